Context: an optimization exercise on an open-source flow, tuned for small area. The choices shown serve that exercise and are no tape-out recipe. Where RTL was checked, it was by simulation tests only, not by an equivalence proof against the original. Runs are listed by start time; runs that overlapped did not see each other's results, and the first one shown may already differ from the original design. Some runs may be left out. An edit can pass the tests and still lose a function that they never use. No functional check of the RTL was part of run 4. The clock input has no modelled driver; a real chip could not lean on it and would need a root buffer or a full tree. No activity file was given, so power comes from the tool's default toggle rates.

<file path="run.sh">
#!/bin/bash
# synth_recipe.tcl (not shown) runs the flow's synth.tcl, then flattens the netlist and writes it again
# the make line also repeats each setting of config.mk as NAME=value (left out here)
make -C /OpenROAD-flow-scripts/flow DESIGN_CONFIG=/design/flow/config.mk WORK_HOME=/design/flow/orfs CLKGATE_MAP_FILE= SYNTH_SCRIPT=/design/flow/synth_recipe.tcl finish
</file>
<file path="config.mk">
export PLATFORM = sky130hd
export DESIGN_NAME = uart
export DESIGN_NICKNAME = uart
export VERILOG_FILES = /design/flow/design.v
export SDC_FILE = /design/flow/constraint.sdc
export NUM_CORES = 4
export LEC_CHECK = 0
export CAP_MARGIN = 20
export CORE_MARGIN = 2
export CORE_UTILIZATION = 40
export SLEW_MARGIN = 20
</file>
<file path="constraint.sdc">
create_clock -name core_clock -period 10.0 [get_ports {clock}]
set_input_delay 2.0000 -clock core_clock [delete_from_list [all_inputs] [get_ports {clock}]]
set_output_delay 2.0000 -clock core_clock [all_outputs]
set_load 0.01 [all_outputs]
</file>
<file path="design.v">
module uart(clock,reset,tx);
input clock,reset;
output tx;
reg [31:0] delay;
reg active;
always @ (negedge reset, posedge clock) begin
	if (!reset) begin
		delay <= 0;
		active <= 0;
	end else begin
		if (delay == 24000000) begin
			delay <= 0;
			active <= !active;
		end else begin
			delay <= delay + 1;
		end
	end
end
reg [6:0] index;
reg [1:0] status;
reg [31:0] baudrate;
reg [31:0] cursor;
reg out;
wire [7:0] message [0:12];
assign message[0] = 104;
assign message[1] = 101;
assign message[2] = 108;
assign message[3] = 108;
assign message[4] = 111;
assign message[5] = 32;
assign message[6] = 119;
assign message[7] = 111;
assign message[8] = 114;
assign message[9] = 108;
assign message[10] = 100;
assign message[11] = 33;
assign message[12] = 10;
always @ (negedge reset, posedge clock) begin
	if (!reset) begin
		baudrate <= 0;
		index <= 0;
		cursor <= 0;
		status <= 2'b01;
		out <= 1;
	end else if (active) begin
		baudrate <= 0;
		index <= 0;
		cursor <= 0;
		status <= 2'b01;
	end else begin
		if (baudrate == 5000) begin
			baudrate <= 0;
			case (status)
				2'b01: begin out <= 0; status <= 2'b11; end
				2'b10: begin
					out <= 1;
					if (cursor == 0) begin
						status <= 2'b00;
					end else begin
						status <= 2'b01;
					end
				end
				2'b11: begin
					out <= message[cursor[3:0]][index[2:0]];
					if (index == 7) begin
						index <= 0;
						status <= 2'b10;
						if (cursor == 12) begin
							cursor <= 0;
						end else begin
							cursor <= cursor + 1;
						end
					end else begin
						status <= 2'b11;
						index <= index + 1;
					end
				end
				default: begin out <= 1; status <= 2'b00; end
			endcase
		end else begin
			baudrate <= baudrate + 1;
		end
	end
end
assign tx = out;
endmodule
</file>
==> results of run 1 <==
==> per-layer routing <==
metal / vias to the layer above / global-route usage
li1: 2399 / -
met1: 2430 / 0.237
met2: 88 / 0.281
met3: 16 / 0.0373
met4: 0 / 0.0562
met5: - / 0
==> flip-flops by register name (all words and copies together) (netlist names) <==
name,cells
active,1
delay,32
cursor,32
status,2
baudrate,32
out,1
index,7
==> how the worst max path moves through the flow <==
stage / start / end / slack, ns / cells past startpoint
floorplan: out / tx / 7.47 / 0
global placement: reset / delay[29] / 6.66 / 2
detailed placement: reset / delay[29] / 6.61 / 2
CTS: out / tx / 6.56 / 1
global route: out / tx / 6.54 / 1
finish: out / tx / 6.58 / 1
==> cell usage after synthesis (2+ instances only) <==
master	number
a2111oi_0	2
and3_1	17
nand4_1	30
ha_1	9
o21ai_0	23
nand2b_1	3
mux2i_1	7
nor4b_1	5
nor2_1	72
nand3_1	39
or4_1	8
a22oi_1	2
inv_1	31
nand2_1	41
a41oi_1	4
a21o_1	2
o31ai_1	2
and2_1	9
nor4bb_1	2
o31a_1	2
xor2_1	23
dfrtp_1	105
a221o_1	3
xnor2_1	36
or2_2	2
mux2_2	3
dfstp_2	2
or3_1	5
a31oi_1	8
o41ai_1	2
a22o_1	11
nor3_1	25
o21ai_1	6
buf_2	11
nor2b_1	3
and4_1	11
a21oi_1	20
nor4_1	31
a31o_2	2
clkbuf_1	20
nor4_2	3
==> cell usage in the layout, fill, tap and decap left out, types with 8 or more instances in the layout <==
cell / instances
a22o_1: 11
nor2_1: 72
and3_1: 17
or4_1: 8
xor2_1: 23
nor3_1: 25
nand2_1: 41
a21oi_1: 20
nor4_1: 31
inv_1: 31
xnor2_1: 36
clkbuf_16: 9
o21ai_0: 23
and4_1: 11
nand3_1: 39
nand4_1: 30
ha_1: 9
dfrtp_1: 105
and2_1: 9
==> area by class of cell <==
class	count	area (um2)	share of cell area
multi-input combinational	492	3140	0.480
sequential	107	2680	0.409
tap	184	230	0.0352
clock buffer	9	225	0.0344
inverter	31	116	0.0178
clock inverter	7	87.6	0.0134
timing repair buffer	8	66.3	0.0101
==> kinds of logic (layout without fill, tap and decap cells) <==
| family | count (synthesis) | after routing | share of synthesized area |
|---|---|---|---|
| xor gates and xnor gates | 59 | 59 | 0.0853 |
| buffers and inverters | 63 | 55 | 0.0415 |
| muxes | 10 | 10 | 0.0172 |
| AOI/OAI and AO/OA | 100 | 100 | 0.112 |
| DFF | 107 | 107 | 0.443 |
| and+or+nand+nor | 314 | 314 | 0.283 |
| adders and majority gates | 9 | 9 | 0.0186 |
==> stage by stage <==
step / utilization / hold slack [ns]
global route: 0.447 / 0.510
global placement: 0.425 / 0.456
detailed placement: 0.425 / 0.460
CTS: 0.446 / 0.472
floorplan: - / 0.443
finish: 0.447 / 0.470
==> flow_metrics.env, run 1 <==
export IMPL_drc=0
export IMPL_syn_avg_cell_area_um2=9.15
export IMPL_met2_length_um=6310
export IMPL_place_congestion=0.786
export IMPL_fin_ws_ns=6.58
export IMPL_drv_cap=0
export IMPL_root_buffer="clkbuf_16"
export IMPL_slowest_delay_ns=0.53
export IMPL_worstRegToRegCells=6
export IMPL_cts_setup_buffers=0
export IMPL_dr_max_layer_used="met4"
export IMPL_synth_seq_cells=107
export IMPL_place_inst=822
export IMPL_slowest_stage="dfstp_2"
export IMPL_num_rows=44
export IMPL_first_pass_iters=5
export IMPL_min_path_cells=1
export IMPL_crit_buf_inv=1
export IMPL_min_delay_start="delay[31]"
export IMPL_ys_seq_area_frac=0.443
export IMPL_finalSetupTns_ns=0
export IMPL_cts_max_level=3
export IMPL_dp_worst_setup_slack_ns=6.61
export IMPL_m1WireLength_um=6370
export IMPL_slew_violations=0
export IMPL_clkLatencyLatePin_ns=0.37
export IMPL_syn_area_um2=6050
export IMPL_diodes=0
export IMPL_grt_pass1_vias=4748
export IMPL_max_freq_ghz=0.292
export IMPL_crit_chain="clkdlybuf4s50_1"
export IMPL_hold_viol=0
export IMPL_maxSlewHeadroom=0.504
export IMPL_grt_max_degree=83
export IMPL_arrival_ns=1.42
export IMPL_synth_top_area_frac=0.434
export IMPL_worstMarginPinSlew_ns=0.744
export IMPL_post_route_cells_drive_above_1_share=0.0673
export IMPL_area_growth_pct=8.14
export IMPL_ys_warnings_count=1
export IMPL_core_area_um2=14600
export IMPL_syn_nets=673
export IMPL_clock_path_buffers=2
export IMPL_grt_ovfl_total=0
export IMPL_worstPathRequired_ns=8.00
export IMPL_cts_sinks=107
export IMPL_synth_largest_area_cell="dfrtp_1"
export IMPL_yosys_top_cells_area="dfrtp_1 (43%), xnor2_1 (5.2%), nor2_1 (4.5%)"
export IMPL_min_to="delay[31]"
export IMPL_end_kind="output port"
export IMPL_wl_met3_um=446
export IMPL_numCtsBuffers=9
export IMPL_die_h_um=127
export IMPL_placed_area_um2=6220
export IMPL_antenna_left=0
export IMPL_die_area_um2=16100
export IMPL_routed_wl_um=13300
export IMPL_cts_repair_resized=0
export IMPL_synth_ff_type="dfrtp_1"
export IMPL_synth_edf_count=0
export IMPL_async_flop_share=1.00
export IMPL_io_pins=3
export IMPL_io_buffers=2
export IMPL_final_cells=838
export IMPL_period_needed_ns=3.42
export IMPL_min_path_type="reg -> reg"
export IMPL_wl_per_cell_um=15.9
export IMPL_cp_start_kind="flip-flop"
export IMPL_grt_pass1_wl_um=23300
export IMPL_via_count=4933
export IMPL_antenna_found_initial=0
export IMPL_crit_type="reg -> out"
export IMPL_r2r_setup_slack_ns=7.10
export IMPL_reg2reg_to="cursor[28]"
export IMPL_grt_setup_unrepaired="no"
export IMPL_clkTransAtPathRegs_ns=0.08
export IMPL_n_fill_cell=1421
export IMPL_postLayoutCellArea_um2=6550
export IMPL_gr_usage_all_layers=0.175
export IMPL_cp_max_fo=2
export IMPL_ctsHoldBuffers=0
export IMPL_dr_first_iter_drc_count=379
export IMPL_cts_tree="yes"
export IMPL_status="complete, no violations"
export IMPL_skew_ns=0.0132
export IMPL_setup_viol=0
export IMPL_post_route_period_util=0.342
export IMPL_vias_per_cell=5.89
export IMPL_die_w_um=127
export IMPL_crit_family="flip-flops"
export IMPL_synth_distinct_cells=61
export IMPL_synthCells=662
export IMPL_initial_core_util=0.413
export IMPL_layout_nets=660
export IMPL_r2r_start="baudrate[17]"
export IMPL_dp_final_hpwl_um=8680
Power of run 1 is not shown: the default activity estimate is doubtful for this run.
==> run 2, diff against run 1 <==
==> design.v (replaced) <==
module uart(clock, reset, tx);
input clock, reset;
output tx;
localparam [15:0] TAPS = 16'b1000100000000101;
localparam [15:0] Z    = 16'b1100111111100001;
localparam [15:0] X1   = 16'b0110011111110000;
localparam [15:0] X3   = 16'b1111000011000001;
localparam [15:0] PB   = 16'b1010101010101010;
localparam [3:0] PR = 4'b0101;
localparam [5:0] PJ = 6'b010101;
localparam [255:0] ROM = 256'b1111111111111111111111111111111111111110000101001111111001000010111111101100100011111110110110001111111011100100111111101101111011111110111011101111111001000000111111101101111011111110110110001111111011011000111111101100101011111110110100001111111111111111;
reg [15:0] bq;
reg [3:0] rq;
reg [5:0] jq;
wire [15:0] b = bq ^ PB;    
wire [3:0] r = rq ^ PR;        
wire [5:0] j = jq ^ PJ;   
wire tick = (b == X1);
wire jhi  = (|j[5:4]) | (j[3] & j[2] & j[1]);           
wire msg  = !jhi && (j[3:0] != 4'd0);                    
wire rw   = msg ? (r == 4'd9) : (r == 4'd15);
wire pend = (j[0] & j[1] & j[3] & j[4] & j[5]) & (r[0] & r[1]) & (b == X3);
wire fb   = (^(b & TAPS)) ^ (tick & !jhi);
always @(posedge clock) begin
  if (!reset || pend) bq <= Z ^ PB;
  else bq <= {b[14:0], fb} ^ PB;
  if (!reset || pend) begin
    rq <= 4'd15 ^ PR;
    jq <= PJ;
  end else if (tick) begin
    rq <= (rw ? 4'd0 : r + 4'd1) ^ PR;
    if (rw) jq <= (j + 6'd1) ^ PJ;
  end
end
assign tx = !reset | jhi | ROM[{j[3:0], r}];
endmodule
==> flow/run.sh (new file) <==
#!/bin/bash
# Own flow: the standard layout (standard.sh) with three changes:
# - synthesis maps for area: flow/my_synth.tcl wraps synth_recipe.tcl and swaps ABC's script
#   for flow/area.abc; ADDER_MAP_FILE is empty so adders go through ABC, not ha/fa cells;
# - CTS inserts no dummy loads, and flow/post_cts.tcl collapses the small tree to one buffer;
# - port buffers are buf_1.
# make's full output is in flow_make.log, each ORFS step's log under orfs/logs/.
set -euo pipefail
W=$(pwd)
export FLOW_SYNTH_TCL="$W/synth_recipe.tcl"
export MY_ABC_SCRIPT="$W/flow/area.abc"
export CTS_ARGS="-sink_clustering_enable -repair_clock_nets -dont_use_dummy_load -buf_list sky130_fd_sc_hd__clkbuf_8"
#export POST_CTS_TCL="$W/flow/post_cts.tcl"
export ROOT_CLKBUF=sky130_fd_sc_hd__clkbuf_16
export BUFFER_PORTS_ARGS="-buffer_cell sky130_fd_sc_hd__buf_1"
sed -e "s#SYNTH_SCRIPT=[^ ]*#SYNTH_SCRIPT=$W/flow/my_synth.tcl ADDER_MAP_FILE= #" standard.sh > my_standard.sh
bash my_standard.sh > "$W/flow_make.log" 2>&1
==> flow/area.abc (new file) <==
strash
&get -n
&deepsyn -T 30
&put
dch
map -a
topo
==> flow/my_synth.tcl (new file) <==
# The standard flow's synthesis script (synth_recipe.tcl), with ABC's technology mapping run from an
# area-oriented script (flow/area.abc) instead of ORFS's speed script. Everything else,
# including flip-flop mapping, flattening and renaming, is synth_recipe.tcl unchanged.
proc abc {args} {
  set i [lsearch -exact $args -script]
  if {$i >= 0} { lset args [expr {$i + 1}] $::env(MY_ABC_SCRIPT) }
  set j [lsearch -exact $args -D]
  if {$j >= 0} { set args [lreplace $args $j [expr {$j + 1}]] }
  yosys abc {*}$args
}
source $::env(FLOW_SYNTH_TCL)
==> flow/post_cts.tcl (new file) <==
# Hook run by ORFS's cts.tcl after clock tree synthesis (POST_CTS_TCL).
# For this small design CTS builds a root buffer feeding two leaf buffers. Collapse that into
# one buffer: the clock port drives only the root buffer, every clock sink moves onto the root
# buffer's output, the leaf buffers are deleted, and the root is sized to ROOT_CLKBUF.
set block [ord::get_db_block]
set clknet [[$block findBTerm clock] getNet]
set roots {}
foreach it [$clknet getITerms] { lappend roots [$it getInst] }
if {[llength $roots] == 1} {
  set root [lindex $roots 0]
  set rootnet [[$root findITerm X] getNet]
  foreach it [$rootnet getITerms] {
    set inst [$it getInst]
    if {$inst == $root} continue
    if {![string match sky130_fd_sc_hd__clkbuf_* [[$inst getMaster] getName]]} continue
    set onet [[$inst findITerm X] getNet]
    if {$onet != "NULL"} {
      foreach sink [$onet getITerms] {
        if {[$sink getInst] != $inst} { $sink disconnect; $sink connect $rootnet }
      }
    }
    $it disconnect
    odb::dbInst_destroy $inst
    if {$onet != "NULL"} { odb::dbNet_destroy $onet }
  }
  if {[info exists ::env(ROOT_CLKBUF)]} { replace_cell [$root getName] $::env(ROOT_CLKBUF) }
  detailed_placement
  estimate_parasitics -placement
  report_clock_skew
}
==> standard.sh (new file) <==
#!/bin/bash
# synth_recipe.tcl (not shown) runs the flow's synth.tcl, then flattens the netlist and writes it again
# the make line also repeats each setting of config.mk as NAME=value (left out here)
make -C /OpenROAD-flow-scripts/flow DESIGN_CONFIG=/design/flow/config.mk WORK_HOME=/design/flow/orfs CLKGATE_MAP_FILE= SYNTH_SCRIPT=/design/flow/synth_recipe.tcl "${@:-finish}"
--- a/config.mk
+++ b/config.mk
@@ -6,6 +6,6 @@
 export NUM_CORES = 4
 export LEC_CHECK = 0
 export CAP_MARGIN = 20
-export CORE_MARGIN = 2
-export CORE_UTILIZATION = 40
+export CORE_AREA = 3 3 61 61
+export DIE_AREA = 0 0 64 64
 export SLEW_MARGIN = 20
removed: run.sh
==> flow_metrics.env, run 2 <==
export IMPL_first_pass_iters=4
export IMPL_ys_seq_area_frac=0.504
export IMPL_wl_met3_um=86
export IMPL_top_regs="bq (16), jq (6), rq (4)"
export IMPL_clkTransAtPathRegs_ns=0.08
export IMPL_min_path_type="reg -> reg"
export IMPL_vias_per_cell=4.84
export IMPL_maxSlewHeadroom=0.719
export IMPL_min_delay_start="bq[13]"
export IMPL_diodes=0
export IMPL_cts_sinks=26
export IMPL_postLayoutCellArea_um2=1140
export IMPL_drv_cap=0
export IMPL_cp_startpoint="reset"
export IMPL_gr_usage_all_layers=0.107
export IMPL_seqPwrFrac=0.638
export IMPL_largest_register_ffs=16
export IMPL_die_area_um2=4100
export IMPL_dr_max_layer_used="met4"
export IMPL_slew_violations=0
export IMPL_skew_ns=0.00945
export IMPL_layout_nets=142
export IMPL_synth_most_common_cell="dfxtp_1"
export IMPL_die_h_um=64
export IMPL_clkLatencyLatePin_ns=0.27
export IMPL_synth_ff_type="dfxtp_1"
export IMPL_layout_commonest_cell="dfxtp_1"
export IMPL_clockPowerShare=0.321
export IMPL_crit_type="in -> out"
export IMPL_yosys_top_cells_area="dfxtp_1 (50%), nand2_1 (9.1%), nor2_1 (9.1%)"
export IMPL_setup_viol=0
export IMPL_dr_first_iter_drc_count=85
export IMPL_period_needed_ns=4.62
export IMPL_synth_seq_cells=26
export IMPL_placed_area_um2=1090
export IMPL_antenna_left=0
export IMPL_syn_avg_cell_area_um2=7.76
export IMPL_async_flop_share=0
export IMPL_dp_final_hpwl_um=1530
export IMPL_hold_viol=0
export IMPL_switching_share=0.207
export IMPL_final_cell_mix="dfxtp_1 (26), nor2_1 (25), nand2_1 (25)"
export IMPL_antenna_found_initial=0
export IMPL_synth_top_area_frac=0.504
export IMPL_num_rows=20
export IMPL_worstMarginPinSlew_ns=0.419
export IMPL_cellPowerDensity_nw_per_um2=153
export IMPL_cp_max_fo=2
export IMPL_wl_per_cell_um=10.9
export IMPL_post_route_cells_drive_above_1_share=0.0362
export IMPL_arrival_ns=2.62
export IMPL_grt_pass1_vias=823
export IMPL_synth_edf_count=0
export IMPL_end_kind="output port"
export IMPL_grt_max_degree=16
export IMPL_core_area_um2=3130
export IMPL_pwr_share_comb=0.042
export IMPL_grt_ovfl_total=0
export IMPL_drc=0
export IMPL_synthCells=133
export IMPL_io_buffers=2
export IMPL_post_route_period_util=0.462
export IMPL_irDropWorstVdd_uv=93.2
export IMPL_syn_area_um2=1030
export IMPL_status="complete, no violations"
export IMPL_area_growth_pct=10.1
export IMPL_grt_setup_unrepaired="no"
export IMPL_internal_power_uw=138
export IMPL_initial_core_util=0.330
export IMPL_cp_start_kind="input pin"
export IMPL_cts_tree="yes"
export IMPL_p_leak_uw=0.000402
export IMPL_m1WireLength_um=972
export IMPL_via_count=880
export IMPL_synth_distinct_cells=24
export IMPL_met2_length_um=897
export IMPL_synth_largest_area_cell="dfxtp_1"
export IMPL_top_register="bq"
export IMPL_place_congestion=0.867
export IMPL_worstPathRequired_ns=8.00
export IMPL_die_w_um=64
export IMPL_max_freq_ghz=0.216
export IMPL_p_switching_uw=35.9
export IMPL_r2r_start="bq[11]"
export IMPL_syn_nets=135
export IMPL_io_pins=3
export IMPL_ys_warnings_count=1
export IMPL_grt_pass1_wl_um=3540
export IMPL_synth_common_cells="dfxtp_1 (26), nand2_1 (25), nor2_1 (25)"
export IMPL_n_fill_cell=320
export IMPL_fin_util=0.363
export IMPL_routed_wl_um=1980
export IMPL_finalSetupTns_ns=0
[run 2: changes by cell type after synthesis, sizes merged, moves of 31 or more]
| cell | before | now |
|---|---|---|
| dfrtp | 105 | 0 |
| nor2 | 73 | 25 |
| nand3 | 39 | 2 |
| nor4 | 35 | 2 |
| xnor2 | 36 | 3 |
| inv | 31 | 0 |
[run 2: final timing paths]
check,end,depth (start not counted),slack [ns]
worst max-delay path,tx,5,5.38
worst min-delay path,bq[14],1,0.41
worst max register to register,jq[5],14,7.26
worst min register to register,bq[14],1,0.41
[run 2: cells by family after synthesis]
group	Yosys count	share of synthesized area
xor gates and xnor gates	4	0.0339
DFF	26	0.504
buffers and inverters	18	0.0654
and+or+nand+nor	63	0.259
AOI/OAI and AO/OA	22	0.137
[run 2: final cells by class]
type,instances,area (um2),area share
Sequential cell,26,520,0.458
Multi-Input combinational cell,89,444,0.391
Inverter,18,67.6,0.0595
Tap cell,44,55.1,0.0485
Clock buffer,3,41.3,0.0363
Timing Repair Buffer,2,7.51,0.00661
[run 2: worst max-delay path, stage by stage]
cell       delay (ns)
buf_1            0.11
clkinv_1         0.12
a21oi_1          0.13
o2111ai_1        0.11
buf_1            0.15
[run 2: through the flow]
stage,hold WS (ns),power (uW),worst slack (ns),instances
after floorplan,0.366,118,5.67,133
after global placement,0.376,120,5.39,179
after detailed placement,0.390,120,5.38,179
after global routing,0.420,181,5.26,182
final,0.405,173,5.38,182
[run 2: metal layers]
metal / up-vias / GRT usage
li1: 460 / -
met1: 397 / 0.135
met2: 21 / 0.172
met3: 2 / 0.0316
met4: 0 / 0.0377
met5: - / 0
[run 2: power by group through the flow]
stage / logic [uW] / registers, uW / clock network (uW)
after global routing: 8.18 / 111 / 61.9
after global placement: 7.11 / 113 / 0
after detailed placement: 7.32 / 113 / 0
after floorplan: 5.88 / 112 / 0
final: 7.22 / 111 / 55.6
==> run 3, diff against run 2 <==
--- a/flow/run.sh
+++ b/flow/run.sh
@@ -10,7 +10,7 @@
 export FLOW_SYNTH_TCL="$W/synth_recipe.tcl"
 export MY_ABC_SCRIPT="$W/flow/area.abc"
 export CTS_ARGS="-sink_clustering_enable -repair_clock_nets -dont_use_dummy_load -buf_list sky130_fd_sc_hd__clkbuf_8"
-#export POST_CTS_TCL="$W/flow/post_cts.tcl"
+export POST_CTS_TCL="$W/flow/post_cts.tcl"
 export ROOT_CLKBUF=sky130_fd_sc_hd__clkbuf_16
 export BUFFER_PORTS_ARGS="-buffer_cell sky130_fd_sc_hd__buf_1"
 sed -e "s#SYNTH_SCRIPT=[^ ]*#SYNTH_SCRIPT=$W/flow/my_synth.tcl ADDER_MAP_FILE= #" standard.sh > my_standard.sh
==> flow_metrics.env, run 3 <==
export IMPL_gr_usage_all_layers=0.131
export IMPL_postLayoutCellArea_um2=1120
export IMPL_final_cell_mix="dfxtp_1 (26), nor2_1 (24), nand2_1 (23)"
export IMPL_min_path_type="reg -> reg"
export IMPL_syn_nets=136
export IMPL_wl_per_cell_um=11.7
export IMPL_io_buffers=2
export IMPL_cts_sinks=26
export IMPL_via_count=878
export IMPL_io_pins=3
export IMPL_diodes=0
export IMPL_worstPathRequired_ns=8.00
export IMPL_p_leak_uw=0.000379
export IMPL_first_pass_iters=8
export IMPL_ys_warnings_count=1
export IMPL_crit_chain="buf_1 > clkinv_1 > a21oi_1 > o2111a_1 > o21ai_0 > buf_1"
export IMPL_seqCellArea_um2=520
export IMPL_num_rows=20
export IMPL_reg2reg_to="jq[5]"
export IMPL_cpMostUsedCell="buf_1"
export IMPL_die_h_um=64
export IMPL_clkLatencyLatePin_ns=0.16
export IMPL_syn_area_um2=1030
export IMPL_layout_nets=141
export IMPL_slowest_delay_ns=0.20
export IMPL_arrival_ns=2.79
export IMPL_area_growth_pct=8.48
export IMPL_cp_max_fo=2
export IMPL_grt_pass1_wl_um=3710
export IMPL_die_area_um2=4100
export IMPL_top_register="bq"
export IMPL_crit_type="in -> out"
export IMPL_top_regs="bq (16), jq (6), rq (4)"
export IMPL_min_to="bq[14]"
export IMPL_r2r_setup_slack_ns=7.05
export IMPL_synthAdderAreaFrac=0
export IMPL_crit_buf_inv=3
export IMPL_placed_area_um2=1090
export IMPL_antenna_found_initial=0
export IMPL_synth_top_family_by_area="simple AND/OR/NAND/NOR gates"
export IMPL_post_route_period_util=0.479
export IMPL_slowest_stage="o2111a_1"
export IMPL_worstRegToRegCells=16
export IMPL_worst_hold_slack_ns=0.412
export IMPL_synth_compound_area_share=0.136
export IMPL_largest_register_ffs=16
export IMPL_cp_start_kind="input pin"
export IMPL_n_fill_cell=343
export IMPL_status="complete, no violations"
export IMPL_cellPowerDensity_nw_per_um2=143
export IMPL_vias_per_cell=4.85
export IMPL_die_w_um=64
export IMPL_initial_core_util=0.330
export IMPL_place_congestion=0.899
export IMPL_r2r_start="bq[11]"
export IMPL_antenna_left=0
export IMPL_synth_xor_area_frac=0.0339
export IMPL_yosys_top_cells_area="dfxtp_1 (50%), nor2_1 (8.7%), nand2_1 (8.4%)"
export IMPL_grt_max_degree=27
export IMPL_synth_most_common_cell="dfxtp_1"
export IMPL_min_path_cells=1
export IMPL_min_delay_start="bq[13]"
export IMPL_synthMuxAreaShare=0
export IMPL_async_flop_share=0
export IMPL_max_freq_ghz=0.209
export IMPL_end_kind="output port"
export IMPL_irDropWorstVdd_uv=68.3
export IMPL_synth_common_cells="dfxtp_1 (26), nor2_1 (24), nand2_1 (23)"
export IMPL_drv_cap=0
export IMPL_worstMarginPinSlew_ns=0.516
export IMPL_yosys_area_share_simple=0.261
export IMPL_place_inst=180
export IMPL_synth_top_area_frac=0.504
export IMPL_hold_viol=0
export IMPL_synthCells=134
export IMPL_grt_setup_unrepaired="no"
export IMPL_grt_pass1_vias=804
export IMPL_multi_input_area_um2=444
export IMPL_syn_avg_cell_area_um2=7.70
export IMPL_dr_first_iter_drc_count=126
export IMPL_grt_ovfl_total=0
export IMPL_dp_final_hpwl_um=1630
export IMPL_clkTransAtPathRegs_ns=0.09
export IMPL_synth_distinct_cells=21
export IMPL_crit_family="compound AO/OA/AOI/OAI gates"
export IMPL_core_area_um2=3130
export IMPL_finalSetupTns_ns=0
export IMPL_synth_largest_area_cell="dfxtp_1"
export IMPL_final_cells=181
export IMPL_post_route_cells_drive_above_1_share=0.00730
export IMPL_drc=0
export IMPL_synth_seq_cells=26
export IMPL_routed_wl_um=2120
export IMPL_maxSlewHeadroom=0.655
export IMPL_fin_util=0.358
export IMPL_ys_seq_area_frac=0.504
export IMPL_skew_ns=0.00491
export IMPL_synth_edf_count=0
export IMPL_synth_ff_type="dfxtp_1"
export IMPL_setup_viol=0
export IMPL_slew_violations=0
export IMPL_period_needed_ns=4.79
export IMPL_layout_commonest_cell="dfxtp_1"
## run 3: cell types whose count changed after synthesis, sizes merged, moves of 2 or more
cell / previous run / this run
nand2: 25 / 23
a21oi: 5 / 8
nand4: 5 / 3
nand3: 2 / 6
## run 3: metal layers
| layer | global-route usage | wire [um] |
|---|---|---|
| met1 | 0.193 | 989 |
| met5 | 0 | 0 |
| met4 | 0.0162 | 12 |
| met2 | 0.206 | 1010 |
| met3 | 0.0211 | 111 |
## run 3: metrics by stage
stage | setup WS, ns | total power (uW)
floorplan | 5.54 | 118
global placement | 5.28 | 120
detailed placement | 5.25 | 120
global route | 5.15 | 169
finish | 5.21 | 160
## run 3: worst max path at each step
stage	startpoint	end	slack, ns	cells past startpoint
2_1_floorplan	reset	tx	5.54	4
3_3_place_gp	reset	tx	5.28	6
3_5_place_dp	reset	tx	5.25	6
5_1_grt	reset	tx	5.15	6
6_report	reset	tx	5.21	6
## run 3: area by class of cell
type | instances | share of cell area
well taps | 44 | 0.0492
repair buffers | 2 | 0.00670
multi-input cells | 90 | 0.397
clock buffers | 1 | 0.0223
flip-flops and latches | 26 | 0.465
inverters | 18 | 0.0603
## run 3: report_power, final
part           internal, uW  total [uW]  switching [uW]
clock                  18.4        42.9            24.5
combinational          3.28        7.11            3.83
sequential              107         110            3.14
## run 3: worst reg2reg max path: cells and delay by family, from the launching register on
kind	cells	cell delay [ns]
AND/OR/NAND/NOR	10	1.79
AO/OA/AOI/OAI	3	0.38
flip-flops	1	0.38
buffers and inverters	3	0.36
## run 3: cell families (layout without fill, tap and decap cells)
group / count (synthesis) / after routing
xor gates and xnor gates: 4 / 4
DFF: 26 / 26
buffers and inverters: 18 / 21
AOI/OAI and AO/OA: 23 / 23
and+or+nand+nor: 63 / 63
==> run 4, diff against run 3 <==
==> design.v (replaced) <==
module uart(clock, reset, tx);
input clock, reset;
output tx;
localparam [15:0] TAPS = 16'b1000100000000101;
localparam [15:0] Z    = 16'b1100111111100001;
localparam [15:0] X1   = 16'b0110011111110000;
localparam [15:0] X3   = 16'b1111000011000001;
localparam [15:0] PB   = 16'b1010101010101010;
localparam [3:0] PR = 4'b0000;
localparam [5:0] PJ = 6'b000000;
localparam [255:0] ROM = 256'b1111111111111111111111111111111110000101001111111001000010111111101100100011111110110110001111111011100100111111101101111011111110111011101111111001000000111111101101111011111110110110001111111011011000111111101100101011111110110100001111111111111111111111;
reg [15:0] bq;
reg [3:0] rq;
reg [5:0] jq;
wire [15:0] b = bq ^ PB;    
wire [3:0] r = rq ^ PR;        
wire [5:0] j = jq ^ PJ;   
wire tick = (b == X1);
wire jhi  = (|j[5:4]) | (j[3] & j[2] & j[1]);           
wire pend = (j[0] & j[1] & j[3] & j[4] & j[5]) & (r[0] & r[3]) & (b == X3);
wire fb   = (^(b & TAPS)) ^ (tick & !jhi);
wire [4:0] r1 = {1'b0, r} + 5'd1;
always @(posedge clock) begin
  if (!reset || pend) bq <= Z ^ PB;
  else bq <= {b[14:0], fb} ^ PB;
  if (!reset || pend) begin
    rq <= 4'd15 ^ PR;
    jq <= PJ;
  end else if (tick) begin
    rq <= (r1[4] ? {1'b0, !jhi, !jhi, 1'b0} : r1[3:0]) ^ PR;
    if (r1[4]) jq <= (j + 6'd1) ^ PJ;
  end
end
assign tx = !reset | jhi | ROM[{j[3:0], r}];
endmodule
==> flow_metrics.env, run 4 <==
export IMPL_status="complete, no violations"
export IMPL_switching_share=0.205
export IMPL_synth_common_cells="nor2_1 (28), dfxtp_1 (26), clkinv_1 (20)"
export IMPL_maxSlewHeadroom=0.689
export IMPL_layout_nets=142
export IMPL_via_count=948
export IMPL_top_regs="bq (16), jq (6), rq (4)"
export IMPL_synth_largest_area_cell="dfxtp_1"
export IMPL_dr_first_iter_drc_count=117
export IMPL_power_uw=162
export IMPL_synth_distinct_cells=18
export IMPL_grt_pass1_wl_um=3870
export IMPL_p_switching_uw=33.2
export IMPL_min_delay_start="bq[13]"
export IMPL_routed_wl_um=2260
export IMPL_syn_area_um2=1040
export IMPL_internal_power_uw=129
export IMPL_synth_seq_cells=26
export IMPL_area_growth_pct=8.41
export IMPL_first_pass_iters=5
export IMPL_seqPwrFrac=0.683
export IMPL_clkLatencyLatePin_ns=0.16
export IMPL_cp_max_fo=3
export IMPL_post_route_cells_drive_above_1_share=0.00725
export IMPL_ys_warnings_count=1
export IMPL_yosys_top_cells_area="dfxtp_1 (50%), nor2_1 (10%), clkinv_1 (7.2%)"
export IMPL_die_area_um2=4100
export IMPL_io_pins=3
export IMPL_end_kind="output port"
export IMPL_syn_nets=137
export IMPL_worstPathRequired_ns=8.00
export IMPL_slowest_delay_ns=0.29
export IMPL_place_congestion=0.816
export IMPL_vias_per_cell=5.21
export IMPL_crit_type="in -> out"
export IMPL_cellPowerDensity_nw_per_um2=144
export IMPL_irDropWorstVdd_uv=77.8
export IMPL_num_rows=20
export IMPL_drv_cap=0
export IMPL_cpMostUsedCell="buf_1"
export IMPL_min_path_cells=1
export IMPL_layout_commonest_cell="nor2_1"
export IMPL_grt_ovfl_total=0
export IMPL_grt_pass1_vias=905
export IMPL_slowest_stage="nor3_1"
export IMPL_setup_viol=0
export IMPL_dp_final_hpwl_um=1690
export IMPL_slew_violations=0
export IMPL_crit_chain="buf_1 > clkinv_1 > nor3_1 > nand4_1 > buf_1"
export IMPL_synth_most_common_cell="nor2_1"
export IMPL_synth_ff_type="dfxtp_1"
export IMPL_synth_top_area_frac=0.500
export IMPL_synth_edf_count=0
export IMPL_hold_viol=0
export IMPL_die_w_um=64
export IMPL_initial_core_util=0.333
export IMPL_cp_start_kind="input pin"
export IMPL_antenna_left=0
export IMPL_skew_ns=0.00763
export IMPL_worstMarginPinSlew_ns=0.466
export IMPL_diodes=0
export IMPL_r2r_setup_slack_ns=7.15
export IMPL_die_h_um=64
export IMPL_core_area_um2=3130
export IMPL_grt_max_degree=27
export IMPL_arrival_ns=2.80
export IMPL_wl_per_cell_um=12.4
export IMPL_largest_register_ffs=16
export IMPL_antenna_found_initial=0
export IMPL_gr_usage_all_layers=0.135
export IMPL_min_to="bq[14]"
export IMPL_p_leak_uw=0.000382
export IMPL_drc=0
export IMPL_worstRegToRegCells=16
export IMPL_ys_seq_area_frac=0.500
export IMPL_synthCells=135
export IMPL_postLayoutCellArea_um2=1130
export IMPL_grt_setup_unrepaired="no"
export IMPL_fin_util=0.361
export IMPL_syn_avg_cell_area_um2=7.71
export IMPL_pwr_share_comb=0.044
export IMPL_cts_sinks=26
export IMPL_reg2reg_to="jq[5]"
export IMPL_post_route_period_util=0.480
export IMPL_final_cell_mix="nor2_1 (28), dfxtp_1 (26), clkinv_1 (20)"
export IMPL_min_path_type="reg -> reg"
export IMPL_top_register="bq"
export IMPL_placed_area_um2=1100
export IMPL_clockPowerShare=0.273
export IMPL_max_freq_ghz=0.208
export IMPL_clkTransAtPathRegs_ns=0.10
export IMPL_io_buffers=2
export IMPL_r2r_start="bq[11]"
export IMPL_period_needed_ns=4.80
export IMPL_async_flop_share=0
export IMPL_finalSetupTns_ns=0
[run 4: logic make-up after synthesis]
group | count (synthesis) | share of synthesized area
and+or+nand+nor | 69 | 0.294
AOI/OAI and AO/OA | 17 | 0.108
xor gates and xnor gates | 3 | 0.0252
DFF | 26 | 0.500
buffers and inverters | 20 | 0.0721
[run 4: power groups by stage]
stage               Clock (uW)  Sequential (uW)  Combinational, uW
floorplan                    0              112               5.77
global placement             0              113               6.97
detailed placement           0              113               7.18
global route              48.1              112               8.01
finish                    44.3              111               7.06
[run 4: final cells by class]
cell class / count / area (um2)
clock buffer: 1 / 25.0
tap: 44 / 55.1
sequential: 26 / 520
inverter: 20 / 75.1
fill: 334 / 2000
timing repair buffer: 2 / 7.51
multi-input combinational: 89 / 445
[run 4: through the flow]
| stage | setup slack (ns) | hold slack [ns] | instances |
|---|---|---|---|
| after detailed placement | 5.27 | 0.389 | 181 |
| final | 5.20 | 0.411 | 182 |
| after global routing | 5.17 | 0.427 | 182 |
| after global placement | 5.29 | 0.373 | 181 |
| after floorplan | 5.60 | 0.366 | 135 |
[run 4: worst max-delay path by stage]
stage / start / cells past startpoint / end
floorplan: reset / 3 / tx
global placement: reset / 5 / tx
detailed placement: reset / 5 / tx
global route: reset / 5 / tx
finish: reset / 5 / tx
[run 4: routing by layer]
layer	track usage	vias up	wire (um)
li1	-	470	-
met3	0.0176	4	130
met2	0.239	40	1160
met1	0.169	434	942
met5	0	-	0
met4	0.0377	0	32
[run 4: worst max-delay path: cells and delay by family]
family                 cells  cell delay [ns]
buffers and inverters      3             0.36
and+or+nand+nor            2             0.43
==> run 5, diff against run 4 <==
==> design.v (replaced) <==
module uart(clock, reset, tx);
input clock, reset;
output tx;
localparam [15:0] TAPS = 16'b1000000101010000;
localparam [15:0] Z    = 16'b0100111011001101;
localparam [15:0] X1   = 16'b0010011101100110;
localparam [15:0] X3   = 16'b0110001101101110;
localparam [15:0] SAME = 16'b1011101111110111;    
localparam [15:0] PB   = 16'b1010101010101010;
localparam [3:0] PR = 4'b0000;
localparam [5:0] PJ = 6'b000000;
localparam [5:0] JR = 6'd0;
localparam [255:0] ROM = 256'b1111111111111111111111111111111110000101000001011001000010010000101100100011001010110110001101101011100100111001101101111011011110111011101110111001000000010000101101111011011110110110001101101011011000110110101100101011001010110100001101001111111111111111;
reg [15:0] bq;
reg [3:0] rq;
reg [5:0] jq;
wire [15:0] b = bq ^ PB;    
wire [3:0] r = rq ^ PR;        
wire [5:0] j = jq ^ PJ;   
wire near = ((b & SAME) == (X1 & SAME));
wire tick = near && ((b & ~SAME) == (X1 & ~SAME));      
wire done = ((|j[5:4]) | (j[3:0] >= 4'd14));    
wire pend = (j[0] & j[1] & j[3] & j[4] & j[5]) & (r[0] & r[3]) & near && ((b & ~SAME) == (X3 & ~SAME));    
wire fb   = (^(b & TAPS)) ^ (tick & !done);
wire [4:0] r1 = {1'b0, r} + 5'd1;
always @(posedge clock) begin
  if (!reset || pend) bq <= Z ^ PB;
  else bq <= {b[14:0], fb} ^ PB;
  if (!reset || pend) begin
    rq <= 4'd15 ^ PR;
    jq <= JR ^ PJ;
  end else if (tick) begin
    rq <= (r1[4] ? {1'b0, !done, !done, 1'b0} : r1[3:0]) ^ PR;
    if (r1[4]) jq <= (j + 6'd1) ^ PJ;
  end
end
assign tx = !reset | done | ROM[{j[3:0], r}];
endmodule
==> flow/run.sh (replaced) <==
#!/bin/bash
# Own flow: the standard layout (standard.sh) with three changes:
# - synthesis maps for area: flow/my_synth.tcl wraps synth_recipe.tcl, runs ABC with each
#   flow/area*.abc script and keeps the smallest netlist; ADDER_MAP_FILE is empty so adders
#   go through ABC, not ha/fa cells;
# - CTS inserts no dummy loads, and flow/post_cts.tcl collapses the small tree to one buffer;
# - port buffers are buf_1.
# make's full output is in flow_make.log, each ORFS step's log under orfs/logs/.
set -euo pipefail
W=$(pwd)
export FLOW_SYNTH_TCL="$W/synth_recipe.tcl"
export MY_ABC_DIR="$W/flow"
export CTS_ARGS="-sink_clustering_enable -repair_clock_nets -dont_use_dummy_load -buf_list sky130_fd_sc_hd__clkbuf_8"
export POST_CTS_TCL="$W/flow/post_cts.tcl"
export ROOT_CLKBUF=sky130_fd_sc_hd__clkbuf_16
export BUFFER_PORTS_ARGS="-buffer_cell sky130_fd_sc_hd__buf_1"
sed -e "s#SYNTH_SCRIPT=[^ ]*#SYNTH_SCRIPT=$W/flow/my_synth.tcl ADDER_MAP_FILE= #" standard.sh > my_standard.sh
bash my_standard.sh > "$W/flow_make.log" 2>&1
==> flow/area0.abc (new file) <==
strash
&get -n
&deepsyn -J 1000 -T 300 -S 0
&put
dch
amap
==> flow/area1.abc (new file) <==
strash
&get -n
&deepsyn -J 1000 -T 300 -S 1
&put
dch
amap
==> flow/area2.abc (new file) <==
strash
&get -n
&deepsyn -J 1000 -T 300 -S 2
&put
dch
amap
==> flow/area3.abc (new file) <==
strash
&get -n
&deepsyn -J 1000 -T 300 -S 3
&put
dch
amap
==> flow/area4.abc (new file) <==
strash
&get -n
&deepsyn -J 1000 -T 300 -S 4
&put
dch
amap
==> flow/area5.abc (new file) <==
strash
&get -n
&deepsyn -J 1000 -T 300 -S 5
&put
dch
amap
==> flow/area6.abc (new file) <==
strash
&get -n
&deepsyn -J 1000 -T 300
&put
dch -f
amap
==> flow/my_synth.tcl (replaced) <==
# The standard flow's synthesis script (synth_recipe.tcl), with ABC's technology mapping done for area:
# ABC runs once for each flow/area*.abc script (area-oriented scripts that differ in the
# random seed of &deepsyn and in dch's options) and the smallest mapped netlist is kept.
# Everything else, including flip-flop mapping, flattening and renaming, is synth_recipe.tcl.
proc abc {args} {
  set j [lsearch -exact $args -D]
  if {$j >= 0} { set args [lreplace $args $j [expr {$j + 1}]] }
  set i [lsearch -exact $args -script]
  set best ""
  yosys design -save my_pre_abc
  foreach s [lsort [glob $::env(MY_ABC_DIR)/area*.abc]] {
    yosys design -load my_pre_abc
    lset args [expr {$i + 1}] $s
    yosys abc {*}$args
    set out [tee -q -s result.string stat {*}$::lib_args]
    regexp {Chip area for module[^:]*:\s*([0-9.]+)} $out -> area
    puts "area-oriented ABC script [file tail $s]: cell area $area"
    if {$best eq "" || $area < $best} {
      set best $area
      set kept $s
      yosys design -save my_best_abc
    }
  }
  yosys design -load my_best_abc
  puts "kept the netlist of [file tail $kept]: cell area $best"
}
source $::env(FLOW_SYNTH_TCL)
removed: flow/area.abc
==> flow_metrics.env, run 5 <==
export IMPL_slew_violations=0
export IMPL_synthCells=121
export IMPL_drv_cap=0
export IMPL_first_pass_iters=6
export IMPL_cellPowerDensity_nw_per_um2=149
export IMPL_largest_register_ffs=16
export IMPL_async_flop_share=0
export IMPL_setup_viol=0
export IMPL_cp_max_fo=2
export IMPL_wl_per_cell_um=10.8
export IMPL_synth_edf_count=0
export IMPL_clkTransAtPathRegs_ns=0.09
export IMPL_top_register="bq"
export IMPL_antenna_left=0
export IMPL_fin_ws_ns=5.45
export IMPL_power_uw=160
export IMPL_ys_seq_area_frac=0.531
export IMPL_grt_setup_unrepaired="no"
export IMPL_internal_power_uw=129
export IMPL_die_h_um=64
export IMPL_synth_ff_type="dfxtp_1"
export IMPL_skew_ns=0.00571
export IMPL_arrival_ns=2.55
export IMPL_grt_max_degree=27
export IMPL_syn_avg_cell_area_um2=8.11
export IMPL_io_buffers=2
export IMPL_area_growth_pct=9.69
export IMPL_p_leak_uw=0.000387
export IMPL_post_route_cells_drive_above_1_share=0.0160
export IMPL_r2r_setup_slack_ns=7.53
export IMPL_yosys_top_cells_area="dfxtp_1 (53%), nand2_1 (9.2%), nor2_1 (8.8%)"
export IMPL_gr_usage_all_layers=0.115
export IMPL_grt_ovfl_total=0
export IMPL_routed_wl_um=1820
export IMPL_via_count=844
export IMPL_dr_first_iter_drc_count=127
export IMPL_clkLatencyLatePin_ns=0.16
export IMPL_drc=0
export IMPL_worst_hold_slack_ns=0.391
export IMPL_synth_distinct_cells=24
export IMPL_finalSetupTns_ns=0
export IMPL_synth_seq_cells=26
export IMPL_antenna_found_initial=0
export IMPL_die_area_um2=4100
export IMPL_end_kind="output port"
export IMPL_grt_pass1_wl_um=3260
export IMPL_top_regs="bq (16), jq (6), rq (4)"
export IMPL_postLayoutCellArea_um2=1080
export IMPL_pwr_share_comb=0.042
export IMPL_syn_nets=123
export IMPL_irDropWorstVdd_uv=70.2
export IMPL_period_needed_ns=4.55
export IMPL_cp_start_kind="input pin"
export IMPL_synth_common_cells="dfxtp_1 (26), nand2_1 (24), nor2_1 (23)"
export IMPL_p_switching_uw=31.1
export IMPL_layout_nets=129
export IMPL_switching_share=0.194
export IMPL_placed_area_um2=1050
export IMPL_initial_core_util=0.314
export IMPL_post_route_period_util=0.455
export IMPL_n_fill_cell=327
export IMPL_num_rows=20
export IMPL_synth_largest_area_cell="dfxtp_1"
export IMPL_synth_top_area_frac=0.531
export IMPL_place_congestion=0.843
export IMPL_synth_most_common_cell="dfxtp_1"
export IMPL_dp_final_hpwl_um=1420
export IMPL_grt_pass1_vias=742
export IMPL_maxSlewHeadroom=0.782
export IMPL_min_path_type="reg -> reg"
export IMPL_clockPowerShare=0.267
export IMPL_max_freq_ghz=0.220
export IMPL_layout_commonest_cell="dfxtp_1"
export IMPL_status="complete, no violations"
export IMPL_core_area_um2=3130
export IMPL_worstMarginPinSlew_ns=0.325
export IMPL_diodes=0
export IMPL_dp_worst_setup_slack_ns=5.46
export IMPL_io_pins=3
export IMPL_seqPwrFrac=0.691
export IMPL_hold_viol=0
export IMPL_cts_sinks=26
export IMPL_final_cell_mix="dfxtp_1 (26), nand2_1 (24), nor2_1 (23)"
export IMPL_ys_warnings_count=1
export IMPL_die_w_um=64
export IMPL_worstPathRequired_ns=8.00
export IMPL_syn_area_um2=981
export IMPL_vias_per_cell=4.99
export IMPL_crit_type="in -> out"
==> run 5: worst paths after layout <==
path / from / endpoint / depth (start not counted)
worst max-delay path: reset / tx / 5
worst max register to register: bq[1] / jq[5] / 11
worst min-delay path: bq[12] / bq[13] / 1
worst min register to register: bq[12] / bq[13] / 1
==> run 5: layout make-up <==
| cell class | instances | area, um2 | share of cell area |
|---|---|---|---|
| Multi-Input combinational cell | 83 | 415 | 0.386 |
| Clock buffer | 1 | 25.0 | 0.0233 |
| Tap cell | 44 | 55.1 | 0.0512 |
| Timing Repair Buffer | 3 | 15.0 | 0.0140 |
| Inverter | 12 | 45.0 | 0.0419 |
| Sequential cell | 26 | 520 | 0.484 |
==> run 5: critical path, cell delays in order <==
cell and delay [ns]:
buf_1 0.08, clkinv_1 0.07, nor2_1 0.12, o2111ai_1 0.13, buf_1 0.15
==> run 5: cell families (layout without fill, tap and decap cells) <==
| logic type | Yosys count | count (layout) | synth area share |
|---|---|---|---|
| simple gates | 58 | 58 | 0.246 |
| flops | 26 | 26 | 0.531 |
| compound gates | 24 | 24 | 0.168 |
| buf+inv | 12 | 16 | 0.0459 |
| xor+xnor | 1 | 1 | 0.00893 |
==> run 5: power groups by stage <==
stage	registers [uW]	clock network, uW	logic, uW
global route	111	48.2	7.82
floorplan	112	0	5.03
finish	111	42.8	6.75
global placement	113	0	6.60
detailed placement	113	0	6.77
==> run 5: layer usage <==
metal  GRT usage  share of wire  routed length (um)
met1       0.148           0.48                 874
met2       0.206           0.46                 844
met3      0.0105          0.040                  73
met4      0.0243          0.016                  29
met5           0              0                   0
==> run 5: metrics by stage <==
| step | cells | util |
|---|---|---|
| final | 169 | 0.344 |
| after global routing | 169 | 0.344 |
| after detailed placement | 168 | 0.336 |
| after global placement | 168 | 0.336 |
| after floorplan | 121 | - |
==> run 6, diff against run 5 <==
==> flow/run.sh (replaced) <==
#!/bin/bash
# Own flow: the standard layout (standard.sh) with three changes:
# - synthesis maps for area: flow/my_synth.tcl wraps synth_recipe.tcl, runs ABC with each
#   flow/area*.abc script and keeps the smallest netlist; ADDER_MAP_FILE is empty so adders
#   go through ABC, not ha/fa cells;
# - CTS inserts no dummy loads, and flow/post_cts.tcl collapses the small tree to one buffer
#   (a buf_12, strong enough for the 26 flip-flops);
# - port buffers are buf_1.
# make's full output is in flow_make.log, each ORFS step's log under orfs/logs/.
set -euo pipefail
W=$(pwd)
export FLOW_SYNTH_TCL="$W/synth_recipe.tcl"
export MY_ABC_DIR="$W/flow"
export CTS_ARGS="-sink_clustering_enable -repair_clock_nets -dont_use_dummy_load -buf_list sky130_fd_sc_hd__clkbuf_8"
export POST_CTS_TCL="$W/flow/post_cts.tcl"
export ROOT_CLKBUF=sky130_fd_sc_hd__buf_12
export BUFFER_PORTS_ARGS="-buffer_cell sky130_fd_sc_hd__buf_1"
sed -e "s#SYNTH_SCRIPT=[^ ]*#SYNTH_SCRIPT=$W/flow/my_synth.tcl ADDER_MAP_FILE= #" standard.sh > my_standard.sh
bash my_standard.sh > "$W/flow_make.log" 2>&1
==> flow/area0.abc (replaced) <==
strash
&get -n
&deepsyn -J 1000 -T 300 -S 4
&put
dch
amap
--- a/config.mk
+++ b/config.mk
@@ -8,4 +8,5 @@
 export CAP_MARGIN = 20
 export CORE_AREA = 3 3 61 61
 export DIE_AREA = 0 0 64 64
+export GPL_TIMING_DRIVEN = 0
 export SLEW_MARGIN = 20
removed: flow/area1.abc
removed: flow/area2.abc
removed: flow/area3.abc
removed: flow/area4.abc
removed: flow/area5.abc
removed: flow/area6.abc
==> flow_metrics.env, run 6 <==
export IMPL_slew_violations=0
export IMPL_maxSlewHeadroom=0.539
export IMPL_multi_input_area_um2=422
export IMPL_layout_commonest_cell="dfxtp_1"
export IMPL_seqCellArea_um2=520
export IMPL_syn_avg_cell_area_um2=8.11
export IMPL_worstRegToRegCells=11
export IMPL_synth_common_cells="dfxtp_1 (26), nand2_1 (24), nor2_1 (23)"
export IMPL_synthCells=121
export IMPL_syn_area_um2=981
export IMPL_grt_pass1_vias=775
export IMPL_crit_family="buffers and inverters"
export IMPL_final_cells=168
export IMPL_min_to="bq[2]"
export IMPL_io_buffers=2
export IMPL_crit_type="in -> out"
export IMPL_worstMarginPinSlew_ns=0.689
export IMPL_clkLatencyLatePin_ns=0.13
export IMPL_drc=0
export IMPL_gr_usage_all_layers=0.114
export IMPL_finalSetupTns_ns=0
export IMPL_via_count=834
export IMPL_cellPowerDensity_nw_per_um2=148
export IMPL_synth_most_common_cell="dfxtp_1"
export IMPL_synth_edf_count=0
export IMPL_first_pass_iters=5
export IMPL_crit_buf_inv=3
export IMPL_largest_register_ffs=16
export IMPL_synth_largest_area_cell="dfxtp_1"
export IMPL_grt_ovfl_total=0
export IMPL_slowest_stage="nor2_1"
export IMPL_synth_ff_type="dfxtp_1"
export IMPL_yosys_top_cells_area="dfxtp_1 (53%), nand2_1 (9.2%), nor2_1 (8.8%)"
export IMPL_routed_wl_um=1820
export IMPL_max_freq_ghz=0.217
export IMPL_grt_max_degree=27
export IMPL_cts_sinks=26
export IMPL_setup_viol=0
export IMPL_grt_setup_unrepaired="no"
export IMPL_cpMostUsedCell="buf_1"
export IMPL_slowest_delay_ns=0.15
export IMPL_synth_seq_cells=26
export IMPL_drv_cap=0
export IMPL_n_fill_cell=340
export IMPL_post_route_cells_drive_above_1_share=0.0161
export IMPL_wl_per_cell_um=10.8
export IMPL_synth_top_area_frac=0.531
export IMPL_cp_start_kind="input pin"
export IMPL_syn_nets=123
export IMPL_place_inst=167
export IMPL_p_leak_uw=0.000379
export IMPL_worstPathRequired_ns=8.00
export IMPL_period_needed_ns=4.61
export IMPL_cp_max_fo=2
export IMPL_dr_first_iter_drc_count=102
export IMPL_die_area_um2=4100
export IMPL_crit_chain="buf_1 > clkinv_1 > nor2_1 > o2111ai_1 > buf_1"
export IMPL_arrival_ns=2.61
export IMPL_dp_final_hpwl_um=1400
export IMPL_status="complete, no violations"
export IMPL_synth_distinct_cells=24
export IMPL_vias_per_cell=4.96
export IMPL_r2r_start="bq[1]"
export IMPL_num_rows=20
export IMPL_cp_startpoint="reset"
export IMPL_top_regs="bq (16), jq (6), rq (4)"
export IMPL_final_cell_mix="dfxtp_1 (26), nand2_1 (24), nor2_1 (23)"
export IMPL_irDropWorstVdd_uv=66.0
export IMPL_area_growth_pct=9.06
export IMPL_async_flop_share=0
export IMPL_clkTransAtPathRegs_ns=0.10
export IMPL_initial_core_util=0.314
export IMPL_reg2reg_to="jq[5]"
export IMPL_power_uw=158
export IMPL_end_kind="output port"
export IMPL_min_path_type="reg -> reg"
export IMPL_die_w_um=64
export IMPL_core_area_um2=3130
export IMPL_antenna_found_initial=0
export IMPL_antenna_left=0
export IMPL_min_path_cells=1
export IMPL_min_delay_start="bq[1]"
export IMPL_place_congestion=0.812
export IMPL_top_register="bq"
export IMPL_diodes=0
export IMPL_layout_nets=128
export IMPL_io_pins=3
export IMPL_hold_viol=0
export IMPL_skew_ns=0.00381
export IMPL_r2r_setup_slack_ns=7.35
export IMPL_ys_seq_area_frac=0.531
export IMPL_post_route_period_util=0.461
export IMPL_ys_warnings_count=1
export IMPL_die_h_um=64
export IMPL_grt_pass1_wl_um=3310
-- run 6: cell counts after synthesis --
Identical to the previous run, type by type.
-- run 6: cells by family (layout without fill, tap and decap cells) --
family,count (synthesis),after routing,synth area share
XOR/XNOR,1,1,0.00893
AND/OR/NAND/NOR,58,58,0.246
AO/OA/AOI/OAI,24,24,0.168
buffers and inverters,12,15,0.0459
flip-flops,26,26,0.531
-- run 6: final cells by class --
cell class | instances | area share
Inverter | 12 | 0.0421
Multi-Input combinational cell | 83 | 0.394
Timing Repair Buffer | 2 | 0.00702
Clock buffer | 1 | 0.0187
Tap cell | 44 | 0.0515
Sequential cell | 26 | 0.487
-- run 6: how the worst max path moves through the flow --
stage,end,slack (ns),cells after the start
floorplan,tx,5.69,3
global placement,tx,5.42,5
detailed placement,tx,5.39,5
global route,tx,5.34,5
finish,tx,5.39,5
-- run 6: report_power, final --
part,internal (uW),switching (uW)
Clock,16.3,24.4
Combinational,2.47,3.98
Sequential,108,2.56
-- run 6: through the flow --
step / cell area (um2) / hold slack, ns / setup WS [ns] / util
after global placement: 1040 / 0.365 / 5.42 / 0.334
after global routing: 1070 / 0.400 / 5.34 / 0.342
final: 1070 / 0.391 / 5.39 / 0.342
after floorplan: 981 / 0.353 / 5.69 / -
after detailed placement: 1050 / 0.369 / 5.39 / 0.336
-- run 6: metal layers --
layer,share of wire,track usage,vias to the layer above
met5,0,0,-
met4,0.015,0.0323,0
met3,0.029,0.0105,2
met2,0.45,0.186,17
met1,0.51,0.160,390
li1,-,-,425
==> run 7, diff against run 6 <==
--- a/config.mk
+++ b/config.mk
@@ -5,8 +5,8 @@
 export SDC_FILE = /design/flow/constraint.sdc
 export NUM_CORES = 4
 export LEC_CHECK = 0
-export CAP_MARGIN = 20
+export CAP_MARGIN = 0
 export CORE_AREA = 3 3 61 61
 export DIE_AREA = 0 0 64 64
 export GPL_TIMING_DRIVEN = 0
-export SLEW_MARGIN = 20
+export SLEW_MARGIN = 0
==> flow_metrics.env, run 7 <==
export IMPL_ys_warnings_count=1
export IMPL_drc=0
export IMPL_crit_type="in -> out"
export IMPL_diodes=0
export IMPL_grt_max_degree=27
export IMPL_status="complete, no violations"
export IMPL_n_fill_cell=340
export IMPL_synth_top_area_frac=0.531
export IMPL_max_freq_ghz=0.218
export IMPL_place_inst=167
export IMPL_synthAdderAreaFrac=0
export IMPL_finalSetupTns_ns=0
export IMPL_placed_area_um2=1040
export IMPL_dp_final_hpwl_um=1400
export IMPL_vias_per_cell=4.89
export IMPL_post_route_period_util=0.459
export IMPL_initial_core_util=0.314
export IMPL_area_growth_pct=8.42
export IMPL_postLayoutCellArea_um2=1060
export IMPL_grt_busiest_layer="met2"
export IMPL_cts_sinks=26
export IMPL_die_h_um=64
export IMPL_irDropWorstVdd_uv=65.5
export IMPL_arrival_ns=2.59
export IMPL_io_buffers=2
export IMPL_grt_use_met2=0.190
export IMPL_end_kind="output port"
export IMPL_clkTransAtPathRegs_ns=0.10
export IMPL_skew_ns=0.00433
export IMPL_setup_viol=0
export IMPL_min_path_type="reg -> reg"
export IMPL_die_w_um=64
export IMPL_synth_compound_area_share=0.168
export IMPL_synth_seq_cells=26
export IMPL_layout_commonest_cell="dfxtp_1"
export IMPL_io_pins=3
export IMPL_synth_xor_area_frac=0.00893
export IMPL_top_register="bq"
export IMPL_synth_common_cells="dfxtp_1 (26), nand2_1 (24), nor2_1 (23)"
export IMPL_synth_edf_count=0
export IMPL_place_congestion=0.812
export IMPL_async_flop_share=0
export IMPL_synth_largest_area_cell="dfxtp_1"
export IMPL_synth_distinct_cells=24
export IMPL_ys_seq_area_frac=0.531
export IMPL_largest_register_ffs=16
export IMPL_cellPowerDensity_nw_per_um2=149
export IMPL_wl_per_cell_um=10.8
export IMPL_seqCellArea_um2=520
export IMPL_cp_start_kind="input pin"
export IMPL_num_rows=20
export IMPL_slew_violations=0
export IMPL_gr_usage_all_layers=0.112
export IMPL_final_cells=168
export IMPL_grt_setup_unrepaired="no"
export IMPL_layout_nets=128
export IMPL_post_route_cells_drive_above_1_share=0.00806
export IMPL_synth_ff_type="dfxtp_1"
export IMPL_antenna_left=0
export IMPL_worst_hold_slack_ns=0.389
export IMPL_cp_max_fo=2
export IMPL_first_pass_iters=5
export IMPL_grt_pass1_wl_um=3200
export IMPL_multi_input_area_um2=415
export IMPL_top_regs="bq (16), jq (6), rq (4)"
export IMPL_grt_pass1_vias=768
export IMPL_final_cell_mix="dfxtp_1 (26), nand2_1 (24), nor2_1 (23)"
export IMPL_synthMuxAreaShare=0
export IMPL_grt_ovfl_total=0
export IMPL_yosys_area_share_simple=0.246
export IMPL_routed_wl_um=1810
export IMPL_synth_top_family_by_area="simple AND/OR/NAND/NOR gates"
export IMPL_p_leak_uw=0.000379
export IMPL_drv_cap=0
export IMPL_worstPathRequired_ns=8.00
export IMPL_period_needed_ns=4.59
export IMPL_use_met1=0.150
export IMPL_maxSlewHeadroom=0.214
export IMPL_synthCells=121
export IMPL_die_area_um2=4100
export IMPL_syn_nets=123
export IMPL_core_area_um2=3130
export IMPL_yosys_top_cells_area="dfxtp_1 (53%), nand2_1 (9.2%), nor2_1 (8.8%)"
export IMPL_gr_usage_met3=0.0105
export IMPL_dr_first_iter_drc_count=103
export IMPL_clkLatencyLatePin_ns=0.13
export IMPL_syn_avg_cell_area_um2=8.11
export IMPL_via_count=822
export IMPL_syn_area_um2=981
export IMPL_synth_most_common_cell="dfxtp_1"
export IMPL_hold_viol=0
export IMPL_worstMarginPinSlew_ns=1.17
export IMPL_antenna_found_initial=0
-- run 7: worst paths after layout --
check	startpoint	end	slack [ns]	depth (start not counted)
min reg2reg	bq[1]	bq[2]	0.39	1
max reg2reg	bq[1]	jq[5]	7.41	11
min	bq[1]	bq[2]	0.39	1
max	reset	tx	5.41	5
-- run 7: cell families after synthesis --
group	count (synthesis)
compound gates	24
xor+xnor	1
buf+inv	12
flops	26
simple gates	58
-- run 7: per-layer routing --
| metal | part of all wire | wire length (um) |
|---|---|---|
| met5 | 0 | 0 |
| met4 | 0 | 0 |
| met3 | 0.073 | 132 |
| met2 | 0.46 | 832 |
| met1 | 0.47 | 846 |
-- run 7: area by class of cell --
| class | count | share of cell area |
|---|---|---|
| multi-input combinational | 83 | 0.391 |
| timing repair buffer | 2 | 0.00706 |
| inverter | 12 | 0.0424 |
| sequential | 26 | 0.489 |
| clock buffer | 1 | 0.0188 |
| tap | 44 | 0.0518 |
-- run 7: through the flow --
stage / worst slack [ns] / util / power, uW
after floorplan: 5.69 / - / 117
after global placement: 5.42 / 0.334 / 119
after detailed placement: 5.40 / 0.334 / 120
after global routing: 5.36 / 0.340 / 164
final: 5.41 / 0.340 / 158
-- run 7: worst max-delay path, cell delays in order --
cell,delay [ns]
buf_1,0.07
clkinv_1,0.08
nor2_1,0.14
o2111ai_1,0.14
buf_1,0.15
-- run 7: where the power goes --
part           leakage (uW)  switching (uW)  internal, uW  total [uW]
clock network    0.00000940            24.9          16.3        41.2
logic              0.000155            3.89          2.43        6.32
registers          0.000214            2.52           108         111
==> run 8, diff against run 7 <==
--- a/design.v
+++ b/design.v
@@ -1,11 +1,11 @@
 module uart(clock, reset, tx);
 input clock, reset;
 output tx;
-localparam [15:0] TAPS = 16'b1000000101010000;
-localparam [15:0] Z    = 16'b0100111011001101;
-localparam [15:0] X1   = 16'b0010011101100110;
-localparam [15:0] X3   = 16'b0110001101101110;
-localparam [15:0] SAME = 16'b1011101111110111;    
+localparam [15:0] TAPS = 16'b1000000001000000;
+localparam [15:0] Z    = 16'b0110001010011010;
+localparam [15:0] X1   = 16'b0010111010001011;
+localparam [15:0] X3   = 16'b0010111000001011;
+localparam [15:0] SAME = 16'b1111111101111111;    
 localparam [15:0] PB   = 16'b1010101010101010;
 localparam [3:0] PR = 4'b0000;
 localparam [5:0] PJ = 6'b000000;
@@ -20,11 +20,12 @@
 wire near = ((b & SAME) == (X1 & SAME));
 wire tick = near && ((b & ~SAME) == (X1 & ~SAME));      
 wire done = ((|j[5:4]) | (j[3:0] >= 4'd14));    
-wire pend = (j[0] & j[1] & j[3] & j[4] & j[5]) & (r[0] & r[3]) & near && ((b & ~SAME) == (X3 & ~SAME));    
-wire fb   = (^(b & TAPS)) ^ (tick & !done);
+wire pend = (j[0] & j[2] & j[3] & j[4] & j[5]) & (r[0]) & near && ((b & ~SAME) == (X3 & ~SAME));    
+wire fb   = ^(b & TAPS);
+wire load = !reset || pend || (tick && !done);    
 wire [4:0] r1 = {1'b0, r} + 5'd1;
 always @(posedge clock) begin
-  if (!reset || pend) bq <= Z ^ PB;
+  if (load) bq <= Z ^ PB;
   else bq <= {b[14:0], fb} ^ PB;
   if (!reset || pend) begin
     rq <= 4'd15 ^ PR;
==> flow/area0.abc (replaced) <==
strash
&get -n
&deepsyn -J 1000 -T 300 -S 0
&put
dch
amap
==> flow/area1.abc (new file) <==
strash
&get -n
&deepsyn -J 1000 -T 300 -S 1
&put
dch
amap
==> flow/area2.abc (new file) <==
strash
&get -n
&deepsyn -J 1000 -T 300 -S 2
&put
dch
amap
==> flow/area3.abc (new file) <==
strash
&get -n
&deepsyn -J 1000 -T 300 -S 3
&put
dch
amap
==> flow/area4.abc (new file) <==
strash
&get -n
&deepsyn -J 1000 -T 300 -S 4
&put
dch
amap
==> flow/area5.abc (new file) <==
strash
&get -n
&deepsyn -J 1000 -T 300 -S 5
&put
dch
amap
==> flow/area6.abc (new file) <==
strash
&get -n
&deepsyn -J 1000 -T 300
&put
dch -f
amap
==> flow_metrics.env, run 8 <==
export IMPL_status="complete, no violations"
export IMPL_antenna_found_initial=0
export IMPL_synth_distinct_cells=18
export IMPL_top_register="bq"
export IMPL_fin_util=0.338
export IMPL_min_path_type="reg -> reg"
export IMPL_syn_avg_cell_area_um2=8.12
export IMPL_syn_area_um2=975
export IMPL_max_freq_ghz=0.229
export IMPL_place_congestion=0.843
export IMPL_cts_sinks=26
export IMPL_n_fill_cell=335
export IMPL_use_met1=0.182
export IMPL_synthMuxAreaShare=0
export IMPL_clkTransAtPathRegs_ns=0.10
export IMPL_synth_most_common_cell="nor2_1"
export IMPL_vias_per_cell=5.01
export IMPL_top_regs="bq (16), jq (6), rq (4)"
export IMPL_post_route_cells_drive_above_1_share=0.00813
export IMPL_ys_warnings_count=1
export IMPL_yosys_top_cells_area="dfxtp_1 (53%), nor2_1 (12%), o21ai_0 (5.1%)"
export IMPL_setup_viol=0
export IMPL_async_flop_share=0
export IMPL_routed_wl_um=1870
export IMPL_period_needed_ns=4.37
export IMPL_yosys_area_share_simple=0.240
export IMPL_crit_type="in -> out"
export IMPL_synth_ff_type="dfxtp_1"
export IMPL_die_area_um2=4100
export IMPL_largest_register_ffs=16
export IMPL_power_uw=156
export IMPL_wl_per_cell_um=11.2
export IMPL_cp_start_kind="input pin"
export IMPL_fin_ws_ns=5.63
export IMPL_gr_usage_all_layers=0.126
export IMPL_num_rows=20
export IMPL_synth_largest_area_cell="dfxtp_1"
export IMPL_initial_core_util=0.312
export IMPL_arrival_ns=2.37
export IMPL_p_leak_uw=0.000403
export IMPL_drc=0
export IMPL_io_buffers=2
export IMPL_first_pass_iters=5
export IMPL_worstPathRequired_ns=8.00
export IMPL_synthCells=120
export IMPL_cellPowerDensity_nw_per_um2=147
export IMPL_layout_commonest_cell="nor2_1"
export IMPL_end_kind="output port"
export IMPL_synth_seq_cells=26
export IMPL_layout_nets=127
export IMPL_grt_pass1_wl_um=3520
export IMPL_clkLatencyLatePin_ns=0.13
export IMPL_synth_compound_area_share=0.176
export IMPL_dr_first_iter_drc_count=79
export IMPL_synth_xor_area_frac=0
export IMPL_synth_top_family_by_area="simple AND/OR/NAND/NOR gates"
export IMPL_gr_usage_met3=0.0176
export IMPL_synth_common_cells="nor2_1 (32), dfxtp_1 (26), clkinv_1 (13)"
export IMPL_maxSlewHeadroom=0.363
export IMPL_grt_setup_unrepaired="no"
export IMPL_ys_seq_area_frac=0.534
export IMPL_grt_use_met2=0.203
export IMPL_die_h_um=64
export IMPL_drv_cap=0
export IMPL_grt_ovfl_total=0
export IMPL_dp_final_hpwl_um=1450
export IMPL_die_w_um=64
export IMPL_irDropWorstVdd_uv=97.3
export IMPL_skew_ns=0.00306
export IMPL_antenna_left=0
export IMPL_core_area_um2=3130
export IMPL_worstMarginPinSlew_ns=0.946
export IMPL_syn_nets=122
export IMPL_slew_violations=0
export IMPL_synth_edf_count=0
export IMPL_hold_viol=0
export IMPL_finalSetupTns_ns=0
export IMPL_post_route_period_util=0.437
export IMPL_dp_worst_setup_slack_ns=5.63
export IMPL_area_growth_pct=8.47
export IMPL_grt_busiest_layer="met2"
export IMPL_cp_max_fo=2
export IMPL_grt_max_degree=27
export IMPL_grt_pass1_vias=817
export IMPL_synth_top_area_frac=0.534
export IMPL_synthAdderAreaFrac=0
export IMPL_final_cell_mix="nor2_1 (32), dfxtp_1 (26), clkinv_1 (13)"
export IMPL_via_count=836
export IMPL_io_pins=3
export IMPL_diodes=0
run 8: cell count changes after synthesis, sizes merged, moves of 3 or more:
cell	before	now
nor4	3	0
a211oi	1	5
nor3	4	7
nand2	24	10
nor2	23	32
run 8: final cells by class:
| cell class | instances | area (um2) | area share |
|---|---|---|---|
| inverters | 13 | 48.8 | 0.0462 |
| clock buffers | 1 | 20.0 | 0.0189 |
| well taps | 44 | 55.1 | 0.0521 |
| repair buffers | 2 | 7.51 | 0.00710 |
| flip-flops and latches | 26 | 520 | 0.492 |
| multi-input cells | 81 | 405 | 0.383 |
run 8: layer usage:
layer  part of all wire  vias to the layer above
li1                   -                      423
met1               0.44                      390
met2               0.50                       23
met3              0.050                        0
met4                  0                        0
met5                  0                        -
run 8: critical path, stage by stage:
cell       delay (ns)
buf_1            0.09
o2111ai_1        0.12
buf_1            0.16
run 8: worst paths after layout:
check | slack, ns | end | from | cells past startpoint
worst min register to register | 0.39 | bq[4] | bq[3] | 1
worst max register to register | 7.15 | bq[2] | bq[9] | 7
worst min-delay path | 0.39 | bq[4] | bq[3] | 1
worst max-delay path | 5.63 | tx | reset | 3
run 8: logic make-up after synthesis:
kind of cell / Yosys count
buffers and inverters: 13
and+or+nand+nor: 55
DFF: 26
AOI/OAI and AO/OA: 26
run 8: metrics by stage:
| step | instances | cell area (um2) | hold slack, ns |
|---|---|---|---|
| 2_1_floorplan | 120 | 975 | 0.354 |
| 3_3_place_gp | 166 | 1040 | 0.368 |
| 3_5_place_dp | 166 | 1040 | 0.370 |
| 5_1_grt | 167 | 1060 | 0.409 |
| 6_report | 167 | 1060 | 0.388 |
run 8: power breakdown:
| group | leakage [uW] | total (uW) | internal [uW] | switching (uW) |
|---|---|---|---|---|
| logic | 0.000179 | 4.85 | 1.64 | 3.21 |
| clock network | 0.00000940 | 40.9 | 16.3 | 24.6 |
| registers | 0.000214 | 110 | 108 | 2.25 |
==> run 9, diff against run 8 <==
==> flow/area10.abc (new file) <==
strash
&get -n
&deepsyn -J 1000 -T 300 -S 19
&put
dch
amap
==> flow/area7.abc (new file) <==
strash
&get -n
&deepsyn -J 1000 -T 300 -S 9
&put
dch
amap
==> flow/area8.abc (new file) <==
strash
&get -n
&deepsyn -J 1000 -T 300 -S 15
&put
dch
amap
==> flow/area9.abc (new file) <==
strash
&get -n
&deepsyn -J 1000 -T 300 -S 16
&put
dch
amap
--- a/flow/my_synth.tcl
+++ b/flow/my_synth.tcl
@@ -1,6 +1,7 @@
 # The standard flow's synthesis script (synth_recipe.tcl), with ABC's technology mapping done for area:
 # ABC runs once for each flow/area*.abc script (area-oriented scripts that differ in the
 # random seed of &deepsyn and in dch's options) and the smallest mapped netlist is kept.
+# The scripts are run in file-name order; on equal areas the first is kept.
 # Everything else, including flip-flop mapping, flattening and renaming, is synth_recipe.tcl.
 proc abc {args} {
   set j [lsearch -exact $args -D]
==> flow_metrics.env, run 9 <==
export IMPL_initial_core_util=0.306
export IMPL_diodes=0
export IMPL_area_growth_pct=9.40
export IMPL_slew_violations=0
export IMPL_post_route_cells_drive_above_1_share=0.0164
export IMPL_status="complete, no violations"
export IMPL_layout_nets=126
export IMPL_clkLatencyLatePin_ns=0.13
export IMPL_wl_per_cell_um=11.3
export IMPL_slowest_stage="nor3_1"
export IMPL_die_h_um=64
export IMPL_end_kind="output port"
export IMPL_syn_area_um2=958
export IMPL_num_rows=20
export IMPL_core_area_um2=3130
export IMPL_dr_first_iter_drc_count=35
export IMPL_cp_start_kind="input pin"
export IMPL_dp_worst_setup_slack_ns=5.29
export IMPL_first_pass_iters=4
export IMPL_layout_commonest_cell="dfxtp_1"
export IMPL_dp_final_hpwl_um=1450
export IMPL_synth_seq_cells=26
export IMPL_ys_seq_area_frac=0.543
export IMPL_grt_pass1_wl_um=3110
export IMPL_grt_ovfl_total=0
export IMPL_cp_max_fo=3
export IMPL_via_count=801
export IMPL_post_route_period_util=0.471
export IMPL_top_regs="bq (16), jq (6), rq (4)"
export IMPL_syn_avg_cell_area_um2=8.12
export IMPL_maxSlewHeadroom=0.197
export IMPL_syn_nets=120
export IMPL_io_buffers=2
export IMPL_io_pins=3
export IMPL_worstMarginPinSlew_ns=1.19
export IMPL_r2r_start="bq[9]"
export IMPL_setup_viol=0
export IMPL_ys_warnings_count=1
export IMPL_n_fill_cell=342
export IMPL_max_freq_ghz=0.212
export IMPL_synth_most_common_cell="dfxtp_1"
export IMPL_synth_edf_count=0
export IMPL_drc=0
export IMPL_final_cell_mix="dfxtp_1 (26), nor2_1 (25), clkinv_1 (13), o21ai_0 (13), nand2_1 (12)"
export IMPL_clkTransAtPathRegs_ns=0.10
export IMPL_yosys_top_cells_area="dfxtp_1 (54%), nor2_1 (9.8%), o21ai_0 (6.8%)"
export IMPL_worstPathRequired_ns=8.00
export IMPL_top_register="bq"
export IMPL_p_leak_uw=0.000393
export IMPL_grt_setup_unrepaired="no"
export IMPL_seqCellArea_um2=520
export IMPL_crit_family="buffers and inverters"
export IMPL_cp_startpoint="reset"
export IMPL_arrival_ns=2.71
export IMPL_skew_ns=0.00455
export IMPL_largest_register_ffs=16
export IMPL_die_area_um2=4100
export IMPL_slowest_delay_ns=0.18
export IMPL_cellPowerDensity_nw_per_um2=149
export IMPL_finalSetupTns_ns=0
export IMPL_antenna_left=0
export IMPL_synth_common_cells="dfxtp_1 (26), nor2_1 (25), clkinv_1 (13), o21ai_0 (13), nand2_1 (12)"
export IMPL_fin_util=0.335
export IMPL_synthCells=118
export IMPL_irDropWorstVdd_uv=68.1
export IMPL_synth_distinct_cells=21
export IMPL_async_flop_share=0
export IMPL_multi_input_area_um2=389
export IMPL_place_inst=165
export IMPL_min_path_type="reg -> reg"
export IMPL_gr_usage_all_layers=0.113
export IMPL_antenna_found_initial=0
export IMPL_synth_largest_area_cell="dfxtp_1"
export IMPL_cts_sinks=26
export IMPL_drv_cap=0
export IMPL_place_congestion=0.825
export IMPL_grt_max_degree=27
export IMPL_period_needed_ns=4.71
export IMPL_routed_wl_um=1880
export IMPL_vias_per_cell=4.83
export IMPL_crit_chain="buf_1 > o21ai_0 > nor3_1 > o21ai_0 > buf_1"
export IMPL_grt_pass1_vias=776
export IMPL_crit_type="in -> out"
export IMPL_hold_viol=0
export IMPL_die_w_um=64
export IMPL_min_delay_start="bq[3]"
export IMPL_synth_ff_type="dfxtp_1"
export IMPL_synth_top_area_frac=0.543
export IMPL_crit_buf_inv=2
export IMPL_final_cells=166
export IMPL_fin_ws_ns=5.29
-- run 9: cell types whose count changed in the layout (fill, tap and decap cells not counted), moves of 2 or more --
cell      change
nand2_1       +2
a211oi_1      -2
nor2_1        -7
o21ai_0       +3
a31oi_1       -2
a21oi_1       +2
-- run 9: final cells by class --
| cell class | count | area share |
|---|---|---|
| Clock buffer | 1 | 0.0191 |
| Inverter | 13 | 0.0465 |
| Multi-Input combinational cell | 79 | 0.371 |
| Sequential cell | 26 | 0.496 |
| Tap cell | 44 | 0.0525 |
| Timing Repair Buffer | 3 | 0.0143 |
-- run 9: where the power goes --
group	switching [uW]	internal, uW	leakage, uW
logic	3.46	1.97	0.000169
registers	2.26	108	0.000214
clock network	24.6	16.3	0.00000940
total	30.3	126	0.000393
-- run 9: path summary, 6_finish.rpt --
path | to | slack [ns] | cells after the start
max | tx | 5.29 | 5
min | bq[4] | 0.40 | 1
max reg2reg | bq[15] | 6.33 | 9
min reg2reg | bq[4] | 0.40 | 1
-- run 9: worst register-to-register path, cell delays in order (launching register included) --
cell	delay (ns)
dfxtp_1	0.33
or4_1	0.52
nor4b_1	0.32
nand4_1	0.17
o41ai_1	0.97
clkinv_1	0.36
o21ai_0	0.42
buf_4	0.28
clkinv_1	0.14
nand2_1	0.10
-- run 9: logic make-up (layout without fill, tap and decap cells) --
logic type | count (synthesis) | after routing | synth area share
compound gates | 29 | 29 | 0.184
flops | 26 | 26 | 0.543
simple gates | 50 | 50 | 0.222
buf+inv | 13 | 17 | 0.0509
-- run 9: metal layers --
| metal | part of all wire | global-route usage | up-vias |
|---|---|---|---|
| met5 | 0 | 0 | - |
| met4 | 0.0053 | 0.0216 | 0 |
| met3 | 0.030 | 0.0158 | 2 |
| met2 | 0.52 | 0.213 | 16 |
| met1 | 0.45 | 0.135 | 372 |
| li1 | - | - | 411 |
-- run 9: metrics by stage --
stage               total power [uW]  area, um2  hold slack (ns)
finish                           156       1050            0.397
global placement                 118       1020            0.371
floorplan                        116        958            0.354
detailed placement               118       1030            0.379
global route                     164       1050            0.410
==> run 10, diff against run 9 <==
--- a/flow/run.sh
+++ b/flow/run.sh
@@ -15,5 +15,7 @@
 export POST_CTS_TCL="$W/flow/post_cts.tcl"
 export ROOT_CLKBUF=sky130_fd_sc_hd__buf_12
 export BUFFER_PORTS_ARGS="-buffer_cell sky130_fd_sc_hd__buf_1"
+# let repair_design fix slew by resizing a driver to any footprint, not only by buffering
+export MATCH_CELL_FOOTPRINT=0
 sed -e "s#SYNTH_SCRIPT=[^ ]*#SYNTH_SCRIPT=$W/flow/my_synth.tcl ADDER_MAP_FILE= #" standard.sh > my_standard.sh
 bash my_standard.sh > "$W/flow_make.log" 2>&1
==> flow/area0.abc (replaced) <==
strash
&get -n
&deepsyn -J 1000 -T 300 -S 16
&put
dch
amap
--- a/flow/my_synth.tcl
+++ b/flow/my_synth.tcl
@@ -1,7 +1,6 @@
 # The standard flow's synthesis script (synth_recipe.tcl), with ABC's technology mapping done for area:
-# ABC runs once for each flow/area*.abc script (area-oriented scripts that differ in the
-# random seed of &deepsyn and in dch's options) and the smallest mapped netlist is kept.
-# The scripts are run in file-name order; on equal areas the first is kept.
+# ABC runs once for each flow/area*.abc script and the smallest mapped netlist is kept (here
+# a single area-oriented script: &deepsyn with seed 16, then dch and amap).
 # Everything else, including flip-flop mapping, flattening and renaming, is synth_recipe.tcl.
 proc abc {args} {
   set j [lsearch -exact $args -D]
removed: flow/area1.abc
removed: flow/area10.abc
removed: flow/area2.abc
removed: flow/area3.abc
removed: flow/area4.abc
removed: flow/area5.abc
removed: flow/area6.abc
removed: flow/area7.abc
removed: flow/area8.abc
removed: flow/area9.abc
==> flow_metrics.env, run 10 <==
export IMPL_multi_input_area_um2=389
export IMPL_maxSlewHeadroom=0.197
export IMPL_wl_per_cell_um=11.3
export IMPL_grt_pass1_vias=776
export IMPL_synth_distinct_cells=21
export IMPL_drc=0
export IMPL_clkLatencyLatePin_ns=0.13
export IMPL_die_h_um=64
export IMPL_initial_core_util=0.306
export IMPL_min_delay_start="bq[3]"
export IMPL_first_pass_iters=4
export IMPL_cp_start_kind="input pin"
export IMPL_synth_ff_type="dfxtp_1"
export IMPL_synth_top_area_frac=0.543
export IMPL_crit_chain="buf_1 > o21ai_0 > nor3_1 > o21ai_0 > buf_1"
export IMPL_crit_type="in -> out"
export IMPL_post_route_cells_drive_above_1_share=0.0164
export IMPL_top_regs="bq (16), jq (6), rq (4)"
export IMPL_arrival_ns=2.71
export IMPL_clkTransAtPathRegs_ns=0.10
export IMPL_layout_commonest_cell="dfxtp_1"
export IMPL_diodes=0
export IMPL_grt_setup_unrepaired="no"
export IMPL_post_route_period_util=0.471
export IMPL_worstRegToRegCells=9
export IMPL_top_register="bq"
export IMPL_worst_hold_slack_ns=0.397
export IMPL_synthCells=118
export IMPL_vias_per_cell=4.83
export IMPL_seqCellArea_um2=520
export IMPL_yosys_top_cells_area="dfxtp_1 (54%), nor2_1 (9.8%), o21ai_0 (6.8%)"
export IMPL_die_w_um=64
export IMPL_min_to="bq[4]"
export IMPL_drv_cap=0
export IMPL_place_congestion=0.825
export IMPL_period_needed_ns=4.71
export IMPL_worstPathRequired_ns=8.00
export IMPL_status="complete, no violations"
export IMPL_slowest_stage="nor3_1"
export IMPL_slew_violations=0
export IMPL_worstMarginPinSlew_ns=1.19
export IMPL_layout_nets=126
export IMPL_io_buffers=2
export IMPL_syn_avg_cell_area_um2=8.12
export IMPL_die_area_um2=4100
export IMPL_num_rows=20
export IMPL_skew_ns=0.00455
export IMPL_async_flop_share=0
export IMPL_final_cell_mix="dfxtp_1 (26), nor2_1 (25), clkinv_1 (13), o21ai_0 (13), nand2_1 (12)"
export IMPL_slowest_delay_ns=0.18
export IMPL_p_leak_uw=0.000393
export IMPL_max_freq_ghz=0.212
export IMPL_r2r_start="bq[9]"
export IMPL_grt_pass1_wl_um=3110
export IMPL_crit_family="buffers and inverters"
export IMPL_synth_seq_cells=26
export IMPL_dr_first_iter_drc_count=35
export IMPL_synth_common_cells="dfxtp_1 (26), nor2_1 (25), clkinv_1 (13), o21ai_0 (13), nand2_1 (12)"
export IMPL_syn_area_um2=958
export IMPL_ys_seq_area_frac=0.543
export IMPL_dp_final_hpwl_um=1450
export IMPL_n_fill_cell=342
export IMPL_crit_buf_inv=2
export IMPL_largest_register_ffs=16
export IMPL_via_count=801
export IMPL_grt_max_degree=27
export IMPL_min_path_type="reg -> reg"
export IMPL_syn_nets=120
export IMPL_routed_wl_um=1880
export IMPL_ys_warnings_count=1
export IMPL_setup_viol=0
export IMPL_cp_max_fo=3
export IMPL_synth_largest_area_cell="dfxtp_1"
export IMPL_core_area_um2=3130
export IMPL_finalSetupTns_ns=0
export IMPL_end_kind="output port"
export IMPL_antenna_left=0
export IMPL_synth_most_common_cell="dfxtp_1"
export IMPL_antenna_found_initial=0
export IMPL_area_growth_pct=9.40
export IMPL_io_pins=3
export IMPL_min_path_cells=1
export IMPL_synth_edf_count=0
export IMPL_r2r_setup_slack_ns=6.33
export IMPL_reg2reg_to="bq[15]"
export IMPL_irDropWorstVdd_uv=68.1
export IMPL_cts_sinks=26
export IMPL_cellPowerDensity_nw_per_um2=149
export IMPL_cp_depth=5
export IMPL_hold_viol=0
export IMPL_gr_usage_all_layers=0.113
export IMPL_grt_ovfl_total=0
## run 10: where the power goes
| group | leakage, uW | switching (uW) | internal [uW] |
|---|---|---|---|
| Clock | 0.00000940 | 24.6 | 16.3 |
| Sequential | 0.000214 | 2.26 | 108 |
| Combinational | 0.000169 | 3.46 | 1.97 |
## run 10: logic make-up (layout without fill, tap and decap cells)
logic type | Yosys count | in the layout | synth area share
AND/OR/NAND/NOR | 50 | 50 | 0.222
AO/OA/AOI/OAI | 29 | 29 | 0.184
flip-flops | 26 | 26 | 0.543
buffers and inverters | 13 | 17 | 0.0509
## run 10: how the worst max path moves through the flow
stage                      from  end  slack [ns]
after floorplan           reset   tx        5.64
after global placement    reset   tx        5.35
after detailed placement  reset   tx        5.29
after global routing      reset   tx        5.19
final                     reset   tx        5.29
## run 10: cell type report
type | instances | area share
multi-input cells | 79 | 0.371
inverters | 13 | 0.0465
repair buffers | 3 | 0.0143
well taps | 44 | 0.0525
clock buffers | 1 | 0.0191
flip-flops and latches | 26 | 0.496
## run 10: stage by stage
step | area (um2) | total power (uW) | std cells | util | worst slack (ns)
floorplan | 958 | 116 | 118 | - | 5.64
global placement | 1020 | 118 | 164 | 0.326 | 5.35
detailed placement | 1030 | 118 | 165 | 0.329 | 5.29
global route | 1050 | 164 | 166 | 0.335 | 5.19
finish | 1050 | 156 | 166 | 0.335 | 5.29
## run 10: routing by layer
metal	up-vias	global-route usage	wire length [um]
li1	411	-	-
met1	372	0.135	842
met2	16	0.213	974
met3	2	0.0158	56
met4	0	0.0216	10
met5	-	0	0

==> port drivers added, routing unchanged <==
The results above use ideal ports. As a check the final layouts listed here were re-extracted and re-timed, cells and wires unchanged.
Step 1, drivers: a clkbuf_16 drives clock and a buf_2 each remaining input, both assumed.
Step 2, shift: input delay + t, output delay - t, t = (earliest + latest rising clock arrival at the registers) / 2. This alone moves slack from input paths to output paths.
Slacks: no drivers / after step 1 / after step 2; pairs: no drivers / after step 1.
| run | t, ns | setup slack, ns | worst setup path after step 2 | clock arrival spread, ns | worst data-port slew with drivers (ns) |
|---|---|---|---|---|---|
| run 1 | 0.400 | 6.580 / 6.538 / 6.939 | register to output | 0.013 / 0.013 | 0.04 |
| run 2 | 0.281 | 5.375 / 5.353 / 5.353 | input to output | 0.009 / 0.009 | 0.03 |
| run 3 | 0.181 | 5.213 / 5.191 / 5.191 | input to output | 0.005 / 0.005 | 0.03 |
| run 4 | 0.187 | 5.204 / 5.181 / 5.181 | input to output | 0.008 / 0.008 | 0.03 |
| run 5 | 0.183 | 5.452 / 5.423 / 5.423 | input to output | 0.006 / 0.006 | 0.03 |
| run 6 | 0.160 | 5.394 / 5.372 / 5.372 | input to output | 0.004 / 0.003 | 0.03 |
| run 7 | 0.158 | 5.415 / 5.391 / 5.391 | input to output | 0.004 / 0.004 | 0.03 |
| run 8 | 0.157 | 5.629 / 5.600 / 5.600 | input to output | 0.003 / 0.003 | 0.03 |
| run 9 | 0.159 | 5.290 / 5.266 / 5.266 | input to output | 0.005 / 0.004 | 0.03 |
| run 10 | 0.159 | 5.290 / 5.266 / 5.266 | input to output | 0.005 / 0.004 | 0.03 |
After both steps setup and hold are still met in every run listed.
